Context: an optimization exercise on an open-source flow, tuned for small area. The choices shown serve that exercise and are no tape-out recipe. At most, simulation tests tie the RTL to the original design; equivalence was not proved. Runs are listed by start time; runs that overlapped did not see each other's results, and the first one shown may already differ from the original design. The series may have gaps, and a smaller design here may also do less where the tests do not look. The RTL of runs 2 and 9 was laid out without a check of its function. Power is estimated from default activity; no workload was simulated.

==> flow/design.v <==
module FirFilterSymmetric
#(
    parameter INPUT_WIDTH        = 16,
    parameter COEFF_WIDTH        = 8,
    parameter OUTPUT_WIDTH       = 26,
    parameter OUTPUT_WIDTH_FULL  = 26,
    parameter SYMMETRY           = 0,   
    parameter NUM_TAPS           = 37,  
    parameter logic [NUM_TAPS * COEFF_WIDTH - 1: 0] COEFFS = '0,
    parameter PIPELINE_MUL       = 1,  
    parameter PIPELINE_PREADD    = 1,  
    parameter PIPELINE_ADD_RATIO = 1,  
    parameter OUTPUT_REG         = 1   
)
(
    input   logic                       clk,
    input   logic                       rst,
    input   logic                       valid_in,
    output  logic                       valid_out,
    input   logic [INPUT_WIDTH - 1: 0]  din,
    output  logic [OUTPUT_WIDTH - 1: 0] dout
);
localparam TreeLevels = $clog2(NUM_TAPS) - 1;  
localparam TreeWidth0 = 1 << TreeLevels;   
localparam TreeLinkWidthMin = INPUT_WIDTH + COEFF_WIDTH + 1;      
localparam TreeLinkWidthMax = TreeLinkWidthMin + TreeLevels;  
localparam SymmetricSamplesCount = (NUM_TAPS + NUM_TAPS % 2) / 2;
logic [INPUT_WIDTH - 1: 0] delayLine [0: NUM_TAPS - 1];
logic [INPUT_WIDTH: 0] symSamples [0: SymmetricSamplesCount - 1];
logic [OUTPUT_WIDTH_FULL - 1: 0] doutFullPrec;
logic [OUTPUT_WIDTH - 1: 0] dout_i;
logic valid_d, valid_pa;
logic valid_i[TreeLevels: 0];
genvar i;
genvar j;
always_ff @(posedge clk) begin
    if (rst) begin
        for (int i = 0; i < NUM_TAPS; ++i) begin
            delayLine[i] <= '0;
        end
    end else begin
        if (valid_in) begin
            delayLine[0] <= din;
            for (int i = 1; i < NUM_TAPS; ++i) begin
                delayLine[i] <= delayLine[i - 1];
            end
        end
    end
    valid_d <= (~rst) & valid_in;
end
generate
    if (PIPELINE_PREADD) begin
        for (i = 0; i < NUM_TAPS / 2; ++i) begin : preadd
            always_ff @(posedge clk) begin
                if (SYMMETRY == 0) begin  
                    symSamples[i] <= $signed(delayLine[i]) + $signed(delayLine[NUM_TAPS - 1 - i]);
                end else begin  
                    symSamples[i] <= $signed(delayLine[i]) - $signed(delayLine[NUM_TAPS - 1 - i]);
                end
            end
        end
        if (NUM_TAPS % 2 != 0) begin : preadd_mid
            always_ff @(posedge clk) begin
                symSamples[NUM_TAPS / 2] <= $signed(delayLine[NUM_TAPS / 2]);
            end
        end
        always_ff @(posedge clk) begin
            valid_pa <= (~rst) & valid_d;
        end
    end else begin
        for (i = 0; i < NUM_TAPS / 2; ++i) begin : preadd
            if (SYMMETRY == 0) begin  
                assign symSamples[i] = $signed(delayLine[i]) + $signed(delayLine[NUM_TAPS - 1 - i]);
            end else begin  
                assign symSamples[i] = $signed(delayLine[i]) - $signed(delayLine[NUM_TAPS - 1 - i]);
            end
        end
        if (NUM_TAPS % 2 != 0) begin : preadd_mid
            assign symSamples[NUM_TAPS / 2] = $signed(delayLine[NUM_TAPS / 2]);
        end
        assign valid_pa = valid_d;
    end
endgenerate
generate
    for (j = 0; j <= TreeLevels; ++j) begin : adderTree
        for (i = 0; i < (TreeWidth0 >> j); ++i) begin : add
            logic [TreeLinkWidthMin - 1 + j: 0] link;
            if (j == 0) begin : mul
                if (i < SymmetricSamplesCount) begin
                    localparam logic [COEFF_WIDTH - 1: 0] Coeff = COEFFS[(NUM_TAPS - 1 - i) * COEFF_WIDTH +: COEFF_WIDTH];
                    if (PIPELINE_MUL) begin
                        always_ff @(posedge clk) begin
                            link <= $signed(symSamples[i]) * $signed(Coeff);
                        end
                    end else begin
                        assign link = $signed(symSamples[i]) * $signed(Coeff);
                    end
                end else begin
                    assign link = '0;
                end
            end else begin : sum
                if (PIPELINE_ADD_RATIO && (j % PIPELINE_ADD_RATIO == 0)) begin
                    always_ff @(posedge clk) begin
                        link <= $signed(adderTree[j - 1].add[2 * i].link) + $signed(adderTree[j - 1].add[2 * i + 1].link);
                    end
                end else begin
                    assign link = $signed(adderTree[j - 1].add[2 * i].link) + $signed(adderTree[j - 1].add[2 * i + 1].link);
                end
            end
        end
        if (j == 0) begin : vmul
            if (PIPELINE_MUL) begin
                always_ff @(posedge clk) begin
                    valid_i[0] <= (~rst) & valid_pa;
                end
            end else begin
                assign valid_i[0] = valid_pa;
            end
        end else begin : vadd
            if (j % PIPELINE_ADD_RATIO == 0) begin
                always_ff @(posedge clk) begin
                    valid_i[j] <= (~rst) & valid_i[j - 1];
                end
            end else begin
                assign valid_i[j] = valid_i[j - 1];
            end
        end
    end
endgenerate
assign doutFullPrec = adderTree[TreeLevels].add[0].link[OUTPUT_WIDTH_FULL - 1: 0];
generate
    if (OUTPUT_WIDTH <= OUTPUT_WIDTH_FULL) begin
        assign dout_i = doutFullPrec[OUTPUT_WIDTH_FULL - 1: OUTPUT_WIDTH_FULL - OUTPUT_WIDTH];
    end else begin
        assign dout_i = $signed(doutFullPrec);
    end
    if (OUTPUT_REG) begin
        always_ff @(posedge clk) begin
            dout      <= (rst) ? '0   : dout_i;
            valid_out <= (rst) ? 1'b0 : valid_i[TreeLevels];
        end
    end else begin
        assign dout      = dout_i;
        assign valid_out = valid_i[TreeLevels];
    end
endgenerate
endmodule
module FirFilter
#(
    parameter INPUT_WIDTH        = 16,
    parameter COEFF_WIDTH        = 8,
    parameter OUTPUT_WIDTH       = 26,  
    parameter OUTPUT_WIDTH_FULL  = 26,  
    parameter SYMMETRY           = 1,  
    parameter NUM_TAPS           = 37,
    parameter logic [NUM_TAPS * COEFF_WIDTH - 1: 0] COEFFS = '0,
    parameter PIPELINE_MUL       = 1,  
    parameter PIPELINE_PREADD    = 1,  
    parameter PIPELINE_ADD_RATIO = 1,  
    parameter OUTPUT_REG         = 1   
)
(
    input   logic                       clk,
    input   logic                       rst,
    input   logic                       valid_in,
    output  logic                       valid_out,
    input   logic [INPUT_WIDTH - 1: 0]  din,
    output  logic [OUTPUT_WIDTH - 1: 0] dout
);
FirFilterSymmetric
#(
    .INPUT_WIDTH        (INPUT_WIDTH),
    .COEFF_WIDTH        (COEFF_WIDTH),
    .OUTPUT_WIDTH       (OUTPUT_WIDTH),
    .OUTPUT_WIDTH_FULL  (OUTPUT_WIDTH_FULL),
    .SYMMETRY           (SYMMETRY - 1),
    .NUM_TAPS           (NUM_TAPS),
    .COEFFS             (COEFFS),
    .PIPELINE_MUL       (PIPELINE_MUL),
    .PIPELINE_PREADD    (PIPELINE_PREADD),
    .PIPELINE_ADD_RATIO (PIPELINE_ADD_RATIO),
    .OUTPUT_REG         (OUTPUT_REG)
)
i_FirFilterSymmetric
(
    .clk       (clk),
    .rst       (rst),
    .valid_in  (valid_in),
    .valid_out (valid_out),
    .din       (din),
    .dout      (dout)
);
endmodule
module FirFilterSym_top
#(
    parameter INPUT_WIDTH        = 16,
    parameter COEFF_WIDTH        = 8,
    parameter OUTPUT_WIDTH       = 26,
    parameter SYMMETRY           = 1,  
    parameter NUM_TAPS           = 37,
    parameter logic [NUM_TAPS * COEFF_WIDTH - 1: 0] COEFFS = {8'sd8, 8'sd6, 8'sd0, -8'sd7, -8'sd11, -8'sd8, 8'sd0, 8'sd10, 8'sd16, 8'sd12, 8'sd0, -8'sd16, -8'sd26, -8'sd22, 8'sd0, 8'sd38, 8'sd80, 8'sd114, 8'sd127, 8'sd114, 8'sd80, 8'sd38, 8'sd0, -8'sd22, -8'sd26, -8'sd16, 8'sd0, 8'sd12, 8'sd16, 8'sd10, 8'sd0, -8'sd8, -8'sd11, -8'sd7, 8'sd0, 8'sd6, 8'sd8},
    parameter PIPELINE_MUL       = 1,  
    parameter PIPELINE_PREADD    = 1,  
    parameter PIPELINE_ADD_RATIO = 1,  
    parameter OUTPUT_REG         = 1   
)
(
    input   logic                       clk,
    input   logic                       rst,
    input   logic                       valid_in,
    output  logic                       valid_out,
    input   logic [INPUT_WIDTH - 1: 0]  din,
    output  logic [OUTPUT_WIDTH - 1: 0] dout
);
function automatic integer calcOutWidthFull();
    integer Acc;
    integer tmp;
    Acc = 0;
    for (integer i = 0; i < NUM_TAPS; i = i + 1) begin
        tmp = $signed(COEFFS[(NUM_TAPS - 1 - i) * COEFF_WIDTH +: COEFF_WIDTH]);
        tmp = (tmp >= 0) ? tmp : -tmp;
        Acc = Acc + tmp;
    end
    calcOutWidthFull = $clog2(Acc) + INPUT_WIDTH;
endfunction
localparam OUTPUT_WIDTH_FULL = calcOutWidthFull();
FirFilter
#(
    .INPUT_WIDTH        (INPUT_WIDTH),
    .COEFF_WIDTH        (COEFF_WIDTH),
    .OUTPUT_WIDTH       (OUTPUT_WIDTH),
    .OUTPUT_WIDTH_FULL  (OUTPUT_WIDTH_FULL),
    .SYMMETRY           (SYMMETRY),
    .NUM_TAPS           (NUM_TAPS),
    .COEFFS             (COEFFS),
    .PIPELINE_MUL       (PIPELINE_MUL),
    .PIPELINE_PREADD    (PIPELINE_PREADD),
    .PIPELINE_ADD_RATIO (PIPELINE_ADD_RATIO),
    .OUTPUT_REG         (OUTPUT_REG)
)
i_FirFilter
(
    .clk       (clk),
    .rst       (rst),
    .valid_in  (valid_in),
    .valid_out (valid_out),
    .din       (din),
    .dout      (dout)
);
endmodule
==> flow/run.sh <==
#!/bin/bash
# synth_recipe.tcl (not shown) runs the flow's synth.tcl, then flattens the netlist and writes it again
# the make line also repeats each setting of config.mk as NAME=value (left out here)
make -C /OpenROAD-flow-scripts/flow DESIGN_CONFIG=/design/flow/config.mk WORK_HOME=/design/flow/orfs CLKGATE_MAP_FILE= SYNTH_SCRIPT=/design/flow/synth_recipe.tcl finish
==> flow/config.mk <==
export PLATFORM = sky130hd
export DESIGN_NAME = FirFilterSym_top
export DESIGN_NICKNAME = FirFilterSym_top
export VERILOG_FILES = /design/flow/design.v
export SDC_FILE = /design/flow/constraint.sdc
export NUM_CORES = 4
export LEC_CHECK = 0
export CAP_MARGIN = 20
export CORE_MARGIN = 2
export CORE_UTILIZATION = 40
export SLEW_MARGIN = 20
==> flow/constraint.sdc <==
create_clock -name core_clock -period 5.0 [get_ports {clk}]
set_input_delay 1.0000 -clock core_clock [delete_from_list [all_inputs] [get_ports {clk}]]
set_output_delay 1.0000 -clock core_clock [all_outputs]
set_load 0.01 [all_outputs]
==> results of run 1 <==
routing by layer:
| metal | part of all wire [%] | vias up | track usage [%] |
|---|---|---|---|
| met5 | 0 | - | 0 |
| met4 | 2.4 | 0 | 4.62 |
| met3 | 3.4 | 264 | 2.47 |
| met2 | 43 | 827 | 26.2 |
| met1 | 51 | 26600 | 24.5 |
| li1 | - | 29300 | - |
per-stage QoR:
step	worst slack (ns)	hold WS, ns	utilization (%)
floorplan	0.420	0.310	-
global route	-0.0532	0.326	45.0
finish	0.253	0.311	45.0
detailed placement	0.157	0.312	42.0
CTS	0.0902	0.315	45.0
global placement	0.149	0.310	42.0
final cells by class:
class / instances / area [um2]
Multi-Input combinational cell: 5820 / 46400
Fill cell: 19600 / 115000
Timing Repair Buffer: 80 / 848
Clock inverter: 92 / 1220
Sequential cell: 1702 / 34100
Clock buffer: 238 / 5040
Tap cell: 2805 / 3510
Antenna cell: 7 / 17.5
Inverter: 838 / 3150
flip-flops by register name, indices dropped and copies added, names as in the netlist:
name and count:
i_FirFilter.i_FirFilterSymmetric.valid_out 1, i_FirFilter.i_FirFilterSymmetric.delayLine 592, i_FirFilter.i_FirFilterSymmetric.adderTree.add.link 821, i_FirFilter.i_FirFilterSymmetric.valid_d 1, i_FirFilter.i_FirFilterSymmetric.valid_pa 1, i_FirFilter.i_FirFilterSymmetric.valid_i 6, i_FirFilter.i_FirFilterSymmetric.dout 26, i_FirFilter.i_FirFilterSymmetric.symSamples 254
how the worst max path moves through the flow:
stage | start | end | depth (start not counted)
2_1_floorplan | i_FirFilter.i_FirFilterSymmetric.symSamples[18][15] | flip-flop | 15
3_3_place_gp | i_FirFilter.i_FirFilterSymmetric.symSamples[18][5] | flip-flop | 17
3_5_place_dp | i_FirFilter.i_FirFilterSymmetric.symSamples[18][5] | flip-flop | 17
4_1_cts | i_FirFilter.i_FirFilterSymmetric.symSamples[18][5] | flip-flop | 17
5_1_grt | i_FirFilter.i_FirFilterSymmetric.symSamples[18][5] | flip-flop | 17
6_report | i_FirFilter.i_FirFilterSymmetric.symSamples[18][5] | flip-flop | 17
power groups by stage:
stage	Sequential [mW]	Combinational (mW)	Clock [mW]
after floorplan	14.6	1.81	0
after global placement	14.8	2.36	0
after detailed placement	14.8	2.41	0
after CTS	14.5	2.43	14.3
after global routing	14.5	2.68	14.9
final	14.4	2.41	13.9
cell families after synthesis:
logic type | share of synthesized area (%)
muxes | 7.23
DFF | 40.5
xor gates and xnor gates | 6.52
AOI/OAI and AO/OA | 11.0
and+or+nand+nor | 10.5
buffers and inverters | 4.40
adders and majority gates | 19.9
synth_stat cells, types with 19 or more instances:
library cell	number	area [um2]
dfxtp_1	1702	34100
ha_1	1026	12800
nor2_1	976	3660
inv_1	838	3150
mux2i_1	600	6010
xnor2_1	475	4160
a21oi_1	425	2130
nand2_1	270	1010
o21ai_0	243	1220
fa_1	196	3920
a21o_1	190	1430
xor2_1	152	1330
nor3_1	151	756
nand3_1	143	716
nor2b_1	136	851
clkbuf_1	95	357
o21a_1	77	578
o21bai_1	72	541
nand2b_1	69	432
and3_1	58	363
or3_1	57	357
buf_1	51	191
a211oi_1	49	368
a31oi_1	39	244
o211ai_1	35	263
a21boi_0	33	248
o31ai_1	24	180
a2111oi_0	19	166
timing repair:
action                                  4_1_cts  5_1_grt
buffers inserted                              0        1
resized for setup                             0        4
endpoints found under the setup margin        0        5
==> metrics.yaml, run 1 <==
critical_path:
  path_common_cell: "fa_1"
  reg2reg_slack_ns: 0.25
  end_kind: "flip-flop"
  r2r_start: "i_FirFilter.i_FirFilterSymmetric.symSamples[18][5]"
  path_buf_inv: 5
  cp_max_fo: 4
  cp.required_ns: 5.75
  timing.critical_path.max_delay_family: "adder cells"
  r2r_cells: 17
  critPathLaunchType: "flip-flop"
  arrival_ns: 5.50
  slowest_stage: "fa_1"
  max_stage_delay_ns: 0.55
  worstPathCellList: "clkinvlp_4, fa_1, inv_1, fa_1, fa_1, inv_1, fa_1, inv_1, ha_1, nor3_1, a21boi_1, o31ai_1, a2111oi_1, buf_4, nor2_1, a31oi_1, xnor2_1"
  worst-setup-path-type: "flip-flop to flip-flop"
floorplanning:
  dieArea_mm2: 0.214
  row_count: 168
  die_x_um: 463
  io-pin-count: 46
  die_height_um: 463
  start_util_pct: 40.2
  design.core.area_mm2: 0.209
placed_design:
  place.detailed.hpwl_um: 145000
  place_area_mm2: 0.0880
  io_buffers: 45
  globalplace.congestion: 0.840
  dp.cells: 11200
routing:
  wl_um: 184000
  drc: 0
  viasPerCell: 4.92
  vias: 57000
  first_pass_iters: 5
  drt_iter0_markers: 2787
  ant_nets: 0
  routedWlPerCell_um: 15.9
sta:
  fmax_ghz: 0.211
  worst_pin_slew_ns: 1.09
  relSlewSlack_pct: 26.8
  clock_skew_ns: 0.0405
  final_hold_viol_count: 0
  rsz0062_at_grt: "yes"
  setup_violations: 0
  report.final.slew_viol_count: 0
  fin_tns_setup_ns: 0
  period_share_pct: 94.9
  min_period_ns: 4.75
clocking:
  cts.sinks: 1702
  cts_root_buf: "clkbuf_16"
  holdBufCountCts: 0
  clock_path_buffers: 3
  clk_latency_ns: 0.84
  cts_buffers: 179
  cts_max_level: 4
  cts_tree: "yes"
  clk_pin_slew_ns: 0.06
cells_and_area:
  layout_common_cells: "1,702 x dfxtp_1, 1,026 x ha_1, 975 x nor2_1"
  nets: 9862
  stdcell_count: 11600
  final_common_cell: "dfxtp_1"
  stdcell_area_mm2: 0.0943
  area_growth_pct: 12.0
  drive_above_1_share_pct: 4.63
pwr:
  power.leakage_nw: 45.5
  seqPwrFrac_pct: 46.9
  power_mw: 30.8
  pwr_density_cell_mw_per_mm2: 326
  power.internal_mw: 23.4
  power.switching_mw: 7.34
  p_sw_share_pct: 23.9
  ir_drop_mv: 0.380
  p_comb_share_pct: 7.8
  clkPwrFrac_pct: 45.2
grt:
  grt_pass1_wl_um: 296000
  grt_start_max_net_pins: 137
  grt_usage_pct: 16.9
  overflow: 0
  antenna_found_initial: 22
  grt_pass1_vias: 55600
yosys:
  synth_seq_cells: 1702
  yosys_warnings: 4
  synth_edf_count: 0
  syn-num-nets: 9749
  yosysSeqAreaShare_pct: 40.5
  netlist_area_mm2: 0.0842
  avgSynthCellArea_um2: 9.89
  ys_types: 84
  async_reset_ff_share_pct: 0
  synthCells: 8508
  synth-main-ff-cell: "dfxtp_1"
run:
  cap_violations: 0
status:
  status: "complete, no violations"
min_path:
  hp-class: "flip-flop to flip-flop"
  hold_depth: 0
--- run 2: outline of the changes from run 1 ---
flow/design.v: 250 -> 2794 lines; modules unchanged: 0
  FirFilterSym_top: edited, 57 -> 2794 lines, shown in part
  removed: FirFilterSymmetric, FirFilter
==> module FirFilterSym_top as of run 2, first 65 of 2794 lines <==
module FirFilterSym_top (
    input  logic        clk,
    input  logic        rst,
    input  logic        valid_in,
    output logic        valid_out,
    input  logic [15:0] din,
    output logic [25:0] dout
);
wire sh = valid_in & ~rst;
wire hd = ~valid_in & ~rst;
logic [15:0] x1;
logic [15:0] x2;
logic [15:0] x3;
logic [15:0] x4;
logic [15:0] x5;
logic [15:0] x6;
logic [15:0] x7;
logic [15:0] x8;
logic [15:0] x9;
logic [15:0] x10;
logic [15:0] x11;
logic [15:0] x12;
logic [15:0] x13;
logic [15:0] x14;
logic [15:0] x15;
logic [15:0] x16;
logic [15:0] x17;
logic [15:0] x18;
logic [15:0] x19;
logic [15:0] x20;
logic [15:0] x21;
logic [15:0] x22;
logic [15:0] x23;
logic [15:0] x24;
logic [15:0] x25;
logic [15:0] x26;
logic [15:0] x27;
logic [15:0] x28;
logic [15:0] x29;
logic [15:0] x30;
logic [15:0] x31;
logic [15:0] x32;
logic [15:0] x33;
logic [15:0] x34;
logic [15:0] x35;
logic [15:0] x36;
always_ff @(posedge clk) begin
    x1 <= ({16{sh}} & din) | ({16{hd}} & x1);
    x2 <= ({16{sh}} & x1) | ({16{hd}} & x2);
    x3 <= ({16{sh}} & x2) | ({16{hd}} & x3);
    x4 <= ({16{sh}} & x3) | ({16{hd}} & x4);
    x5 <= ({16{sh}} & x4) | ({16{hd}} & x5);
    x6 <= ({16{sh}} & x5) | ({16{hd}} & x6);
    x7 <= ({16{sh}} & x6) | ({16{hd}} & x7);
    x8 <= ({16{sh}} & x7) | ({16{hd}} & x8);
    x9 <= ({16{sh}} & x8) | ({16{hd}} & x9);
    x10 <= ({16{sh}} & x9) | ({16{hd}} & x10);
    x11 <= ({16{sh}} & x10) | ({16{hd}} & x11);
    x12 <= ({16{sh}} & x11) | ({16{hd}} & x12);
    x13 <= ({16{sh}} & x12) | ({16{hd}} & x13);
    x14 <= ({16{sh}} & x13) | ({16{hd}} & x14);
    x15 <= ({16{sh}} & x14) | ({16{hd}} & x15);
    x16 <= ({16{sh}} & x15) | ({16{hd}} & x16);
    x17 <= ({16{sh}} & x16) | ({16{hd}} & x17);
    x18 <= ({16{sh}} & x17) | ({16{hd}} & x18);
==> metrics.yaml, run 2 <==
status:
  status: "failed layout checks"
  so_faults: "setup timing"
clocking:
  holdBufCountCts: 0  # unchanged
  clk_latency_ns: 0.65  # -0.19 ns
  cts.sinks: 639  # -62%
  cts_max_level: 3  # -1
  cts_buffers: 70  # -61%
  clk_pin_slew_ns: 0.06  # about the same
  cts_root_buf: "clkbuf_16"
  clock_path_buffers: 3  # unchanged
  cts_tree: "yes"
critical_path:
  cp.required_ns: 5.57  # -0.18 ns
  arrival_ns: 5.80  # +0.30 ns
  worst-setup-path-type: "flip-flop to flip-flop"
  end_kind: "flip-flop"
  critPathLaunchType: "flip-flop"
  r2r_end: "p17_2"
  r2r_start: "x33[12]"
  reg2reg_slack_ns: -0.23  # -0.49 ns
  cp_max_fo: 2  # -2
  r2r_cells: 16  # -1
yosys:
  synth-main-ff-cell: "dfxtp_1"
  synthTopCellsByCount: "1,073 x inv_1, 747 x fa_1, 639 x dfxtp_1"
  yosys.area.top_type: "fa_1"
  yosysSeqAreaShare_pct: 30.5  # -10 points
  synth_seq_cells: 639  # -62%
  yosysTopAreaCellShare_pct: 35.7  # -4.8 points
  async_reset_ff_share_pct: 0  # unchanged
  avgSynthCellArea_um2: 10.7  # +8.6%
  yosys_warnings: 1  # -3
  synthCells: 3900  # -54%
  synth_most_common_cell: "inv_1"
  ys_types: 28  # -67%
  netlist_area_mm2: 0.0419  # -50%
  synth_edf_count: 0  # unchanged
  syn-num-nets: 4753  # -51%
  synth_area_leaders: "fa_1 36%, dfxtp_1 31%, mux2i_1 14%, inv_1 9.6%, nor2_1 5.2%"
grt:
  grt_start_max_net_pins: 135  # -1.5%
  grt_pass1_vias: 28000  # -50%
  use_met2_pct: 35.5  # +9.3 points
  met3_usage_pct: 3.04  # +0.57 points
  antenna_found_initial: 0  # -100%
  grt_pass1_wl_um: 160000  # -46%
  use_met1_pct: 22.9  # -1.5 points
  grt_usage_pct: 19.8  # +2.8 points
  overflow: 0  # unchanged
  top_usage_layer: "met2"
routing:
  viasPerCell: 4.43  # -10%
  first_pass_iters: 5  # unchanged
  drt_iter0_markers: 1197  # -57%
  ant_nets: 0  # unchanged
  routedWlPerCell_um: 17.8  # +12%
  vias: 25100  # -56%
  drc: 0  # unchanged
  wl_um: 101000  # -45%
min_path:
  hold_depth: 2  # +2
  hp-class: "flip-flop to flip-flop"
  hold_path.startpoint: "x10[13]"
  min_to: "x11[13]"
floorplanning:
  die_x_um: 328  # -29%
  row_count: 118  # -30%
  io-pin-count: 46  # unchanged
  start_util_pct: 40.4  # +0.22 points
  die_height_um: 328  # -29%
  dieArea_mm2: 0.107  # -50%
  design.core.area_mm2: 0.104  # -50%
cells_and_area:
  final_common_cell: "inv_1"
  stdcell_area_mm2: 0.0497  # -47%
  area_growth_pct: 18.6
  drive_above_1_share_pct: 20.1  # +15 points
  nets: 5092  # -48%
  num_antenna_cells: 0  # -7
  stdcell_count: 5668  # -51%
  layout_common_cells: "974 x inv_1, 577 x nor2_1, 576 x mux2i_1, 576 x dfxtp_1, 575 x fa_1"
sta:
  final_hold_viol_count: 0  # unchanged
  fmax_ghz: 0.191  # -9.3%
  worst_pin_slew_ns: 0.732  # -0.359 ns
  rsz0062_at_grt: "yes"
  period_share_pct: 105  # +9.7 points
  fin_ws_ns: -0.234  # -0.487 ns
  relSlewSlack_pct: 51.2  # +24 points
  min_period_ns: 5.23  # +0.487 ns
  setup_violations: 13  # +13
  clock_skew_ns: 0.0326  # -0.00787 ns
  report.final.slew_viol_count: 0  # unchanged
placed_design:
  io_buffers: 45  # unchanged
  globalplace.congestion: 0.900  # +7.1%
  dp.cells: 5530  # -51%
  place_area_mm2: 0.0463  # -47%
  place.detailed.hpwl_um: 82700  # -43%
pwr:
  pwr_density_cell_mw_per_mm2: 325  # -0.53%
  power.leakage_nw: 22.9  # -50%
  ir_drop_mv: 0.708  # +86%
run:
  cap_violations: 0  # unchanged
run 2: changes by cell type after synthesis, moves of 135 or more:
cell,before,now
xor2_1,152,10
nand2_1,270,5
xnor2_1,475,1
a21o_1,190,3
o21ai_0,243,4
nor2b_1,136,1
ha_1,1026,87
a21oi_1,425,7
inv_1,838,1073
nor3_1,151,0
dfxtp_1,1702,639
fa_1,196,747
nor2_1,976,577
nand3_1,143,0
run 2: what timing repair did:
item | CTS | global route
pin swaps | 121 | 133
setup endpoints to repair | 43 | 44
gates resized for setup | 239 | 130
gates cloned | 0 | 0
endpoints found under the hold margin | 0 | 0
setup buffers | 11 | 8
run 2: through the flow:
step	TNS (ns)	hold slack, ns	total power, mW	util, %	worst slack (ns)
after floorplan	-0.0336	0.460	8.97	-	-0.0336
after CTS	-1.81	0.485	16.4	47.6	-0.229
after detailed placement	-8.73	0.480	10.7	44.7	-0.629
after global placement	-8.18	0.467	10.7	44.7	-0.627
after global routing	-3.83	0.516	17.2	47.9	-0.347
final	-1.62	0.476	16.1	47.9	-0.234
run 2: power breakdown:
part / internal, mW / switching, mW
clock network: 3.23 / 2.22
logic: 2.51 / 2.80
registers: 5.28 / 0.0847
run 2: logic make-up after synthesis:
family          synth area share, %
fa+ha+maj                      38.3
flops                          30.5
buf+inv                        11.4
simple gates                   5.26
xor+xnor                      0.230
mux                            13.8
compound gates                0.463
run 2: how the worst max path moves through the flow:
| stage | start | end | slack [ns] | cells after the start |
|---|---|---|---|---|
| 3_3_place_gp | din[14] | p17_2 | -0.63 | 13 |
| 6_report | x33[12] | p17_2 | -0.23 | 16 |
| 5_1_grt | x13[8] | p14_1 | -0.35 | 15 |
| 3_5_place_dp | din[14] | p17_2 | -0.63 | 13 |
| 2_1_floorplan | x17[12] | p17_2 | -0.03 | 15 |
| 4_1_cts | x21[8] | p15_0 | -0.23 | 15 |
run 2: final cells by class:
type | count | area, um2
clock buffer | 94 | 1950
clock inverter | 27 | 447
fill | 9524 | 54000
inverter | 1073 | 4050
multi-input combinational | 2034 | 25100
sequential | 639 | 12900
tap | 1380 | 1730
timing repair buffer | 421 | 3480
run 2: metal layers:
layer,wire length (um),vias up
met3,3020,212
met2,51700,386
met5,0,-
met4,6030,0
met1,40100,12500
li1,-,12000
run 2: worst max-delay path: stages, from the launching register on:
cell and delay [ns]:
dfxtp_2 0.34, ha_4 0.16, inv_2 0.05, fa_2 0.47, fa_2 0.40, fa_1 0.55, inv_2 0.05, fa_1 0.55
inv_2 0.05, fa_2 0.52, inv_2 0.04, fa_2 0.43, fa_1 0.48, inv_1 0.05, fa_1 0.49, inv_2 0.04
fa_2 0.52
--- run 3: outline of the changes from run 2 ---
flow/design.v: 2794 -> 2886 lines; modules unchanged: 0
  FirFilterSym_top: edited, 2794 -> 2886 lines, shown in part
==> module FirFilterSym_top as of run 3, first 60 of 2886 lines <==
module FirFilterSym_top (
    input  logic        clk,
    input  logic        rst,
    input  logic        valid_in,
    output logic        valid_out,
    input  logic [15:0] din,
    output logic [25:0] dout
);
wire sh = valid_in & ~rst;
wire hd = ~valid_in & ~rst;
logic [15:0] x1;
logic [15:0] x2;
logic [15:0] x3;
logic [15:0] x4;
logic [15:0] x5;
logic [15:0] x6;
logic [15:0] x7;
logic [15:0] x8;
logic [15:0] x9;
logic [15:0] x10;
logic [15:0] x11;
logic [15:0] x12;
logic [15:0] x13;
logic [15:0] x14;
logic [15:0] x15;
logic [15:0] x16;
logic [15:0] x17;
logic [15:0] x18;
logic [15:0] x19;
logic [15:0] x20;
logic [15:0] x21;
logic [15:0] x22;
logic [15:0] x23;
logic [15:0] x24;
logic [15:0] x25;
logic [15:0] x26;
logic [15:0] x27;
logic [15:0] x28;
logic [15:0] x29;
logic [15:0] x30;
logic [15:0] x31;
logic [15:0] x32;
logic [15:0] x33;
logic [15:0] x34;
logic [15:0] x35;
logic [15:0] x36;
always_ff @(posedge clk) begin
    x1 <= ({16{sh}} & {~din[15], din[14:0]}) | ({16{hd}} & x1) | {rst, 15'd0};
    x2 <= ({16{sh}} & x1) | ({16{hd}} & x2) | {rst, 15'd0};
    x3 <= ({16{sh}} & x2) | ({16{hd}} & x3) | {rst, 15'd0};
    x4 <= ({16{sh}} & x3) | ({16{hd}} & x4) | {rst, 15'd0};
    x5 <= ({16{sh}} & x4) | ({16{hd}} & x5) | {rst, 15'd0};
    x6 <= ({16{sh}} & x5) | ({16{hd}} & x6) | {rst, 15'd0};
    x7 <= ({16{sh}} & x6) | ({16{hd}} & x7) | {rst, 15'd0};
    x8 <= ({16{sh}} & x7) | ({16{hd}} & x8) | {rst, 15'd0};
    x9 <= ({16{sh}} & x8) | ({16{hd}} & x9) | {rst, 15'd0};
    x10 <= ({16{sh}} & x9) | ({16{hd}} & x10) | {rst, 15'd0};
    x11 <= ({16{sh}} & x10) | ({16{hd}} & x11) | {rst, 15'd0};
    x12 <= ({16{sh}} & x11) | ({16{hd}} & x12) | {rst, 15'd0};
    x13 <= ({16{sh}} & x12) | ({16{hd}} & x13) | {rst, 15'd0};
--- a/flow/config.mk
+++ b/flow/config.mk
@@ -5,6 +5,7 @@
 export SDC_FILE = /design/flow/constraint.sdc
 export NUM_CORES = 4
 export LEC_CHECK = 0
+export ABC_AREA = 1
 export CAP_MARGIN = 20
 export CORE_MARGIN = 2
 export CORE_UTILIZATION = 40
==> metrics.yaml, run 3 <==
sta:
  final_hold_viol_count: 0  # unchanged
  rsz0062_at_grt: "no"
  setup_violations: 0  # -13
  fmax_ghz: 0.213  # +11%
  report.final.slew_viol_count: 0  # unchanged
  min_period_ns: 4.70  # -0.538 ns
  period_share_pct: 93.9  # -11 points
  relSlewSlack_pct: 49.8  # -1.4 points
  fin_tns_setup_ns: 0  # +1.62 ns
  worst_pin_slew_ns: 0.752  # +0.0204 ns
  clock_skew_ns: 0.0254  # -0.00722 ns
critical_path:
  end_kind: "flip-flop"
  crit_path_start: "x21[4]"
  slowest_stage: "fa_1"
  r2r_start: "x21[4]"
  cp.required_ns: 5.52  # -0.05 ns
  max_stage_delay_ns: 0.75  # +0.20 ns
  critPathLaunchType: "flip-flop"
  cp_max_fo: 2  # unchanged
  worst-setup-path-type: "flip-flop to flip-flop"
  path_common_cell: "fa_1"
  worstPathCellList: "ha_1, inv_1, fa_1, inv_1, fa_1, fa_1, inv_1, fa_1, fa_1, fa_1, inv_1, fa_1"
  arrival_ns: 5.22  # -0.58 ns
floorplanning:
  row_count: 116  # -1.7%
  die_height_um: 322  # -1.8%
  design.core.area_mm2: 0.100  # -3.4%
  die_x_um: 322  # -1.8%
  start_util_pct: 40.3  # -0.086 points
  dieArea_mm2: 0.104  # -3.5%
  io-pin-count: 46  # unchanged
cells_and_area:
  area_growth_pct: 10.9
  drive_above_1_share_pct: 4.07  # -16 points
  num_antenna_cells: 0  # unchanged
  fin_util_pct: 44.7  # -3.2 points
  layout_common_cells: "1,460 x inv_1, 745 x fa_1, 709 x dfxtp_1"
  multiInputGateArea_mm2: 0.0201  # -20%
  regArea_mm2: 0.0142  # +10%
  final_common_cell: "inv_1"
  top_register: "dout"
  nets: 4676  # -8.2%
  largest_reg_flops: 26
  nFillCells: 9467  # -0.60%
grt:
  grt_start_max_net_pins: 114  # -16%
  grt_usage_pct: 19.2  # -0.62 points
  grt_pass1_wl_um: 147000  # -8.0%
  grt_pass1_vias: 25300  # -9.6%
  overflow: 0  # unchanged
  antenna_found_initial: 0  # unchanged
yosys:
  synth_xor_area_share_pct: 0.217  # -0.013 points
  avgSynthCellArea_um2: 10.6  # -1.0%
  synth_most_common_cell: "inv_1"
  syn-num-nets: 4654  # -2.1%
  netlist_area_mm2: 0.0404  # -3.6%
  yosysTopAreaCellShare_pct: 36.9  # +1.2 points
  yosysSeqAreaShare_pct: 35.1  # +4.6 points
  synth_edf_count: 0  # unchanged
  synth_seq_cells: 709  # +11%
  synthMuxAreaShare_pct: 0  # -14 points
  synth_compound_area_share_pct: 9.12  # +8.7 points
  ys_types: 24  # -14%
  synth_top_family_by_area: "adder cells"
  synthTopCellsByCount: "1,460 x inv_1, 745 x fa_1, 709 x dfxtp_1"
  yosys_warnings: 1  # unchanged
  yosys.area_share.simple_pct: 0.731  # -4.5 points
  synth_area_leaders: "fa_1 37%, dfxtp_1 35%, inv_1 14%, o22ai_1 8.0%, ha_1 2.8%"
  synthCells: 3800  # -2.6%
  synthAdderAreaFrac_pct: 39.7  # +1.4 points
  synth-main-ff-cell: "dfxtp_1"
  async_reset_ff_share_pct: 0  # unchanged
  yosys.area.top_type: "fa_1"
clocking:
  cts.sinks: 709  # +11%
  cts_max_level: 3  # unchanged
  ctsResizeCount: 0  # -100%
  clk_latency_ns: 0.65  # about the same
  cts_tree: "yes"
  cts_setup_buffers: 0  # -11
  holdBufCountCts: 0  # unchanged
  clk_pin_slew_ns: 0.06  # about the same
  cts_buffers: 77  # +10%
  cts_root_buf: "clkbuf_16"
  clock_path_buffers: 3  # unchanged
pwr:
  ir_drop_mv: 0.244  # -65%
  power_mw: 14.1  # -12%
  power.leakage_nw: 18.6  # -19%
  pwr_density_cell_mw_per_mm2: 316  # -2.7%
run:
  cap_violations: 0  # unchanged
routing:
  drt_iter0_markers: 1345  # +12%
  routedWlPerCell_um: 18.5  # +3.7%
  drc: 0  # unchanged
  vias: 23700  # -5.5%
  viasPerCell: 4.58  # +3.4%
  first_pass_iters: 6  # +1
  ant_nets: 0  # unchanged
  wl_um: 95600  # -5.2%
min_path:
  hold_path.startpoint: "p1_0"
  hp-class: "flip-flop to flip-flop"
placed_design:
  globalplace.congestion: 0.883  # -1.8%
  io_buffers: 45  # unchanged
  place.detailed.hpwl_um: 78400  # -5.2%
status:
  status: "complete, no violations"
-- run 3: final cells by class --
| cell class | count | area share, % |
|---|---|---|
| timing repair buffer | 68 | 1.59 |
| tap | 1298 | 3.63 |
| inverter | 1462 | 12.3 |
| multi-input combinational | 1504 | 44.9 |
| sequential | 709 | 31.7 |
| clock inverter | 37 | 1.05 |
| clock buffer | 104 | 4.87 |
-- run 3: final timing paths --
| kind | to | slack [ns] | depth (start not counted) |
|---|---|---|---|
| setup / recovery | p11_1 | 0.30 | 12 |
| hold / removal | dout[1] | 0.36 | 1 |
| setup reg to reg | p11_1 | 0.30 | 12 |
| hold reg to reg | dout[1] | 0.36 | 1 |
-- run 3: routing by layer --
metal  GRT usage, %  part of all wire [%]  wire (um)
met1           22.1                    39      37100
met2           35.3                    54      51400
met3           3.08                   3.2       3090
met4           7.66                   4.2       4010
met5              0                     0          0
-- run 3: cells by family after synthesis --
logic type | count (synthesis)
buffers and inverters | 1587
adder cells (fa/ha/maj) | 835
flip-flops | 709
AO/OA/AOI/OAI | 587
AND/OR/NAND/NOR | 72
XOR/XNOR | 10
-- run 3: critical path, delay by kind of cell, from the launching register on --
family / cells / cell delay (ns)
adders and majority gates: 8 / 3.85
buffers and inverters: 4 / 0.40
DFF: 1 / 0.34
-- run 3: where the power goes --
part	internal, mW	switching (mW)
Clock	3.55	2.43
Combinational	0.908	1.32
Sequential	5.87	0.0707
-- run 3: stage by stage --
step                cells  worst slack (ns)  instance area (um2)  hold WS (ns)
floorplan            3800             0.465                40400         0.338
CTS                  5182             0.263                44800         0.360
finish               5182             0.304                44800         0.357
global route         5182             0.132                44800         0.387
global placement     5041             0.184                42100         0.343
detailed placement   5041             0.148                42100         0.346
==> run 4: changes to the inputs <==
--- a/flow/config.mk
+++ b/flow/config.mk
@@ -9,4 +9,5 @@
 export CAP_MARGIN = 20
 export CORE_MARGIN = 2
 export CORE_UTILIZATION = 40
+export CTS_BUF_LIST = sky130_fd_sc_hd__clkbuf_4
 export SLEW_MARGIN = 20
==> metrics.yaml, run 4 <==
cells_and_area:
  stdcell_area_mm2: 0.0445  # -0.71%
  largest_reg_flops: 26  # unchanged
  nFillCells: 9611  # +1.5%
  nets: 4783  # +2.3%
  final_common_cell: "inv_1"
  top_register: "dout"
  drive_above_1_share_pct: 7.71  # +3.6 points
  area_growth_pct: 10.1
  layout_common_cells: "1,460 x inv_1, 745 x fa_1, 709 x dfxtp_1"
sta:
  setup_violations: 0  # unchanged
  fin_tns_setup_ns: 0  # unchanged
  worst_pin_slew_ns: 0.747  # -0.00529 ns
  final_hold_viol_count: 0  # unchanged
  report.final.slew_viol_count: 0  # unchanged
  period_share_pct: 94.4  # +0.46 points
  clock_skew_ns: 0.0468  # +0.0214 ns
  rsz0062_at_grt: "no"
  relSlewSlack_pct: 50.2  # +0.35 points
  min_period_ns: 4.72  # +0.0228 ns
  fmax_ghz: 0.212  # -0.48%
clocking:
  cts.sinks: 709  # unchanged
  clk_latency_ns: 1.03  # +0.38 ns
  clock_path_buffers: 3  # unchanged
  ctsResizeCount: 0  # unchanged
  cts_buffers: 184  # +140%
  cts_tree: "yes"
  cts_max_level: 4  # +1
  clk_pin_slew_ns: 0.07  # about the same
  cts_root_buf: "clkbuf_4"
  cts_setup_buffers: 0  # unchanged
  holdBufCountCts: 0  # unchanged
routing:
  routedWlPerCell_um: 17.9  # -2.8%
  vias: 24400  # +3.0%
  drt_iter0_markers: 1303  # -3.1%
  ant_nets: 0  # unchanged
  drc: 0  # unchanged
  first_pass_iters: 5  # -1
  wl_um: 96200  # +0.60%
  viasPerCell: 4.56  # -0.46%
critical_path:
  slowest_stage: "fa_1"
  timing.critical_path.max_delay_family: "adder cells"
  r2r_cells: 12  # unchanged
  end_kind: "flip-flop"
  critPathLaunchType: "flip-flop"
  max_stage_delay_ns: 0.68  # -0.07 ns
  r2r_end: "p11_1"
  worst-setup-path-type: "flip-flop to flip-flop"
  r2r_start: "x21[8]"
  path_buf_inv: 4  # unchanged
  cp.required_ns: 5.95  # +0.43 ns
  arrival_ns: 5.67  # +0.45 ns
  worstPathCellList: "ha_1, inv_1, fa_1, inv_1, fa_1, inv_1, fa_1, fa_1, fa_1, fa_1, inv_1, fa_1"
  reg2reg_slack_ns: 0.28  # -0.02 ns
  cp_max_fo: 2  # unchanged
  path_common_cell: "fa_1"
yosys:
  async_reset_ff_share_pct: 0  # unchanged
  synthTopCellsByCount: "1,460 x inv_1, 745 x fa_1, 709 x dfxtp_1"
  yosys.area.top_type: "fa_1"
  synth-main-ff-cell: "dfxtp_1"
  syn-num-nets: 4654  # unchanged
  netlist_area_mm2: 0.0404  # unchanged
  ys_types: 24  # unchanged
  synthCells: 3800  # unchanged
  avgSynthCellArea_um2: 10.6  # unchanged
  synth_edf_count: 0  # unchanged
  yosys_warnings: 1  # unchanged
  synth_most_common_cell: "inv_1"
  synth_area_leaders: "fa_1 37%, dfxtp_1 35%, inv_1 14%, o22ai_1 8.0%, ha_1 2.8%"
  yosysTopAreaCellShare_pct: 36.9  # unchanged
  synth_seq_cells: 709  # unchanged
  yosysSeqAreaShare_pct: 35.1  # unchanged
floorplanning:
  dieArea_mm2: 0.104  # unchanged
  die_height_um: 322  # unchanged
  start_util_pct: 40.3  # unchanged
  design.core.area_mm2: 0.100  # unchanged
  row_count: 116  # unchanged
  die_x_um: 322  # unchanged
  io-pin-count: 46  # unchanged
placed_design:
  place_area_mm2: 0.0421  # unchanged
  io_buffers: 45  # unchanged
  globalplace.congestion: 0.883  # unchanged
  place.detailed.hpwl_um: 78400  # unchanged
grt:
  grt_pass1_vias: 26000  # +2.9%
  antenna_found_initial: 2  # +2
  grt_start_max_net_pins: 114  # unchanged
  grt_usage_pct: 19.3  # +0.14 points
  grt_pass1_wl_um: 148000  # +0.66%
  overflow: 0  # unchanged
pwr:
  p_comb_share_pct: 16.8  # +1.1 points
  power.internal_mw: 9.41  # -8.8%
  power.switching_mw: 3.80  # -0.45%
  clkPwrFrac_pct: 38.3  # -4.0 points
  power.leakage_nw: 18.7  # +0.53%
  seqPwrFrac_pct: 44.9  # +2.9 points
  p_sw_share_pct: 28.8  # +1.8 points
  pwr_density_cell_mw_per_mm2: 297  # -5.9%
  ir_drop_mv: 0.217  # -11%
min_path:
  hold_path.startpoint: "p1_0"
  min_to: "dout[1]"
  hp-class: "flip-flop to flip-flop"
  hold_depth: 1  # unchanged
status:
  status: "complete, no violations"
run:
  cap_violations: 0  # unchanged
## run 4: cell counts after synthesis
No cell type changed its count.
## run 4: worst max-delay path by stage
stage | to | startpoint | cells past startpoint
floorplan | p11_1 | x8[7] | 10
global route | p11_1 | x21[4] | 12
detailed placement | p11_1 | din[8] | 9
CTS | p13_4 | x17[4] | 11
finish | p11_1 | x21[8] | 12
global placement | p11_1 | din[8] | 9
## run 4: final cells by class
class	count	area (um2)	area share (%)
multi-input cells	1504	20100	45.2
flip-flops and latches	709	14200	31.9
inverters	1462	5500	12.4
clock buffers	259	1940	4.37
well taps	1298	1620	3.65
repair buffers	68	711	1.60
clock inverters	59	384	0.864
diodes	3	7.51	0.0169
## run 4: cell families after synthesis
| group | Yosys count | share of synthesized area, % |
|---|---|---|
| AOI/OAI and AO/OA | 587 | 9.12 |
| xor gates and xnor gates | 10 | 0.217 |
| adders and majority gates | 835 | 39.7 |
| buffers and inverters | 1587 | 15.1 |
| DFF | 709 | 35.1 |
| and+or+nand+nor | 72 | 0.731 |
## run 4: metal layers
| layer | share of wire, % | GRT usage (%) |
|---|---|---|
| met1 | 38 | 21.8 |
| met2 | 53 | 35.0 |
| met3 | 3.9 | 3.62 |
| met4 | 4.2 | 9.09 |
| met5 | 0 | 0 |
## run 4: worst reg2reg max path: stages (launching register included)
cell and delay (ns):
dfxtp_1 0.33, ha_1 0.15, inv_1 0.05, fa_1 0.68, inv_1 0.21, fa_1 0.52
inv_1 0.05, fa_1 0.56, fa_1 0.46, fa_1 0.53, fa_1 0.54, inv_1 0.06
fa_1 0.52
## run 4: metrics by stage
step                std cells  utilization [%]  total power, mW  setup slack, ns  hold WS (ns)
floorplan                3800                -             7.57            0.465         0.338
global placement         5041             42.1             8.30            0.184         0.343
detailed placement       5041             42.1             8.33            0.148         0.346
CTS                      5359             44.4             13.4            0.251         0.360
global route             5361             44.4             14.1            0.103         0.390
finish                   5362             44.4             13.2            0.281         0.356
## run 4: power groups by stage
stage / Combinational [mW] / Sequential (mW) / Clock (mW)
4_1_cts: 2.29 / 5.94 / 5.22
5_1_grt: 2.58 / 5.95 / 5.53
3_3_place_gp: 2.23 / 6.07 / 0
2_1_floorplan: 1.48 / 6.10 / 0
6_report: 2.22 / 5.93 / 5.05
3_5_place_dp: 2.27 / 6.07 / 0
==> run 5: changes to the inputs <==
==> flow/flow/run.sh (new file) <==
#!/bin/bash
# Own layout flow: the standard flow, with two changes to synthesis only.
#  1. Yosys's early "abc -fast" is skipped (SYNTH_ARGS=-noabc), so extract_fa sees the
#     RTL's full-adder equations as written and maps them without extra inverters.
#  2. flow/post.py rewrites the delay-line next-state logic of the synthesized netlist
#     (one a22o/a221o per register instead of o22ai + inverter); registers are untouched.
# Then the standard flow runs from the netlist on (floorplan ... finish).
set -euo pipefail
W=$(pwd)
RES=$W/orfs/results/${FLOW_PLATFORM}/FirFilterSym_top/base
bash standard.sh SYNTH_ARGS=-noabc synth > $W/synth.log 2>&1
cp $RES/1_2_yosys.v $W/synth_orig.v
python3 $W/flow/post.py $W/synth_orig.v $W/synth_post.v > $W/post.log 2>&1
cp $W/synth_post.v $RES/1_2_yosys.v
rm -f $RES/1_synth.odb $RES/1_synth.sdc
bash standard.sh SYNTH_ARGS=-noabc finish > $W/layout.log 2>&1
==> flow/flow/post.py (new file) <==
#!/usr/bin/env python3
"""Rewrite the delay-line next-state logic of the synthesized netlist.

Each delay-line register x<k>[i] loads x<k-1>[i] (din for k=1) on an accepted
sample, holds otherwise, and clears on reset (bit 15 is stored inverted, so it
sets).  ABC maps this as o22ai plus inverters; here every such D input gets one
a22o (a221o for bit 15) fed by two shared select nets, and the old cones that
become unused are removed.  Everything else is left as it was.

usage: post.py IN.v OUT.v
"""
import re
import sys
from collections import defaultdict

OUTPINS = {'X', 'Y', 'Q', 'Q_N', 'SUM', 'COUT', 'HI', 'LO'}
P = 'sky130_fd_sc_hd__'


def esc(n):
    return n + ' ' if n.startswith('\\') else n


def main(src, dst):
    text = open(src).read()
    text = re.sub(r'\(\*.*?\*\)', '', text, flags=re.S)
    text = re.sub(r'/\*.*?\*/', '', text, flags=re.S)
    text = re.sub(r'//[^\n]*', '', text)
    m = re.search(r'\bmodule\b', text)
    body = text[m.start():]
    end = body.rfind('endmodule')
    body = body[:end]
    stmts = [s.strip() for s in body.split(';')]
    header = stmts[0]
    decls, assigns, cells = [], [], []
    for s in stmts[1:]:
        if not s:
            continue
        w = s.split(None, 1)[0]
        if w in ('input', 'output', 'wire', 'inout'):
            decls.append(s)
        elif w == 'assign':
            assigns.append(s)
        else:
            mm = re.match(r'^(\S+)\s+(\\\S+\s|\S+)\s*\((.*)\)$', s, re.S)
            if not mm:
                raise SystemExit('cannot parse: %r' % s[:200])
            typ, name, pbody = mm.group(1), mm.group(2).strip(), mm.group(3)
            pins = {}
            for pm in re.finditer(r'\.(\w+)\s*\(\s*(\\\S+\s|[^()\s]+)\s*\)', pbody):
                pins[pm.group(1)] = pm.group(2).strip()
            cells.append([typ, name, pins])

    # nets read by assigns or driving ports count as loads
    assign_refs = set()
    for a in assigns:
        for tok in re.findall(r'\\\S+|[A-Za-z_][\w$]*(?:\s*\[\d+\])?', a[len('assign'):]):
            assign_refs.add(re.sub(r'\s+', '', tok))
    ports = set()
    for d in decls:
        w = d.split(None, 1)[0]
        if w in ('input', 'output'):
            mm = re.match(r'(input|output)\s*(\[(\d+):(\d+)\])?\s*(.*)$', d, re.S)
            for nm in mm.group(5).split(','):
                nm = nm.strip()
                if mm.group(2):
                    hi, lo = int(mm.group(3)), int(mm.group(4))
                    for b in range(min(hi, lo), max(hi, lo) + 1):
                        ports.add('%s[%d]' % (nm, b))
                else:
                    ports.add(nm)

    qnet = {}
    ff = {}
    for c in cells:
        mm = re.match(r'^\\x(\d+)\[(\d+)\]\$_DFF_P_$', c[1])
        if mm and c[0].startswith(P + 'dfxtp'):
            k, i = int(mm.group(1)), int(mm.group(2))
            qnet[(k, i)] = c[2]['Q']
            ff[(k, i)] = c
    nk = max(k for k, i in ff) if ff else 0
    assert len(ff) == nk * 16, (len(ff), nk)

    new = []
    newwires = ['dl_sh', 'dl_hd', 'dl_din15n']
    new.append([P + 'nor2b_1', 'dl_shg', {'A': 'rst', 'B_N': 'valid_in', 'Y': 'dl_sh'}])
    new.append([P + 'nor2_1', 'dl_hdg', {'A': 'valid_in', 'B': 'rst', 'Y': 'dl_hd'}])
    new.append([P + 'inv_1', 'dl_dinv', {'A': 'din[15]', 'Y': 'dl_din15n'}])
    for (k, i), c in sorted(ff.items()):
        if k == 1:
            prev = 'dl_din15n' if i == 15 else 'din[%d]' % i
        else:
            prev = qnet[(k - 1, i)]
        dn = 'dl_d_%d_%d' % (k, i)
        newwires.append(dn)
        if i == 15:
            new.append([P + 'a221o_1', 'dl_g_%d_%d' % (k, i),
                        {'A1': prev, 'A2': 'dl_sh', 'B1': qnet[(k, i)], 'B2': 'dl_hd', 'C1': 'rst', 'X': dn}])
        else:
            new.append([P + 'a22o_1', 'dl_g_%d_%d' % (k, i),
                        {'A1': prev, 'A2': 'dl_sh', 'B1': qnet[(k, i)], 'B2': 'dl_hd', 'X': dn}])
        c[2]['D'] = dn
    cells += new

    # remove cells that drive nothing, repeatedly (never registers)
    removed = 0
    while True:
        loads = defaultdict(int)
        for typ, name, pins in cells:
            for p, n in pins.items():
                if p not in OUTPINS:
                    loads[n] += 1
        keep = []
        for c in cells:
            outs = [n for p, n in c[2].items() if p in OUTPINS]
            isreg = re.search(r'__(df|edf|sdf|dl)', c[0]) is not None
            if not isreg and outs and all(loads[n] == 0 and n not in ports and n not in assign_refs
                                          for n in outs):
                removed += 1
                continue
            keep.append(c)
        if len(keep) == len(cells):
            break
        cells = keep

    with open(dst, 'w') as f:
        f.write(header + ' ;\n')
        for d in decls:
            f.write('  ' + d + ' ;\n')
        for w in newwires:
            f.write('  wire %s;\n' % w)
        for a in assigns:
            f.write('  ' + a + ' ;\n')
        for typ, name, pins in cells:
            f.write('  %s %s (%s);\n' % (typ, esc(name),
                    ', '.join('.%s(%s)' % (p, esc(n)) for p, n in pins.items())))
        f.write('endmodule\n')
    print('delay-line registers rewired: %d; cells removed: %d; cells now: %d'
          % (len(ff), removed, len(cells)))


if __name__ == '__main__':
    main(sys.argv[1], sys.argv[2])
==> flow/standard.sh (new file) <==
#!/bin/bash
# synth_recipe.tcl (not shown) runs the flow's synth.tcl, then flattens the netlist and writes it again
# the make line also repeats each setting of config.mk as NAME=value (left out here)
make -C /OpenROAD-flow-scripts/flow DESIGN_CONFIG=/design/flow/config.mk WORK_HOME=/design/flow/orfs CLKGATE_MAP_FILE= SYNTH_SCRIPT=/design/flow/synth_recipe.tcl "${@:-finish}"
removed: flow/run.sh
==> metrics.yaml, run 5 <==
pwr:
  pwr_density_cell_mw_per_mm2: 381  # +28%
  power_mw: 15.4  # +17%
  ir_drop_mv: 0.342  # +58%
  power.leakage_nw: 19.0  # +1.6%
clocking:
  cts_setup_buffers: 0  # unchanged
  cts_tree: "yes"
  cts.sinks: 709  # unchanged
  ctsResizeCount: 0  # unchanged
  cts_buffers: 182  # -1.1%
  cts_max_level: 4  # unchanged
  cts_root_buf: "clkbuf_4"
  clk_latency_ns: 1.05  # +0.02 ns
  clock_path_buffers: 3  # unchanged
  holdBufCountCts: 0  # unchanged
  clk_pin_slew_ns: 0.07  # about the same
grt:
  antenna_found_initial: 3  # +1
  grt_pass1_vias: 23000  # -12%
  grt_start_max_net_pins: 140  # +23%
  grt_usage_pct: 19.8  # +0.50 points
  grt_pass1_wl_um: 138000  # -6.7%
  overflow: 0  # unchanged
floorplanning:
  die_x_um: 305  # -5.4%
  start_util_pct: 40.3  # -0.082 points
  design.core.area_mm2: 0.0897  # -10%
  row_count: 110  # -5.2%
  io-pin-count: 46  # unchanged
  die_height_um: 305  # -5.4%
  dieArea_mm2: 0.0927  # -10%
sta:
  fmax_ghz: 0.214  # +1.2%
  clock_skew_ns: 0.0645  # +0.0177 ns
  setup_violations: 0  # unchanged
  min_period_ns: 4.66  # -0.0564 ns
  timing.hold.ws_ns: 0.356  # +0.0000120 ns
  period_share_pct: 93.2  # -1.1 points
  relSlewSlack_pct: 48.0  # -2.2 points
  worst_pin_slew_ns: 0.778  # +0.0305 ns
  final_hold_viol_count: 0  # unchanged
  rsz0062_at_grt: "no"
  report.final.slew_viol_count: 0  # unchanged
routing:
  wl_met2_um: 45700  # -11%
  ant_nets: 0  # unchanged
  wl_um: 89000  # -7.5%
  drc: 0  # unchanged
  m1WireLength_um: 36000  # -2.6%
  top_layer: "met4"
  dr_wl_met3_um: 4260  # +13%
  routedWlPerCell_um: 23.0  # +28%
  viasPerCell: 5.29  # +16%
  first_pass_iters: 5  # unchanged
  vias: 20500  # -16%
  drt_iter0_markers: 1352  # +3.8%
critical_path:
  cp.required_ns: 5.88  # -0.07 ns
  worstPathCellList: "ha_1, fa_1, fa_1, fa_1, fa_1, fa_1, fa_1, fa_1, fa_1"
  max_stage_delay_ns: 0.78  # +0.10 ns
  arrival_ns: 5.55  # -0.12 ns
  cp_max_fo: 3  # +1
  r2r_cells: 9  # -3
  slowest_stage: "fa_1"
  worst-setup-path-type: "flip-flop to flip-flop"
  path_common_cell: "fa_1"
  critPathLaunchType: "flip-flop"
  end_kind: "flip-flop"
yosys:
  syn-num-nets: 3162  # -32%
  yosys_warnings: 1  # unchanged
  avgSynthCellArea_um2: 15.7  # +47%
  netlist_area_mm2: 0.0361  # -11%
  synthCells: 2308  # -39%
placed_design:
  globalplace.congestion: 0.904  # +2.3%
  dp.cells: 3553  # -30%
  place.detailed.hpwl_um: 71400  # -9.0%
  io_buffers: 45  # unchanged
cells_and_area:
  nets: 3415  # -29%
  area_growth_pct: 12.2
  final_common_cell: "fa_1"
  stdcell_count: 3866  # -28%
  layout_common_cells: "745 x fa_1, 709 x dfxtp_1, 540 x a22o_1"
  regArea_mm2: 0.0142  # unchanged
  nFillCells: 8010  # -17%
  drive_above_1_share_pct: 11.6  # +3.9 points
  multiInputGateArea_mm2: 0.0215  # +6.9%
  largest_reg_flops: 26  # unchanged
  top_register: "dout"
min_path:
  hold_depth: 1  # unchanged
  hp-class: "flip-flop to flip-flop"
status:
  status: "complete, no violations"
run:
  cap_violations: 0  # unchanged
## run 5: critical path: cells and delay by family (launching register included)
| family | cells | cell delay [ns] |
|---|---|---|
| DFF | 1 | 0.33 |
| adders and majority gates | 9 | 4.17 |
## run 5: path summary, 6_finish.rpt
path	from	endpoint	slack (ns)
setup / recovery	x4[8]	p16_4	0.34
hold / removal	p1_0	dout[1]	0.36
setup reg to reg	x4[8]	p16_4	0.34
hold reg to reg	p1_0	dout[1]	0.36
## run 5: area by class of cell
| type | count | area share [%] |
|---|---|---|
| clock buffer | 263 | 4.87 |
| antenna | 8 | 0.0494 |
| tap | 1176 | 3.63 |
| inverter | 118 | 1.09 |
| timing repair buffer | 70 | 1.76 |
| sequential | 709 | 35.0 |
| multi-input combinational | 1480 | 53.0 |
| clock inverter | 42 | 0.543 |
## run 5: report_power, final
part	internal (mW)	switching, mW
clock	2.45	2.35
sequential	6.05	0.145
combinational	1.95	2.49
## run 5: routing by layer
layer  up-vias  GRT usage, %
met5         -             0
met4         0          7.78
met3       166          4.33
met2       526          33.8
met1     10900          24.5
li1       8862             -
## run 5: through the flow
step	util [%]	setup WS (ns)	setup TNS (ns)	cell area, um2
after floorplan	-	-2.78	-1567.19	36100
after global placement	42.7	-0.00506	-0.00506	38300
after detailed placement	42.7	0.0298	0	38300
after CTS	45.1	0.310	0	40500
after global routing	45.2	0.164	0	40500
final	45.2	0.338	0	40500
==> run 6: changes to the inputs <==
--- a/flow/config.mk
+++ b/flow/config.mk
@@ -9,5 +9,7 @@
 export CAP_MARGIN = 20
 export CORE_MARGIN = 2
 export CORE_UTILIZATION = 40
-export CTS_BUF_LIST = sky130_fd_sc_hd__clkbuf_4
+export CTS_BUF_LIST = sky130_fd_sc_hd__clkbuf_8
+export CTS_CLUSTER_DIAMETER = 60
+export CTS_CLUSTER_SIZE = 20
 export SLEW_MARGIN = 20
==> metrics.yaml, run 6 <==
status:
  status: "complete, no violations"
placed_design:
  globalplace.congestion: 0.904  # unchanged
  dp.cells: 3553  # unchanged
  io_buffers: 45  # unchanged
  place_area_mm2: 0.0383  # unchanged
  place.detailed.hpwl_um: 71400  # unchanged
critical_path:
  arrival_ns: 5.29  # -0.26 ns
  critPathLaunchType: "flip-flop"
  cp_max_fo: 3  # unchanged
  end_kind: "flip-flop"
  worst-setup-path-type: "flip-flop to flip-flop"
  cp.required_ns: 5.62  # -0.26 ns
cells_and_area:
  area_growth_pct: 10.1
  nets: 3293  # -3.6%
  layout_common_cells: "745 x fa_1, 709 x dfxtp_1, 540 x a22o_1"
  drive_above_1_share_pct: 5.67  # -5.9 points
  final_common_cell: "fa_1"
  nFillCells: 7977  # -0.41%
  largest_reg_flops: 26  # unchanged
  stdcell_area_mm2: 0.0398  # -1.8%
  top_register: "dout"
  stdcell_count: 3666  # -5.2%
yosys:
  netlist_area_mm2: 0.0361  # unchanged
  yosys_warnings: 1  # unchanged
  syn-num-nets: 3162  # unchanged
  avgSynthCellArea_um2: 15.7  # unchanged
  synthCells: 2308  # unchanged
routing:
  drt_iter0_markers: 1457  # +7.8%
  viasPerCell: 5.35  # +1.1%
  first_pass_iters: 5  # unchanged
  wl_um: 87700  # -1.5%
  routedWlPerCell_um: 23.9  # +3.9%
  vias: 19600  # -4.2%
  drc: 0  # unchanged
  ant_nets: 0  # unchanged
sta:
  fmax_ghz: 0.214  # -0.13%
  fin_tns_setup_ns: 0  # unchanged
  setup_violations: 0  # unchanged
  rsz0062_at_grt: "no"
  report.final.slew_viol_count: 0  # unchanged
  period_share_pct: 93.4  # +0.12 points
  clock_skew_ns: 0.0336  # -0.0309 ns
  timing.hold.ws_ns: 0.367  # +0.0108 ns
  relSlewSlack_pct: 48.7  # +0.67 points
  min_period_ns: 4.67  # +0.00584 ns
  final_hold_viol_count: 0  # unchanged
  worst_pin_slew_ns: 0.768  # -0.0100 ns
clocking:
  cts_max_level: 2  # -2
  cts_buffers: 60  # -67%
  cts.sinks: 709  # unchanged
  cts_root_buf: "clkbuf_8"
  clock_path_buffers: 3  # unchanged
  clk_pin_slew_ns: 0.12  # +0.05 ns
  ctsResizeCount: 0  # unchanged
  clk_latency_ns: 0.75  # -0.30 ns
  cts_setup_buffers: 0  # unchanged
  holdBufCountCts: 0  # unchanged
  cts_tree: "yes"
grt:
  grt_start_max_net_pins: 140  # unchanged
  grt_pass1_wl_um: 136000  # -2.0%
  grt_usage_pct: 19.3  # -0.52 points
  grt_pass1_vias: 21900  # -4.9%
  antenna_found_initial: 2  # -1
  overflow: 0  # unchanged
floorplanning:
  design.core.area_mm2: 0.0897  # unchanged
  die_height_um: 305  # unchanged
  start_util_pct: 40.3  # unchanged
  dieArea_mm2: 0.0927  # unchanged
  row_count: 110  # unchanged
  die_x_um: 305  # unchanged
  io-pin-count: 46  # unchanged
min_path:
  hp-class: "flip-flop to flip-flop"
pwr:
  power_mw: 14.5  # -6.0%
  power.leakage_nw: 18.4  # -3.1%
  pwr_density_cell_mw_per_mm2: 365  # -4.2%
  ir_drop_mv: 0.337  # -1.7%
run:
  cap_violations: 0  # unchanged
## run 6: cell count changes in the layout (fill, tap and decap cells not counted), moves of 6 or more
cell / change
clkbuf_4: -263
clkbuf_8: +64
clkinv_1: -26
diode_2: -6
inv_6: +10
## run 6: area by class of cell
type / instances / area (um2) / share of cell area (%)
Antenna cell: 2 / 5.00 / 0.0126
Clock buffer: 64 / 881 / 2.21
Clock inverter: 47 / 583 / 1.47
Inverter: 118 / 443 / 1.11
Multi-Input combinational cell: 1480 / 21500 / 54.0
Sequential cell: 709 / 14200 / 35.7
Tap cell: 1176 / 1470 / 3.70
Timing Repair Buffer: 70 / 713 / 1.79
## run 6: power breakdown
| group | internal, mW | switching, mW |
|---|---|---|
| clock | 1.57 | 2.31 |
| combinational | 1.95 | 2.49 |
| sequential | 6.05 | 0.144 |
| total | 9.56 | 4.95 |
## run 6: critical path, cell delays in order, from the launching register on
cell and delay, ns:
dfxtp_1 0.35, ha_1 0.22, fa_1 0.41, fa_1 0.69
fa_1 0.54, fa_1 0.43, fa_1 0.49, fa_1 0.48
fa_1 0.53, fa_1 0.40
## run 6: path summary, 6_finish.rpt
path / end / cells past startpoint / startpoint / slack [ns]
worst min register to register: dout[1] / 1 / p1_0 / 0.37
worst max-delay path: p15_1 / 9 / x17[8] / 0.33
worst max register to register: p15_1 / 9 / x17[8] / 0.33
worst min-delay path: dout[1] / 1 / p1_0 / 0.37
## run 6: layer usage
metal	GRT usage (%)	wire, um	up-vias
li1	-	-	8498
met1	24.8	36300	10500
met2	33.7	45000	414
met3	2.75	3510	151
met4	5.85	2830	0
met5	0	0	-
## run 6: through the flow
| stage | util (%) | setup slack, ns |
|---|---|---|
| finish | 44.3 | 0.332 |
| global placement | 42.7 | -0.00506 |
| detailed placement | 42.7 | 0.0298 |
| global route | 44.3 | 0.228 |
| CTS | 44.3 | 0.328 |
| floorplan | - | -2.78 |
==> run 7: changes to the inputs <==
--- a/flow/config.mk
+++ b/flow/config.mk
@@ -9,7 +9,7 @@
 export CAP_MARGIN = 20
 export CORE_MARGIN = 2
 export CORE_UTILIZATION = 40
-export CTS_BUF_LIST = sky130_fd_sc_hd__clkbuf_8
-export CTS_CLUSTER_DIAMETER = 60
-export CTS_CLUSTER_SIZE = 20
+export CTS_BUF_LIST = sky130_fd_sc_hd__clkbuf_16
+export CTS_CLUSTER_DIAMETER = 100
+export CTS_CLUSTER_SIZE = 30
 export SLEW_MARGIN = 20
==> metrics.yaml, run 7 <==
cells_and_area:
  final_common_cell: "fa_1"
  nets: 3264  # -0.88%
  area_growth_pct: 8.89
  layout_common_cells: "745 x fa_1, 709 x dfxtp_1, 540 x a22o_1"
  largest_reg_flops: 26  # unchanged
  drive_above_1_share_pct: 3.14  # -2.5 points
  top_register: "dout"
  num_antenna_cells: 0  # -2
floorplanning:
  design.core.area_mm2: 0.0897  # unchanged
  dieArea_mm2: 0.0927  # unchanged
  row_count: 110  # unchanged
  io-pin-count: 46  # unchanged
  die_x_um: 305  # unchanged
  die_height_um: 305  # unchanged
  start_util_pct: 40.3  # unchanged
yosys:
  yosys_warnings: 1  # unchanged
  avgSynthCellArea_um2: 15.7  # unchanged
  netlist_area_mm2: 0.0361  # unchanged
  syn-num-nets: 3162  # unchanged
  synthCells: 2308  # unchanged
clocking:
  cts_max_level: 1  # -1
  clock_path_buffers: 3  # unchanged
  holdBufCountCts: 0  # unchanged
  cts_root_buf: "clkbuf_16"
  cts_tree: "yes"
  cts_buffers: 31  # -48%
  clk_latency_ns: 0.66  # -0.09 ns
  cts_setup_buffers: 0  # unchanged
  clk_pin_slew_ns: 0.11  # about the same
  cts.sinks: 709  # unchanged
  ctsResizeCount: 0  # unchanged
min_path:
  hold_depth: 1  # unchanged
  hp-class: "flip-flop to flip-flop"
  min_to: "dout[1]"
  hold_path.startpoint: "p1_0"
critical_path:
  cp_max_fo: 3  # unchanged
  r2r_cells: 9  # unchanged
  worst-setup-path-type: "flip-flop to flip-flop"
  path_buf_inv: 0  # unchanged
  r2r_start: "x17[8]"
  arrival_ns: 5.18  # -0.11 ns
  max_stage_delay_ns: 0.69  # about the same
  cp.required_ns: 5.54  # -0.08 ns
  path_common_cell: "fa_1"
  slowest_stage: "fa_1"
  worstPathCellList: "ha_1, fa_1, fa_1, fa_1, fa_1, fa_1, fa_1, fa_1, fa_1"
  reg2reg_slack_ns: 0.35  # +0.02 ns
  end_kind: "flip-flop"
  timing.critical_path.max_delay_family: "adder cells"
  r2r_end: "p15_1"
  critPathLaunchType: "flip-flop"
pwr:
  ir_drop_mv: 0.337  # about the same
  power.leakage_nw: 18.1  # -1.3%
  power_mw: 13.9  # -4.3%
  pwr_density_cell_mw_per_mm2: 353  # -3.2%
grt:
  grt_usage_pct: 19.0  # -0.26 points
  grt_pass1_vias: 21500  # -1.7%
  grt_pass1_wl_um: 134000  # -1.5%
  grt_start_max_net_pins: 140  # unchanged
  overflow: 0  # unchanged
  antenna_found_initial: 2  # unchanged
sta:
  fmax_ghz: 0.215  # +0.47%
  period_share_pct: 92.9  # -0.44 points
  fin_ws_ns: 0.354  # +0.0218 ns
  report.final.slew_viol_count: 0  # unchanged
  worst_pin_slew_ns: 0.760  # -0.00731 ns
  rsz0062_at_grt: "no"
  final_hold_viol_count: 0  # unchanged
  relSlewSlack_pct: 49.2  # +0.49 points
  fin_tns_setup_ns: 0  # unchanged
  clock_skew_ns: 0.0305  # -0.00310 ns
  min_period_ns: 4.65  # -0.0218 ns
  setup_violations: 0  # unchanged
routing:
  ant_nets: 0  # unchanged
  vias: 19300  # -1.5%
  first_pass_iters: 7  # +2
  routedWlPerCell_um: 24.1  # +0.91%
  wl_um: 86800  # -0.94%
  viasPerCell: 5.37  # +0.34%
  drc: 0  # unchanged
  drt_iter0_markers: 1633  # +12%
run:
  cap_violations: 0  # unchanged
placed_design:
  place_ws_ns: 0.0298  # unchanged
  io_buffers: 45  # unchanged
  place.detailed.hpwl_um: 71400  # unchanged
  globalplace.congestion: 0.904  # unchanged
status:
  status: "complete, no violations"
## run 7: area by class of cell
class | instances | area (um2)
Clock inverter | 15 | 240
Sequential cell | 709 | 14200
Tap cell | 1176 | 1470
Fill cell | 7996 | 50400
Clock buffer | 31 | 776
Multi-Input combinational cell | 1480 | 21500
Timing Repair Buffer | 70 | 713
Inverter | 118 | 443
## run 7: worst max-delay path by stage
stage,startpoint,endpoint,slack [ns],cells after the start
final,x17[8],p15_1,0.35,9
after global routing,x4[8],p13_4,0.21,9
after CTS,x4[8],p16_4,0.34,9
after detailed placement,din[7],p15_1,0.03,8
after global placement,din[7],p15_1,-0.005,8
after floorplan,valid_in,x10[15],-2.78,2
## run 7: through the flow
step / std cells / hold WS, ns / instance area, um2 / util (%)
after CTS: 3599 / 0.368 / 39300 / 43.8
after detailed placement: 3553 / 0.342 / 38300 / 42.7
after global placement: 3553 / 0.339 / 38300 / 42.7
after floorplan: 2308 / 0.338 / 36100 / -
final: 3599 / 0.368 / 39300 / 43.8
after global routing: 3599 / 0.388 / 39300 / 43.8
## run 7: layer usage
layer  track usage (%)  vias up  wire, um
li1                  -     8401         -
met1              24.7    10400     35600
met2              33.1      404     44500
met3              2.55      131      3650
met4              6.01        0      3140
met5                 0        -         0
## run 7: power breakdown
group | switching (mW) | internal [mW] | total (mW)
sequential | 0.144 | 6.05 | 6.19
clock | 1.92 | 1.34 | 3.26
combinational | 2.49 | 1.95 | 4.43
total | 4.55 | 9.34 | 13.9
==> run 8: changes to the inputs <==
--- a/flow/flow/post.py
+++ b/flow/flow/post.py
@@ -19,6 +19,101 @@
 
 def esc(n):
     return n + ' ' if n.startswith('\\') else n
+
+
+def push_bubbles(cells, ports, assign_refs, newwires):
+    """A full adder is self-dual: FA(~a,~b,~c) = (~s,~co).  Flip an adder's polarity
+    wherever that removes more inverters around it than it adds."""
+    def isinv(c):
+        return c[0].startswith(P + 'inv_')
+    cnt = [0]
+
+    def newnet():
+        cnt[0] += 1
+        n = 'bp_n%d' % cnt[0]
+        newwires.append(n)
+        return n
+    flips = 0
+    while True:
+        drv = {}
+        loads = defaultdict(list)
+        for idx, c in enumerate(cells):
+            for p, n in c[2].items():
+                if p in OUTPINS:
+                    drv[n] = idx
+                else:
+                    loads[n].append(idx)
+        best = None
+        for idx, c in enumerate(cells):
+            if not c[0].startswith(P + 'fa_'):
+                continue
+            delta = 0
+            ok = True
+            for p in ('A', 'B', 'CIN'):
+                n = c[2][p]
+                d = drv.get(n)
+                if d is not None and isinv(cells[d]):
+                    if len(loads[n]) == 1:
+                        delta -= 1
+                else:
+                    delta += 1
+            for p in ('SUM', 'COUT'):
+                o = c[2][p]
+                invs = [l for l in loads[o] if isinv(cells[l])]
+                others = [l for l in loads[o] if not isinv(cells[l])]
+                ext = o in ports or o in assign_refs
+                for l in invs[1:]:
+                    q = cells[l][2]['Y']
+                    if q in ports or q in assign_refs:
+                        ok = False
+                delta -= len(invs)
+                if others or ext:
+                    delta += 1
+            if ok and delta < 0 and (best is None or delta < best[0]):
+                best = (delta, idx)
+        if best is None:
+            break
+        idx = best[1]
+        c = cells[idx]
+        dead = set()
+        added = []
+        for p in ('A', 'B', 'CIN'):
+            n = c[2][p]
+            d = drv.get(n)
+            if d is not None and isinv(cells[d]):
+                c[2][p] = cells[d][2]['A']
+                if len(loads[n]) == 1:
+                    dead.add(d)
+            else:
+                m = newnet()
+                added.append([P + 'inv_1', 'bp_i' + m[4:], {'A': n, 'Y': m}])
+                c[2][p] = m
+        rename = {}
+        for p in ('SUM', 'COUT'):
+            o = c[2][p]
+            invs = [l for l in loads[o] if isinv(cells[l])]
+            others = [l for l in loads[o] if not isinv(cells[l])]
+            ext = o in ports or o in assign_refs
+            if invs:
+                q0 = cells[invs[0]][2]['Y']
+                c[2][p] = q0
+                for l in invs:
+                    dead.add(l)
+                    if l != invs[0]:
+                        rename[cells[l][2]['Y']] = q0
+            else:
+                q0 = newnet()
+                c[2][p] = q0
+            if others or ext:
+                added.append([P + 'inv_1', 'bp_i%d_%s' % (flips, p), {'A': q0, 'Y': o}])
+        cells[:] = [x for i, x in enumerate(cells) if i not in dead] + added
+        if rename:
+            for x in cells:
+                for p, n in list(x[2].items()):
+                    if p not in OUTPINS and n in rename:
+                        x[2][p] = rename[n]
+        flips += 1
+    return flips
 
 
 def main(src, dst):
@@ -101,6 +196,7 @@
                         {'A1': prev, 'A2': 'dl_sh', 'B1': qnet[(k, i)], 'B2': 'dl_hd', 'X': dn}])
         c[2]['D'] = dn
     cells += new
+    nflip = push_bubbles(cells, ports, assign_refs, newwires)
 
     # remove cells that drive nothing, repeatedly (never registers)
     removed = 0
@@ -135,8 +231,8 @@
             f.write('  %s %s (%s);\n' % (typ, esc(name),
                     ', '.join('.%s(%s)' % (p, esc(n)) for p, n in pins.items())))
         f.write('endmodule\n')
-    print('delay-line registers rewired: %d; cells removed: %d; cells now: %d'
-          % (len(ff), removed, len(cells)))
+    print('delay-line registers rewired: %d; adders flipped: %d; cells removed: %d; cells now: %d'
+          % (len(ff), nflip, removed, len(cells)))
 
 
 if __name__ == '__main__':
--- a/flow/config.mk
+++ b/flow/config.mk
@@ -10,6 +10,6 @@
 export CORE_MARGIN = 2
 export CORE_UTILIZATION = 40
 export CTS_BUF_LIST = sky130_fd_sc_hd__clkbuf_16
-export CTS_CLUSTER_DIAMETER = 100
+export CTS_CLUSTER_DIAMETER = 60
 export CTS_CLUSTER_SIZE = 30
 export SLEW_MARGIN = 20
==> metrics.yaml, run 8 <==
status:
  status: "complete, no violations"
cells_and_area:
  nets: 3264  # unchanged
  final_common_cell: "fa_1"
  largest_reg_flops: 26  # unchanged
  fin_util_pct: 45.0  # +1.1 points
  layout_common_cells: "745 x fa_1, 709 x dfxtp_1, 540 x a22o_1"
  area_growth_pct: 11.9
  top_register: "dout"
  drive_above_1_share_pct: 5.70  # +2.6 points
  num_antenna_cells: 0  # unchanged
  stdcell_area_mm2: 0.0403  # +2.4%
floorplanning:
  row_count: 110  # unchanged
  dieArea_mm2: 0.0924  # -0.34%
  die_height_um: 304  # -0.17%
  io-pin-count: 46  # unchanged
  start_util_pct: 40.2  # -0.076 points
  design.core.area_mm2: 0.0896  # -0.15%
  die_x_um: 304  # -0.17%
clocking:
  cts_tree: "yes"
  holdBufCountCts: 0  # unchanged
  clock_path_buffers: 3  # unchanged
  cts.sinks: 709  # unchanged
  clk_pin_slew_ns: 0.09  # -0.02 ns
  cts_max_level: 2  # +1
  cts_setup_buffers: 0  # unchanged
  cts_root_buf: "clkbuf_16"
  ctsResizeCount: 0  # unchanged
  cts_buffers: 54  # +74%
  clk_latency_ns: 0.65  # about the same
yosys:
  syn-num-nets: 3129  # -1.0%
  synthCells: 2275  # -1.4%
  avgSynthCellArea_um2: 15.8  # +1.1%
  netlist_area_mm2: 0.0360  # -0.34%
  yosys_warnings: 1  # unchanged
grt:
  grt_pass1_wl_um: 137000  # +2.2%
  grt_start_max_net_pins: 131  # -6.4%
  grt_pass1_vias: 21800  # +1.7%
  grt_usage_pct: 19.5  # +0.46 points
  overflow: 0  # unchanged
  antenna_found_initial: 0  # -2
sta:
  fmax_ghz: 0.214  # -0.66%
  final_hold_viol_count: 0  # unchanged
  report.final.slew_viol_count: 0  # unchanged
  relSlewSlack_pct: 46.1  # -3.1 points
  setup_violations: 0  # unchanged
  worst_pin_slew_ns: 0.807  # +0.0464 ns
  fin_ws_ns: 0.323  # -0.0310 ns
  period_share_pct: 93.5  # +0.62 points
  min_period_ns: 4.68  # +0.0310 ns
  rsz0062_at_grt: "no"
  clock_skew_ns: 0.0395  # +0.00900 ns
critical_path:
  arrival_ns: 5.19  # about the same
  worst-setup-path-type: "flip-flop to flip-flop"
  critPathLaunchType: "flip-flop"
  cp_max_fo: 3  # unchanged
  cp.required_ns: 5.51  # -0.03 ns
  end_kind: "flip-flop"
run:
  cap_violations: 0  # unchanged
placed_design:
  place_area_mm2: 0.0383  # about the same
  place_ws_ns: -0.00926  # -0.0390 ns
  io_buffers: 45  # unchanged
  globalplace.congestion: 0.917  # +1.4%
  place.detailed.hpwl_um: 72200  # +1.2%
routing:
  viasPerCell: 5.38  # +0.19%
  ant_nets: 0  # unchanged
  drt_iter0_markers: 1429  # -12%
  wl_um: 88100  # +1.5%
  vias: 19500  # +1.1%
  drc: 0  # unchanged
  first_pass_iters: 5  # -2
  routedWlPerCell_um: 24.3  # +0.54%
pwr:
  power.leakage_nw: 18.5  # +1.9%
  ir_drop_mv: 0.394  # +17%
  pwr_density_cell_mw_per_mm2: 384  # +8.8%
min_path:
  hp-class: "flip-flop to flip-flop"
run 8: critical path, stage by stage, from the launching register on:
cell and delay (ns):
dfxtp_1 0.34, ha_1 0.24, fa_1 0.41, fa_1 0.67, fa_1 0.53, fa_1 0.45
fa_1 0.48, fa_1 0.46, fa_1 0.54, fa_1 0.42
run 8: stage by stage:
step                std cells  power [mW]  setup TNS [ns]  hold WS, ns
floorplan                2275        9.37        -1567.19        0.338
CTS                      3632        15.8               0        0.363
finish                   3632        15.5               0        0.361
global route             3632        16.5               0        0.376
detailed placement       3530        10.9        -0.00926        0.345
global placement         3530        10.8         -0.0135        0.340
run 8: layout make-up:
cell class / instances / area (um2)
clock inverters: 45 / 568
flip-flops and latches: 709 / 14200
multi-input cells: 1480 / 21500
repair buffers: 80 / 813
clock buffers: 57 / 1430
fillers: 7786 / 49300
inverters: 85 / 319
well taps: 1176 / 1470
run 8: worst paths after layout:
| kind | slack (ns) | start | end | cells past startpoint |
|---|---|---|---|---|
| max | 0.32 | x17[8] | p15_1 | 9 |
| min reg2reg | 0.36 | p1_0 | dout[1] | 1 |
| min | 0.36 | p1_0 | dout[1] | 1 |
| max reg2reg | 0.32 | x17[8] | p15_1 | 9 |
run 8: power by group:
part           internal (mW)  switching, mW
sequential              6.04          0.150
combinational           1.95           2.47
clock                   2.37           2.48
run 8: metal layers:
| metal | track usage (%) | wire, um |
|---|---|---|
| met3 | 2.17 | 2930 |
| met2 | 33.7 | 45000 |
| met5 | 0 | 0 |
| met1 | 25.7 | 37300 |
| met4 | 6.38 | 2860 |
==> run 9: too many edits to list; what changed since run 8 <==
flow/design.v: 2886 -> 2845 lines; modules unchanged: 0
  FirFilterSym_top: edited, 2886 -> 2845 lines, shown in part
==> module FirFilterSym_top, changes in run 9, first 44 of 3559 lines <==
@@ -608,23 +608,23 @@
 assign s349 = s339 ^ s345 ^ ~s347;
 assign c350 = (s339 & s345) | (s339 & ~s347) | (s345 & ~s347);
 wire s351, c352;
-assign s351 = x5[0] ^ x31[0] ^ x18[3];
-assign c352 = (x5[0] & x31[0]) | (x5[0] & x18[3]) | (x31[0] & x18[3]);
+assign s351 = x5[0] ^ x31[0];
+assign c352 = x5[0] & x31[0];
 wire s353, c354;
 assign s353 = x36[0] ^ s97 ^ s129;
 assign c354 = (x36[0] & s97) | (x36[0] & s129) | (s97 & s129);
 wire s355, c356;
-assign s355 = s33 ^ s65 ^ s161;
-assign c356 = (s33 & s65) | (s33 & s161) | (s65 & s161);
+assign s355 = x18[3] ^ s351 ^ s33;
+assign c356 = (x18[3] & s351) | (x18[3] & s33) | (s351 & s33);
 wire s357, c358;
 assign s357 = c334 ^ s3 ^ s131;
 assign c358 = (c334 & s3) | (c334 & s131) | (s3 & s131);
 wire s359, c360;
-assign s359 = s353 ^ din[0] ^ s227;
-assign c360 = (s353 & din[0]) | (s353 & s227) | (din[0] & s227);
+assign s359 = s65 ^ s161 ^ s355;
+assign c360 = (s65 & s161) | (s65 & s355) | (s161 & s355);
 wire s361, c362;
-assign s361 = s351 ^ s195 ^ s355;
-assign c362 = (s351 & s195) | (s351 & s355) | (s195 & s355);
+assign s361 = s353 ^ din[0] ^ s227;
+assign c362 = (s353 & din[0]) | (s353 & s227) | (din[0] & s227);
 wire s363, c364;
 assign s363 = s5 ^ s101 ^ c338;
 assign c364 = (s5 & s101) | (s5 & c338) | (s101 & c338);
@@ -632,1842 +632,1867 @@
 assign s365 = s229 ^ s293 ^ c340;
 assign c366 = (s229 & s293) | (s229 & c340) | (s293 & c340);
 wire s367, c368;
-assign s367 = c336 ^ s69 ^ s165;
-assign c368 = (c336 & s69) | (c336 & s165) | (s69 & s165);
+assign s367 = s195 ^ c336 ^ s69;
+assign c368 = (s195 & c336) | (s195 & s69) | (c336 & s69);
 wire s369, c370;
-assign s369 = s197 ^ c342 ^ s361;
-assign c370 = (s197 & c342) | (s197 & s361) | (c342 & s361);
+assign s369 = s165 ^ s197 ^ c342;
--- a/flow/config.mk
+++ b/flow/config.mk
@@ -10,6 +10,6 @@
 export CORE_MARGIN = 2
 export CORE_UTILIZATION = 40
 export CTS_BUF_LIST = sky130_fd_sc_hd__clkbuf_16
-export CTS_CLUSTER_DIAMETER = 60
+export CTS_CLUSTER_DIAMETER = 100
 export CTS_CLUSTER_SIZE = 30
 export SLEW_MARGIN = 20
==> metrics.yaml, run 9 <==
status:
  status: "complete, no violations"
yosys:
  netlist_area_mm2: 0.0356  # -1.2%
  yosys_warnings: 1  # unchanged
  syn-num-nets: 3103  # -0.83%
  avgSynthCellArea_um2: 15.8  # about the same
  synthCells: 2248  # -1.2%
grt:
  grt_start_max_net_pins: 177  # +35%
  grt_pass1_vias: 21800  # -0.11%
  grt_pass1_wl_um: 135000  # -1.2%
  grt_usage_pct: 19.6  # +0.16 points
  antenna_found_initial: 0  # unchanged
  overflow: 0  # unchanged
cells_and_area:
  drive_above_1_share_pct: 10.5  # +4.8 points
  top_register: "dout"
  largest_reg_flops: 26  # unchanged
  layout_common_cells: "709 x fa_1, 669 x dfxtp_1, 540 x a22o_1"
  final_common_cell: "fa_1"
  nFillCells: 7723  # -0.81%
  num_antenna_cells: 0  # unchanged
  stdcell_count: 3636  # +0.11%
  nets: 3312  # +1.5%
  fin_util_pct: 45.1  # +0.17 points
  area_growth_pct: 11.9  # about the same
floorplanning:
  dieArea_mm2: 0.0913  # -1.2%
  io-pin-count: 46  # unchanged
  die_x_um: 302  # -0.58%
  start_util_pct: 40.3  # +0.14 points
  design.core.area_mm2: 0.0882  # -1.5%
  die_height_um: 302  # -0.58%
  row_count: 109  # -0.91%
run:
  cap_violations: 0  # unchanged
sta:
  timing.hold.ws_ns: 0.367  # +0.00577 ns
  clock_skew_ns: 0.0217  # -0.0177 ns
  relSlewSlack_pct: 49.7  # +3.6 points
  period_share_pct: 97.9  # +4.3 points
  rsz0062_at_grt: "no"
  fmax_ghz: 0.204  # -4.4%
  fin_tns_setup_ns: 0  # unchanged
  min_period_ns: 4.89  # +0.217 ns
  report.final.slew_viol_count: 0  # unchanged
  final_hold_viol_count: 0  # unchanged
  worst_pin_slew_ns: 0.755  # -0.0519 ns
  fin_ws_ns: 0.105  # -0.217 ns
  setup_violations: 0  # unchanged
pwr:
  pwr_density_cell_mw_per_mm2: 322  # -16%
  ir_drop_mv: 0.307  # -22%
  power.leakage_nw: 18.2  # -1.4%
critical_path:
  cp.required_ns: 5.52  # about the same
  r2r_cells: 10  # +1
  end_kind: "flip-flop"
  critPathLaunchType: "flip-flop"
  r2r_end: "p15_3"
  reg2reg_slack_ns: 0.11  # -0.22 ns
  cp_max_fo: 3  # unchanged
  worst-setup-path-type: "flip-flop to flip-flop"
  r2r_start: "x32[8]"
  arrival_ns: 5.42  # +0.23 ns
placed_design:
  place_ws_ns: -0.425  # -0.415 ns
  place.detailed.hpwl_um: 72100  # -0.18%
  globalplace.congestion: 0.901  # -1.7%
  io_buffers: 45  # unchanged
  dp.cells: 3587  # +1.6%
clocking:
  cts_tree: "yes"
  cts_buffers: 31  # -43%
  cts_max_level: 1  # -1
  holdBufCountCts: 0  # unchanged
  clk_pin_slew_ns: 0.11  # +0.02 ns
  clock_path_buffers: 3  # unchanged
  clk_latency_ns: 0.65  # about the same
  cts.sinks: 688  # -3.0%
  cts_root_buf: "clkbuf_16"
min_path:
  min_to: "dout[1]"
  hold_depth: 1  # unchanged
  hold_path.startpoint: "p1_0"
  hp-class: "flip-flop to flip-flop"
routing:
  drc: 0  # unchanged
  ant_nets: 0  # unchanged
  viasPerCell: 5.35  # -0.57%
  first_pass_iters: 5  # unchanged
  vias: 19400  # -0.46%
  wl_um: 87100  # -1.1%
  drt_iter0_markers: 1382  # -3.3%
  routedWlPerCell_um: 24.0  # -1.2%
run 9: report_power, final:
part           switching [mW]  internal (mW)  total [mW]
registers               0.182           5.86        6.04
clock network            1.90           1.26        3.16
logic                    1.98           1.65        3.63
run 9: worst max-delay path by stage:
stage / slack [ns] / depth (start not counted) / endpoint / from
after CTS: 0.002 / 10 / p12_0 / x15[4]
after global routing: 0.001 / 10 / p18_1 / x33[12]
after detailed placement: -0.42 / 9 / p12_0 / din[3]
final: 0.11 / 10 / p15_3 / x32[8]
after floorplan: -2.78 / 2 / x10[15] / valid_in
after global placement: -0.41 / 9 / p16_0 / din[7]
run 9: layer usage:
layer	vias to the layer above	wire, um	part of all wire [%]	track usage (%)
met1	10500	35200	40	25.0
met4	0	4200	4.8	7.39
met2	373	44900	52	34.7
met5	-	0	0	0
li1	8473	-	-	-
met3	130	2820	3.2	1.98
run 9: timing repair:
| action | CTS | global route |
|---|---|---|
| setup buffers | 0 | 2 |
| pin swaps | 0 | 3 |
| setup endpoints to repair | 7 | 16 |
| resized for setup | 13 | 64 |
run 9: through the flow:
step | instance area (um2) | total power, mW
final | 39800 | 12.8
after global placement | 38600 | 9.83
after floorplan | 35600 | 8.70
after CTS | 39700 | 13.1
after global routing | 39800 | 13.8
after detailed placement | 38600 | 9.91
run 9: critical path, cell delays in order, from the launching register on:
cell and delay, ns:
dfxtp_1 0.34, ha_2 0.45, fa_2 0.49, fa_1 0.42, fa_1 0.40, fa_1 0.43, fa_1 0.43, fa_1 0.47
fa_1 0.44, fa_1 0.45, fa_1 0.45
run 9: final cells by class:
| cell class | count | area, um2 | area share (%) |
|---|---|---|---|
| inverter | 78 | 293 | 0.735 |
| clock inverter | 16 | 214 | 0.537 |
| multi-input combinational | 1481 | 21700 | 54.5 |
| timing repair buffer | 177 | 1570 | 3.93 |
| clock buffer | 31 | 776 | 1.95 |
| tap | 1165 | 1460 | 3.66 |
| sequential | 688 | 13800 | 34.6 |
==> run 10: changes to the inputs <==
==> flow/design.v: back to that of run 3 <==
==> metrics.yaml, run 10 <==
critical_path:
  cp.required_ns: 5.53  # about the same
  cp_max_fo: 3  # unchanged
  end_kind: "flip-flop"
  crit_path_start: "x12[8]"
  r2r_start: "x12[8]"
  critPathLaunchType: "flip-flop"
  r2r_cells: 9  # -1
  worst-setup-path-type: "flip-flop to flip-flop"
  arrival_ns: 5.20  # -0.22 ns
clocking:
  clock_path_buffers: 3  # unchanged
  cts_buffers: 30  # -3.2%
  cts_setup_buffers: 0  # unchanged
  cts.sinks: 709  # +3.1%
  clk_pin_slew_ns: 0.11  # about the same
  clk_latency_ns: 0.65  # about the same
  cts_root_buf: "clkbuf_16"
  cts_tree: "yes"
  holdBufCountCts: 0  # unchanged
  ctsResizeCount: 0  # -13
  cts_max_level: 1  # unchanged
pwr:
  power.internal_mw: 9.18  # +4.7%
  clkPwrFrac_pct: 22.2  # -2.4 points
  power.leakage_nw: 18.0  # -1.5%
  p_comb_share_pct: 32.4  # +4.1 points
  ir_drop_mv: 0.392  # +28%
  pwr_density_cell_mw_per_mm2: 348  # +8.2%
  power.switching_mw: 4.49  # +10%
  seqPwrFrac_pct: 45.3  # -1.8 points
  p_sw_share_pct: 32.8  # +1.2 points
sta:
  fmax_ghz: 0.214  # +4.9%
  fin_tns_setup_ns: 0  # unchanged
  min_period_ns: 4.67  # -0.228 ns
  period_share_pct: 93.3  # -4.6 points
  clock_skew_ns: 0.0252  # +0.00351 ns
  relSlewSlack_pct: 46.0  # -3.7 points
  final_hold_viol_count: 0  # unchanged
  worst_pin_slew_ns: 0.809  # +0.0539 ns
  report.final.slew_viol_count: 0  # unchanged
  setup_violations: 0  # unchanged
  rsz0062_at_grt: "no"
cells_and_area:
  largest_reg_flops: 26  # unchanged
  final_common_cell: "fa_1"
  drive_above_1_share_pct: 3.38  # -7.1 points
  num_antenna_cells: 0  # unchanged
  top_register: "dout"
  nets: 3240  # -2.2%
  layout_common_cells: "745 x fa_1, 709 x dfxtp_1, 540 x a22o_1"
  fin_util_pct: 43.8  # -1.4 points
  area_growth_pct: 8.92
min_path:
  hp-class: "flip-flop to flip-flop"
  hold_path.startpoint: "p1_0"
  hold_depth: 1  # unchanged
floorplanning:
  die_height_um: 304  # +0.58%
  row_count: 110  # +0.92%
  io-pin-count: 46  # unchanged
  design.core.area_mm2: 0.0896  # +1.5%
  dieArea_mm2: 0.0924  # +1.2%
  start_util_pct: 40.2  # -0.14 points
  die_x_um: 304  # +0.58%
grt:
  grt_start_max_net_pins: 131  # -26%
  overflow: 0  # unchanged
  grt_pass1_vias: 21600  # -1.2%
  grt_usage_pct: 19.2  # -0.45 points
  antenna_found_initial: 0  # unchanged
  grt_pass1_wl_um: 135000  # about the same
routing:
  routedWlPerCell_um: 24.4  # +2.0%
  first_pass_iters: 5  # unchanged
  drc: 0  # unchanged
  viasPerCell: 5.41  # +1.3%
  drt_iter0_markers: 1368  # -1.0%
  ant_nets: 0  # unchanged
  wl_um: 87400  # +0.25%
  vias: 19300  # -0.47%
status:
  status: "complete, no violations"
placed_design:
  globalplace.congestion: 0.917  # +1.7%
  io_buffers: 45  # unchanged
  place.detailed.hpwl_um: 72200  # +0.18%
run:
  cap_violations: 0  # unchanged
yosys:
  yosys_warnings: 1  # unchanged
  netlist_area_mm2: 0.0360  # +1.2%
  syn-num-nets: 3129  # +0.84%
  avgSynthCellArea_um2: 15.8  # about the same
  synthCells: 2275  # +1.2%
==> run 10: power by group through the flow <==
stage / logic, mW / clock network (mW) / registers [mW]
3_3_place_gp: 4.48 / 0 / 6.33
2_1_floorplan: 3.04 / 0 / 6.33
3_5_place_dp: 4.58 / 0 / 6.34
6_report: 4.43 / 3.04 / 6.20
5_1_grt: 5.16 / 3.32 / 6.23
4_1_cts: 4.60 / 3.13 / 6.21
==> run 10: worst max-delay path: stages (launching register included) <==
cell     delay (ns)
dfxtp_1        0.36
ha_1           0.47
fa_1           0.52
fa_1           0.43
fa_1           0.45
fa_1           0.49
fa_1           0.46
fa_1           0.45
fa_1           0.53
fa_1           0.40
==> run 10: layer usage <==
metal  routed length, um  GRT usage [%]  part of all wire (%)  vias up
li1                    -              -                     -     8333
met1               37100           25.6                    42    10600
met2               45100           33.8                    52      361
met3                2700           1.82                   3.1      101
met4                2460           4.74                   2.8        0
met5                   0              0                     0        -
==> run 10: per-stage QoR <==
stage	hold slack, ns	power [mW]	setup WS, ns	cells	area [um2]
floorplan	0.338	9.37	-2.78	2275	36000
global placement	0.340	10.8	-0.0135	3530	38300
detailed placement	0.345	10.9	-0.00926	3530	38300
CTS	0.370	13.9	0.296	3573	39200
global route	0.385	14.7	0.170	3573	39200
finish	0.368	13.7	0.333	3573	39200
==> run 10: worst paths after layout <==
path	end	slack (ns)
worst min register to register	dout[1]	0.37
worst min-delay path	dout[1]	0.37
worst max register to register	p17_4	0.33
worst max-delay path	p17_4	0.33
==> run 10: final cells by class <==
cell class	instances	area (um2)
fillers	7859	50400
clock inverters	12	140
clock buffers	31	776
well taps	1176	1470
flip-flops and latches	709	14200
inverters	85	319
repair buffers	80	813
multi-input cells	1480	21500
==> run 11: changes to the inputs <==
--- a/flow/config.mk
+++ b/flow/config.mk
@@ -8,7 +8,7 @@
 export ABC_AREA = 1
 export CAP_MARGIN = 20
 export CORE_MARGIN = 2
-export CORE_UTILIZATION = 40
+export CORE_UTILIZATION = 60
 export CTS_BUF_LIST = sky130_fd_sc_hd__clkbuf_16
 export CTS_CLUSTER_DIAMETER = 100
 export CTS_CLUSTER_SIZE = 30
==> metrics.yaml, run 11 <==
critical_path:
  worst-setup-path-type: "flip-flop to flip-flop"
  slowest_stage: "fa_1"
  arrival_ns: 5.17  # -0.03 ns
  crit_path_end: "p17_4"
  cp_max_fo: 3  # unchanged
  max_stage_delay_ns: 0.53  # about the same
  cp.required_ns: 5.51  # -0.02 ns
  crit_path_start: "x12[8]"
  r2r_start: "x12[8]"
  path_common_cell: "fa_1"
  r2r_cells: 9  # unchanged
  end_kind: "flip-flop"
  worstPathCellList: "ha_1, fa_1, fa_1, fa_1, fa_1, fa_1, fa_1, fa_1, fa_1"
  critPathLaunchType: "flip-flop"
  r2r_end: "p17_4"
  reg2reg_slack_ns: 0.34  # about the same
clocking:
  cts_tree: "yes"
  clk_latency_ns: 0.65  # about the same
  cts_setup_buffers: 0  # unchanged
  ctsResizeCount: 0  # unchanged
  holdBufCountCts: 0  # unchanged
  cts.sinks: 709  # unchanged
  clock_path_buffers: 3  # unchanged
  cts_root_buf: "clkbuf_16"
  clk_pin_slew_ns: 0.11  # about the same
  cts_max_level: 1  # unchanged
  cts_buffers: 31  # +3.3%
placed_design:
  dp.cells: 3140  # -11%
  globalplace.congestion: 0.943  # +2.9%
  io_buffers: 45  # unchanged
  place_ws_ns: 0.0317  # +0.0409 ns
  place.detailed.hpwl_um: 72500  # +0.40%
grt:
  grt_pass1_wl_um: 136000  # +0.60%
  grt_usage_pct: 29.4  # +10 points
  antenna_found_initial: 0  # unchanged
  grt_pass1_vias: 21400  # -0.74%
  overflow: 0  # unchanged
  grt_start_max_net_pins: 148  # +13%
sta:
  relSlewSlack_pct: 43.8  # -2.1 points
  report.final.slew_viol_count: 0  # unchanged
  clock_skew_ns: 0.0361  # +0.0108 ns
  period_share_pct: 93.3  # about the same
  fin_ws_ns: 0.335  # +0.00211 ns
  min_period_ns: 4.66  # -0.00211 ns
  final_hold_viol_count: 0  # unchanged
  rsz0062_at_grt: "no"
  setup_violations: 0  # unchanged
  worst_pin_slew_ns: 0.840  # +0.0318 ns
  fmax_ghz: 0.214  # about the same
routing:
  vias: 19600  # +1.2%
  routedWlPerCell_um: 27.4  # +12%
  m1WireLength_um: 35900  # -3.2%
  first_pass_iters: 5  # unchanged
  wl_um: 87300  # about the same
  viasPerCell: 6.15  # +14%
  drc: 0  # unchanged
  top_layer: "met4"
  ant_nets: 0  # unchanged
  dr_wl_met3_um: 3360  # +24%
  drt_iter0_markers: 1405  # +2.7%
  wl_met2_um: 44600  # -0.98%
cells_and_area:
  drive_above_1_share_pct: 3.98  # +0.60 points
  area_growth_pct: 7.93
  fin_util_pct: 65.7  # +22 points
  nFillCells: 4233  # -46%
  num_antenna_cells: 0  # unchanged
  layout_common_cells: "745 x fa_1, 709 x dfxtp_1, 540 x a22o_1"
  top_register: "dout"
  nets: 3254  # +0.43%
  largest_reg_flops: 26  # unchanged
  stdcell_count: 3183  # -11%
  final_common_cell: "fa_1"
min_path:
  hp-class: "flip-flop to flip-flop"
floorplanning:
  die_x_um: 249  # -18%
  die_height_um: 249  # -18%
  start_util_pct: 60.9  # +21 points
  design.core.area_mm2: 0.0591  # -34%
  dieArea_mm2: 0.0620  # -33%
  row_count: 89  # -19%
  io-pin-count: 46  # unchanged
pwr:
  power.leakage_nw: 18.0  # +0.48%
  ir_drop_mv: 0.416  # +6.1%
  pwr_density_cell_mw_per_mm2: 357  # +2.5%
  power_mw: 13.9  # +1.6%
yosys:
  synthCells: 2275  # unchanged
  avgSynthCellArea_um2: 15.8  # unchanged
  syn-num-nets: 3129  # unchanged
  yosys_warnings: 1  # unchanged
  netlist_area_mm2: 0.0360  # unchanged
run:
  cap_violations: 0  # unchanged
status:
  status: "complete, no violations"
==> run 11: cell types whose count changed in the layout (fill, tap and decap cells not counted) <==
| cell | delta |
|---|---|
| bufinv_16 | +1 |
| inv_8 | -1 |
| inv_12 | +3 |
| inv_1 | -1 |
| clkinv_4 | -1 |
| buf_4 | +13 |
| clkinv_1 | -1 |
==> run 11: through the flow <==
stage / hold WS [ns] / TNS (ns) / cell area, um2
global placement: 0.347 / 0 / 37900
floorplan: 0.338 / -1567.19 / 36000
finish: 0.371 / 0 / 38900
global route: 0.381 / 0 / 38900
detailed placement: 0.347 / 0 / 37900
CTS: 0.373 / 0 / 38900
==> run 11: cell type report <==
cell class                      count  area (um2)  area share, %
Multi-Input combinational cell   1480       21500           55.3
Sequential cell                   709       14200           36.5
Tap cell                          773         967           2.49
Timing Repair Buffer               93         911           2.34
Clock buffer                       31         776           2.00
Inverter                           85         319          0.821
Clock inverter                     12         191          0.493
==> run 11: how the worst min path moves through the flow <==
stage / from / slack (ns) / endpoint / cells past startpoint
2_1_floorplan: p0_0 / 0.34 / dout[0] / 1
3_3_place_gp: p1_0 / 0.35 / dout[1] / 1
3_5_place_dp: p1_0 / 0.35 / dout[1] / 1
4_1_cts: p1_0 / 0.37 / dout[1] / 1
5_1_grt: p1_0 / 0.38 / dout[1] / 1
6_report: p1_0 / 0.37 / dout[1] / 1
==> run 11: critical path, delay by kind of cell (launching register included) <==
kind | cells | cell delay [ns]
flops | 1 | 0.35
fa+ha+maj | 9 | 4.18
==> run 11: metal layers <==
metal  GRT usage (%)  up-vias
met3            3.25      131
met1            40.3    10600
met2            50.2      452
met4            9.02        0
li1                -     8371
met5               0        -
==> run 11: power by group <==
group,switching [mW],internal (mW),total (mW)
registers,0.165,6.05,6.21
clock network,1.91,1.24,3.15
logic,2.54,1.98,4.52
total,4.61,9.27,13.9
## Run 12: large edit since run 11, in outline
flow/design.v: 2886 -> 2847 lines; modules unchanged: 0
  FirFilterSym_top: edited, 2886 -> 2847 lines, shown in part
==> module FirFilterSym_top, changes in run 12, first 41 of 3550 lines <==
@@ -650,1633 +650,1649 @@
 assign s377 = s369 ^ c348 ^ s375;
 assign c378 = (s369 & c348) | (s369 & s375) | (c348 & s375);
 wire s379, c380;
-assign s379 = x36[1] ^ x8[0] ^ x28[0];
-assign c380 = (x36[1] & x8[0]) | (x36[1] & x28[0]) | (x8[0] & x28[0]);
+assign s379 = s371 ^ s373 ^ c350;
+assign c380 = (s371 & s373) | (s371 & c350) | (s373 & c350);
 wire s381, c382;
-assign s381 = x5[1] ^ x31[1] ^ x11[0];
-assign c382 = (x5[1] & x31[1]) | (x5[1] & x11[0]) | (x31[1] & x11[0]);
+assign s381 = s349 ^ s379 ^ ~s377;
+assign c382 = (s349 & s379) | (s349 & ~s377) | (s379 & ~s377);
 wire s383, c384;
-assign s383 = x25[0] ^ x18[4] ^ s73;
-assign c384 = (x25[0] & x18[4]) | (x25[0] & s73) | (x18[4] & s73);
+assign s383 = x36[1] ^ x8[0] ^ x28[0];
+assign c384 = (x36[1] & x8[0]) | (x36[1] & x28[0]) | (x8[0] & x28[0]);
 wire s385, c386;
-assign s385 = s161 ^ s193 ^ s289;
-assign c386 = (s161 & s193) | (s161 & s289) | (s193 & s289);
+assign s385 = x5[1] ^ x31[1] ^ x11[0];
+assign c386 = (x5[1] & x31[1]) | (x5[1] & x11[0]) | (x31[1] & x11[0]);
 wire s387, c388;
-assign s387 = s41 ^ s257 ^ s379;
-assign c388 = (s41 & s257) | (s41 & s379) | (s257 & s379);
+assign s387 = x25[0] ^ x18[4] ^ s73;
+assign c388 = (x25[0] & x18[4]) | (x25[0] & s73) | (x18[4] & s73);
 wire s389, c390;
-assign s389 = c352 ^ s381 ^ c356;
-assign c390 = (c352 & s381) | (c352 & c356) | (s381 & c356);
+assign s389 = s161 ^ s193 ^ s289;
+assign c390 = (s161 & s193) | (s161 & s289) | (s193 & s289);
 wire s391, c392;
-assign s391 = c354 ^ s99 ^ s131;
-assign c392 = (c354 & s99) | (c354 & s131) | (s99 & s131);
+assign s391 = s41 ^ s257 ^ s383;
+assign c392 = (s41 & s257) | (s41 & s383) | (s257 & s383);
 wire s393, c394;
-assign s393 = s35 ^ s67 ^ s163;
-assign c394 = (s35 & s67) | (s35 & s163) | (s67 & s163);
--- a/flow/config.mk
+++ b/flow/config.mk
@@ -8,7 +8,7 @@
 export ABC_AREA = 1
 export CAP_MARGIN = 20
 export CORE_MARGIN = 2
-export CORE_UTILIZATION = 60
+export CORE_UTILIZATION = 40
 export CTS_BUF_LIST = sky130_fd_sc_hd__clkbuf_16
 export CTS_CLUSTER_DIAMETER = 100
 export CTS_CLUSTER_SIZE = 30
==> metrics.yaml, run 12 <==
status:
  status: "complete, no violations"
floorplanning:
  dieArea_mm2: 0.0917  # +48%
  die_height_um: 303  # +22%
  row_count: 109  # +22%
  start_util_pct: 40.4  # -21 points
  io-pin-count: 46  # unchanged
  design.core.area_mm2: 0.0885  # +50%
  die_x_um: 303  # +22%
sta:
  relSlewSlack_pct: 50.2  # +6.3 points
  fin_tns_setup_ns: 0  # unchanged
  min_period_ns: 4.67  # +0.00782 ns
  period_share_pct: 93.5  # +0.16 points
  final_hold_viol_count: 0  # unchanged
  clock_skew_ns: 0.0428  # +0.00672 ns
  rsz0062_at_grt: "no"
  worst_pin_slew_ns: 0.748  # -0.0929 ns
  report.final.slew_viol_count: 0  # unchanged
  fmax_ghz: 0.214  # -0.17%
  setup_violations: 0  # unchanged
  fin_ws_ns: 0.327  # -0.00782 ns
routing:
  viasPerCell: 5.44  # -12%
  wl_um: 87000  # -0.31%
  drc: 0  # unchanged
  first_pass_iters: 24  # +19
  vias: 19300  # -1.6%
  ant_nets: 0  # unchanged
  drt_iter0_markers: 1767  # +26%
  routedWlPerCell_um: 24.6  # -10%
cells_and_area:
  nets: 3208  # -1.4%
  stdcell_count: 3543  # +11%
  largest_reg_flops: 26  # unchanged
  top_register: "dout"
  nFillCells: 7750  # +83%
  layout_common_cells: "747 x fa_1, 700 x dfxtp_1, 540 x a22o_1"
  num_antenna_cells: 0  # unchanged
  area_growth_pct: 9.37
  final_common_cell: "fa_1"
  drive_above_1_share_pct: 3.49  # -0.49 points
critical_path:
  cp.required_ns: 5.48  # -0.03 ns
  worst-setup-path-type: "flip-flop to flip-flop"
  end_kind: "flip-flop"
  cp_max_fo: 3  # unchanged
  critPathLaunchType: "flip-flop"
  arrival_ns: 5.15  # -0.02 ns
pwr:
  pwr_density_cell_mw_per_mm2: 357  # about the same
  p_comb_share_pct: 31.0  # -1.6 points
  power.internal_mw: 9.36  # +0.98%
  power.leakage_nw: 17.9  # -0.95%
  clkPwrFrac_pct: 25.1  # +2.4 points
  power_mw: 14.0  # +0.61%
  seqPwrFrac_pct: 43.9  # -0.9 points
  ir_drop_mv: 0.450  # +8.2%
  power.switching_mw: 4.61  # -0.15%
  p_sw_share_pct: 33.0  # -0.25 points
clocking:
  cts_max_level: 2  # +1
  cts_tree: "yes"
  cts_setup_buffers: 0  # unchanged
  clk_latency_ns: 0.61  # -0.04 ns
  cts.sinks: 700  # -1.3%
  clock_path_buffers: 3  # unchanged
  holdBufCountCts: 0  # unchanged
  cts_root_buf: "clkbuf_16"
  ctsResizeCount: 0  # unchanged
  clk_pin_slew_ns: 0.12  # about the same
  cts_buffers: 35  # +13%
min_path:
  hp-class: "flip-flop to flip-flop"
grt:
  grt_pass1_wl_um: 134000  # -1.1%
  grt_usage_pct: 19.6  # -9.8 points
  grt_start_max_net_pins: 167  # +13%
  overflow: 0  # unchanged
  grt_pass1_vias: 21300  # -0.71%
  antenna_found_initial: 1  # +1
yosys:
  yosys_warnings: 1  # unchanged
  syn-num-nets: 3102  # -0.86%
  netlist_area_mm2: 0.0357  # -0.76%
  synthCells: 2255  # -0.88%
  avgSynthCellArea_um2: 15.8  # +0.12%
placed_design:
  place.detailed.hpwl_um: 71300  # -1.7%
  place_ws_ns: 0.0110  # -0.0206 ns
  globalplace.congestion: 0.926  # -1.9%
  dp.cells: 3489  # +11%
  io_buffers: 45  # unchanged
run:
  cap_violations: 0  # unchanged
==> run 12: critical path, cell delays in order (launching register included) <==
cell and delay [ns]:
dfxtp_1 0.41, fa_1 0.51, fa_1 0.42, fa_1 0.43, fa_1 0.48, fa_1 0.47, fa_1 0.46, fa_1 0.46
fa_1 0.43, fa_1 0.50
==> run 12: area by class of cell <==
type                    instances  area [um2]  area share (%)
flip-flops and latches        700       14000            35.9
inverters                      84         315           0.807
clock inverters                18         314           0.804
multi-input cells            1470       21400            54.8
repair buffers                 70         663            1.70
clock buffers                  36         901            2.31
well taps                    1165        1460            3.73
==> run 12: final timing paths <==
check         start      end  slack, ns  cells past startpoint
max          x28[3]    p15_1       0.33                      9
min            p3_0  dout[3]       0.34                      0
max reg2reg  x28[3]    p15_1       0.33                      9
min reg2reg    p3_0  dout[3]       0.34                      0
==> run 12: metrics by stage <==
step                      area, um2  hold WS (ns)  utilization, %
after floorplan               35700         0.310               -
after global placement        37900         0.313            42.8
after detailed placement      37900         0.319            42.8
after CTS                     39100         0.345            44.1
after global routing          39100         0.347            44.1
final                         39100         0.344            44.1
==> run 12: per-layer routing <==
metal  track usage (%)  vias up  wire, um
met4              5.51        0      2530
li1                  -     8281         -
met5                 0        -         0
met1              26.3    10400     36900
met3              1.97      118      2940
met2              34.0      433     44600
==> run 12: power by group through the flow <==
stage | Combinational (mW) | Sequential (mW) | Clock, mW
after global routing | 4.99 | 6.17 | 3.81
final | 4.33 | 6.13 | 3.50
after CTS | 4.50 | 6.14 | 3.60
after global placement | 4.36 | 6.26 | 0
after detailed placement | 4.48 | 6.27 | 0
after floorplan | 2.94 | 6.26 | 0
==> run 13: changes to the inputs <==
==> flow/flow/run.sh (replaced) <==
#!/bin/bash
# Own layout flow: the standard flow, with two changes to synthesis only.
#  1. Yosys's early "abc -fast" is skipped (SYNTH_ARGS=-noabc), so extract_fa sees the
#     RTL's full-adder equations as written and maps them without extra inverters.
#  2. flow/post.py rewrites the delay-line next-state logic of the synthesized netlist
#     (one a22o/a221o per register instead of o22ai + inverter) and flips full adders'
#     polarity where that saves inverters; registers are untouched.
# Then the standard flow runs from the netlist on (floorplan ... finish); every port still
# gets its own buffer, but a buf_1 instead of the larger delay buffer buffer_ports picks.
set -euo pipefail
W=$(pwd)
RES=$W/orfs/results/${FLOW_PLATFORM}/FirFilterSym_top/base
bash standard.sh SYNTH_ARGS=-noabc synth > $W/synth.log 2>&1
cp $RES/1_2_yosys.v $W/synth_orig.v
python3 $W/flow/post.py $W/synth_orig.v $W/synth_post.v > $W/post.log 2>&1
cp $W/synth_post.v $RES/1_2_yosys.v
rm -f $RES/1_synth.odb $RES/1_synth.sdc
bash standard.sh SYNTH_ARGS=-noabc 'BUFFER_PORTS_ARGS=-buffer_cell sky130_fd_sc_hd__buf_1' finish > $W/layout.log 2>&1
--- a/flow/flow/post.py
+++ b/flow/flow/post.py
@@ -5,7 +5,9 @@
 sample, holds otherwise, and clears on reset (bit 15 is stored inverted, so it
 sets).  ABC maps this as o22ai plus inverters; here every such D input gets one
 a22o (a221o for bit 15) fed by two shared select nets, and the old cones that
-become unused are removed.  Everything else is left as it was.
+become unused are removed.  Then full adders are flipped to their dual
+polarity (FA(~a,~b,~c) = ~FA(a,b,c)) where that removes inverters around them.
+Registers are never touched.
 
 usage: post.py IN.v OUT.v
 """
==> metrics.yaml, run 13 <==
routing:
  drt_iter0_markers: 1601  # -9.4%
  drc: 0  # unchanged
  top_layer: "met4"
  dr_wl_met3_um: 3590  # +22%
  wl_met2_um: 45700  # +2.5%
  m1WireLength_um: 35700  # -3.4%
  wl_um: 88000  # +1.1%
  routedWlPerCell_um: 24.9  # +1.3%
  first_pass_iters: 19  # -21%
  ant_nets: 0  # unchanged
  viasPerCell: 5.44  # about the same
  vias: 19200  # -0.19%
critical_path:
  r2r_start: "x35[4]"
  r2r_end: "p11_1"
  worstPathCellList: "ha_1, fa_1, fa_1, fa_1, fa_1, fa_1, fa_1, fa_1, fa_1"
  critPathLaunchType: "flip-flop"
  slowest_stage: "fa_1"
  path_buf_inv: 0  # unchanged
  reg2reg_slack_ns: 0.37  # +0.04 ns
  cp.required_ns: 5.49  # about the same
  path_common_cell: "fa_1"
  r2r_cells: 9  # unchanged
  max_stage_delay_ns: 0.57  # +0.06 ns
  arrival_ns: 5.12  # -0.03 ns
  timing.critical_path.max_delay_family: "adder cells"
  cp_max_fo: 3  # unchanged
  end_kind: "flip-flop"
  worst-setup-path-type: "flip-flop to flip-flop"
cells_and_area:
  stdcell_count: 3535  # -0.23%
  num_antenna_cells: 0  # unchanged
  stdcell_area_mm2: 0.0387  # -1.0%
  multiInputGateArea_mm2: 0.0214  # unchanged
  fin_util_pct: 43.7  # -0.44 points
  nFillCells: 7841  # +1.2%
  nets: 3204  # -0.12%
  final_common_cell: "fa_1"
  layout_common_cells: "747 x fa_1, 700 x dfxtp_1, 540 x a22o_1"
  regArea_mm2: 0.0140  # unchanged
  drive_above_1_share_pct: 3.16  # -0.33 points
  largest_reg_flops: 26  # unchanged
  top_register: "dout"
  area_growth_pct: 8.28
clocking:
  clock_path_buffers: 3  # unchanged
  clk_pin_slew_ns: 0.11  # about the same
  clk_latency_ns: 0.62  # about the same
  cts_root_buf: "clkbuf_16"
  ctsResizeCount: 0  # unchanged
  cts_buffers: 34  # -2.9%
  cts_setup_buffers: 0  # unchanged
  cts_max_level: 2  # unchanged
  cts_tree: "yes"
  holdBufCountCts: 0  # unchanged
  cts.sinks: 700  # unchanged
grt:
  antenna_found_initial: 0  # -1
  overflow: 0  # unchanged
  grt_pass1_wl_um: 134000  # -0.38%
  grt_pass1_vias: 21300  # +0.13%
  grt_usage_pct: 19.7  # +0.093 points
  grt_start_max_net_pins: 213  # +28%
yosys:
  synthCells: 2255  # unchanged
  avgSynthCellArea_um2: 15.8  # unchanged
  netlist_area_mm2: 0.0357  # unchanged
  yosys_warnings: 1  # unchanged
  syn-num-nets: 3102  # unchanged
floorplanning:
  io-pin-count: 46  # unchanged
  dieArea_mm2: 0.0917  # unchanged
  row_count: 109  # unchanged
  design.core.area_mm2: 0.0885  # unchanged
  die_x_um: 303  # unchanged
  start_util_pct: 40.4  # unchanged
  die_height_um: 303  # unchanged
pwr:
  power.leakage_nw: 17.7  # -0.99%
  pwr_density_cell_mw_per_mm2: 352  # -1.6%
  power_mw: 13.6  # -2.6%
  ir_drop_mv: 0.406  # -9.9%
min_path:
  hold_depth: 0  # unchanged
  hold_path.startpoint: "p3_0"
  hp-class: "flip-flop to flip-flop"
  min_to: "dout[3]"
placed_design:
  globalplace.congestion: 0.923  # -0.32%
  place.detailed.hpwl_um: 72300  # +1.4%
  place_ws_ns: 0.360  # +0.349 ns
  place_area_mm2: 0.0376  # -0.70%
  dp.cells: 3486  # -0.086%
  io_buffers: 45  # unchanged
sta:
  min_period_ns: 4.63  # -0.0384 ns
  report.final.slew_viol_count: 0  # unchanged
  period_share_pct: 92.7  # -0.77 points
  final_hold_viol_count: 0  # unchanged
  clock_skew_ns: 0.0389  # -0.00391 ns
  fmax_ghz: 0.216  # +0.83%
  fin_ws_ns: 0.366  # +0.0384 ns
  rsz0062_at_grt: "no"
  setup_violations: 0  # unchanged
  relSlewSlack_pct: 33.7  # -16 points
  worst_pin_slew_ns: 0.994  # +0.247 ns
status:
  status: "complete, no violations"
run:
  cap_violations: 0  # unchanged
==> run 13: power by group <==
part           leakage (nW)  switching, mW  internal (mW)  total (mW)
combinational          11.5           2.39           1.75        4.15
sequential             5.68          0.152           5.98        6.13
clock                 0.523           1.96           1.36        3.32
==> run 13: metal layers <==
metal | vias up | global-route usage (%)
met5 | - | 0
met4 | 0 | 6.19
met3 | 129 | 2.66
met2 | 453 | 34.9
met1 | 10400 | 25.1
li1 | 8244 | -
==> run 13: layout make-up <==
class	instances	area share (%)
multi-input combinational	1470	55.3
inverter	84	0.815
clock inverter	14	0.553
timing repair buffer	67	1.03
tap	1165	3.77
sequential	700	36.2
clock buffer	35	2.26
==> run 13: worst max-delay path by stage <==
stage               slack [ns]  endpoint  cells after the start  startpoint
floorplan                -2.78   x10[15]                      2    valid_in
global placement          0.36     p15_1                      9       x8[3]
detailed placement        0.36     p17_2                      9      x15[8]
CTS                       0.34     p11_1                      9      x15[4]
global route              0.23     p11_1                      9      x15[4]
finish                    0.37     p11_1                      9      x35[4]
==> run 13: stage by stage <==
step | hold slack [ns] | TNS, ns
floorplan | 0.310 | -1567.19
global placement | 0.316 | 0
detailed placement | 0.314 | 0
CTS | 0.340 | 0
global route | 0.344 | 0
finish | 0.340 | 0
==> run 14: changes to the inputs <==
--- a/flow/config.mk
+++ b/flow/config.mk
@@ -6,10 +6,10 @@
 export NUM_CORES = 4
 export LEC_CHECK = 0
 export ABC_AREA = 1
-export CAP_MARGIN = 20
+export CAP_MARGIN = 5
 export CORE_MARGIN = 2
 export CORE_UTILIZATION = 40
 export CTS_BUF_LIST = sky130_fd_sc_hd__clkbuf_16
 export CTS_CLUSTER_DIAMETER = 100
 export CTS_CLUSTER_SIZE = 30
-export SLEW_MARGIN = 20
+export SLEW_MARGIN = 5
==> metrics.yaml, run 14 <==
sta:
  worst_pin_slew_ns: 0.994  # unchanged
  fmax_ghz: 0.216  # unchanged
  final_hold_viol_count: 0  # unchanged
  clock_skew_ns: 0.0389  # unchanged
  rsz0062_at_grt: "no"
  relSlewSlack_pct: 33.7  # unchanged
  min_period_ns: 4.63  # unchanged
  setup_violations: 0  # unchanged
  fin_ws_ns: 0.366  # unchanged
  period_share_pct: 92.7  # unchanged
  fin_tns_setup_ns: 0  # unchanged
  report.final.slew_viol_count: 0  # unchanged
pwr:
  p_sw_share_pct: 33.1  # unchanged
  power_mw: 13.6  # unchanged
  clkPwrFrac_pct: 24.4  # about the same
  power.switching_mw: 4.51  # unchanged
  power.leakage_nw: 17.7  # unchanged
  seqPwrFrac_pct: 45.1  # about the same
  pwr_density_cell_mw_per_mm2: 352  # unchanged
  power.internal_mw: 9.10  # unchanged
  ir_drop_mv: 0.406  # unchanged
  p_comb_share_pct: 30.5  # about the same
critical_path:
  max_stage_delay_ns: 0.57  # about the same
  timing.critical_path.max_delay_family: "adder cells"
  arrival_ns: 5.12  # about the same
  worst-setup-path-type: "flip-flop to flip-flop"
  cp.required_ns: 5.49  # about the same
  reg2reg_slack_ns: 0.37  # about the same
  worstPathCellList: "ha_1, fa_1, fa_1, fa_1, fa_1, fa_1, fa_1, fa_1, fa_1"
  slowest_stage: "fa_1"
  path_common_cell: "fa_1"
  critPathLaunchType: "flip-flop"
  cp_max_fo: 3  # unchanged
  path_buf_inv: 0  # unchanged
  end_kind: "flip-flop"
clocking:
  cts_max_level: 2  # unchanged
  holdBufCountCts: 0  # unchanged
  cts_buffers: 34  # unchanged
  ctsResizeCount: 0  # unchanged
  cts_setup_buffers: 0  # unchanged
  cts.sinks: 700  # unchanged
  cts_root_buf: "clkbuf_16"
  clk_pin_slew_ns: 0.11  # about the same
  cts_tree: "yes"
  clock_path_buffers: 3  # unchanged
  clk_latency_ns: 0.62  # about the same
floorplanning:
  dieArea_mm2: 0.0917  # unchanged
  row_count: 109  # unchanged
  die_x_um: 303  # unchanged
  die_height_um: 303  # unchanged
  start_util_pct: 40.4  # unchanged
  io-pin-count: 46  # unchanged
  design.core.area_mm2: 0.0885  # unchanged
routing:
  ant_nets: 0  # unchanged
  drc: 0  # unchanged
  vias: 19200  # unchanged
  first_pass_iters: 19  # unchanged
  drt_iter0_markers: 1601  # unchanged
  viasPerCell: 5.44  # unchanged
  routedWlPerCell_um: 24.9  # unchanged
  wl_um: 88000  # unchanged
placed_design:
  place_ws_ns: 0.360  # unchanged
  globalplace.congestion: 0.923  # unchanged
  io_buffers: 45  # unchanged
  place.detailed.hpwl_um: 72300  # unchanged
  dp.cells: 3486  # unchanged
grt:
  overflow: 0  # unchanged
  grt_pass1_wl_um: 134000  # unchanged
  antenna_found_initial: 0  # unchanged
  grt_start_max_net_pins: 213  # unchanged
  grt_usage_pct: 19.7  # unchanged
  grt_pass1_vias: 21300  # unchanged
run:
  cap_violations: 0  # unchanged
cells_and_area:
  area_growth_pct: 8.28  # unchanged
  stdcell_count: 3535  # unchanged
  top_register: "dout"
  nets: 3204  # unchanged
  largest_reg_flops: 26  # unchanged
  fin_util_pct: 43.7  # unchanged
  layout_common_cells: "747 x fa_1, 700 x dfxtp_1, 540 x a22o_1"
  final_common_cell: "fa_1"
  num_antenna_cells: 0  # unchanged
  drive_above_1_share_pct: 3.16  # unchanged
yosys:
  avgSynthCellArea_um2: 15.8  # unchanged
  netlist_area_mm2: 0.0357  # unchanged
  syn-num-nets: 3102  # unchanged
  yosys_warnings: 1  # unchanged
  synthCells: 2255  # unchanged
status:
  status: "complete, no violations"
min_path:
  hp-class: "flip-flop to flip-flop"
[run 14: cell counts in the layout (fill, tap and decap cells not counted)]
No cell type changed its count.
[run 14: worst paths after layout]
| path | start | to | depth (start not counted) |
|---|---|---|---|
| max | x35[4] | p11_1 | 9 |
| min | p3_0 | dout[3] | 0 |
| max reg2reg | x35[4] | p11_1 | 9 |
| min reg2reg | p3_0 | dout[3] | 0 |
[run 14: final cells by class]
type	instances	area, um2
Tap cell	1165	1460
Inverter	84	315
Multi-Input combinational cell	1470	21400
Clock inverter	14	214
Timing Repair Buffer	67	398
Fill cell	7841	49800
Sequential cell	700	14000
Clock buffer	35	876
[run 14: metrics by stage]
step                cell area [um2]  hold WS [ns]
floorplan                     35700         0.310
global placement              37600         0.316
detailed placement            37600         0.314
CTS                           38700         0.340
global route                  38700         0.344
finish                        38700         0.340
[run 14: layer usage]
metal / vias to the layer above / wire (um) / GRT usage (%)
met3: 129 / 3590 / 2.66
met5: - / 0 / 0
met2: 453 / 45700 / 34.9
met1: 10400 / 35700 / 25.1
li1: 8244 / - / -
met4: 0 / 2990 / 6.19
[run 14: worst reg2reg max path, stage by stage, from the launching register on]
cell and delay [ns]:
dfxtp_1 0.36, ha_1 0.39, fa_1 0.57, fa_1 0.42
fa_1 0.44, fa_1 0.43, fa_1 0.46, fa_1 0.46
fa_1 0.56, fa_1 0.42
[run 14: power groups by stage]
stage	Combinational (mW)	Clock, mW	Sequential (mW)
2_1_floorplan	2.94	0	6.26
3_3_place_gp	4.19	0	6.26
3_5_place_dp	4.33	0	6.27
4_1_cts	4.34	3.41	6.14
5_1_grt	4.86	3.60	6.17
6_report	4.15	3.32	6.13
==> run 15: changes to the inputs <==
--- a/flow/config.mk
+++ b/flow/config.mk
@@ -6,10 +6,10 @@
 export NUM_CORES = 4
 export LEC_CHECK = 0
 export ABC_AREA = 1
-export CAP_MARGIN = 5
+export CAP_MARGIN = 20
 export CORE_MARGIN = 2
 export CORE_UTILIZATION = 40
-export CTS_BUF_LIST = sky130_fd_sc_hd__clkbuf_16
+export CTS_BUF_LIST = sky130_fd_sc_hd__clkbuf_16 sky130_fd_sc_hd__clkbuf_8
 export CTS_CLUSTER_DIAMETER = 100
 export CTS_CLUSTER_SIZE = 30
-export SLEW_MARGIN = 5
+export SLEW_MARGIN = 20
==> metrics.yaml, run 15 <==
status:
  status: "complete, no violations"
routing:
  routedWlPerCell_um: 24.9  # about the same
  ant_nets: 0  # unchanged
  first_pass_iters: 20  # +1
  drt_iter0_markers: 1640  # +2.4%
  wl_um: 87900  # about the same
  viasPerCell: 5.43  # -0.13%
  dr_wl_met3_um: 3630  # +0.89%
  m1WireLength_um: 35700  # about the same
  wl_met2_um: 45500  # -0.42%
  drc: 0  # unchanged
  vias: 19200  # -0.13%
  top_layer: "met4"
sta:
  min_period_ns: 4.64  # +0.00111 ns
  rsz0062_at_grt: "no"
  fin_ws_ns: 0.365  # -0.00111 ns
  final_hold_viol_count: 0  # unchanged
  report.final.slew_viol_count: 0  # unchanged
  period_share_pct: 92.7  # about the same
  worst_pin_slew_ns: 0.979  # -0.0158 ns
  fmax_ghz: 0.216  # about the same
  relSlewSlack_pct: 34.8  # +1.1 points
  setup_violations: 0  # unchanged
  timing.hold.ws_ns: 0.339  # -0.000527 ns
  clock_skew_ns: 0.0415  # +0.00265 ns
clocking:
  clk_latency_ns: 0.62  # about the same
  cts_max_level: 2  # unchanged
  cts_setup_buffers: 0  # unchanged
  cts_root_buf: "clkbuf_16"
  cts.sinks: 700  # unchanged
  holdBufCountCts: 0  # unchanged
  ctsResizeCount: 0  # unchanged
  clk_pin_slew_ns: 0.11  # about the same
  clock_path_buffers: 3  # unchanged
  cts_tree: "yes"
  cts_buffers: 34  # unchanged
placed_design:
  dp.cells: 3486  # unchanged
  place_area_mm2: 0.0376  # unchanged
  place_ws_ns: 0.360  # unchanged
  place.detailed.hpwl_um: 72300  # unchanged
  globalplace.congestion: 0.923  # unchanged
  io_buffers: 45  # unchanged
critical_path:
  critPathLaunchType: "flip-flop"
  arrival_ns: 5.12  # about the same
  end_kind: "flip-flop"
  cp.required_ns: 5.49  # about the same
  r2r_start: "x35[4]"
  worst-setup-path-type: "flip-flop to flip-flop"
  r2r_cells: 9  # unchanged
  r2r_end: "p11_1"
  reg2reg_slack_ns: 0.36  # about the same
  cp_max_fo: 3  # unchanged
pwr:
  ir_drop_mv: 0.406  # about the same
  pwr_density_cell_mw_per_mm2: 352  # +0.17%
  power.leakage_nw: 17.7  # about the same
yosys:
  avgSynthCellArea_um2: 15.8  # unchanged
  netlist_area_mm2: 0.0357  # unchanged
  synthCells: 2255  # unchanged
  syn-num-nets: 3102  # unchanged
  yosys_warnings: 1  # unchanged
min_path:
  hold_path.startpoint: "p3_0"
  hp-class: "flip-flop to flip-flop"
  hold_depth: 0  # unchanged
  min_to: "dout[3]"
grt:
  grt_pass1_wl_um: 134000  # about the same
  antenna_found_initial: 0  # unchanged
  grt_pass1_vias: 21300  # -0.0094%
  overflow: 0  # unchanged
  grt_start_max_net_pins: 213  # unchanged
  grt_usage_pct: 19.7  # about the same
floorplanning:
  start_util_pct: 40.4  # unchanged
  die_height_um: 303  # unchanged
  io-pin-count: 46  # unchanged
  die_x_um: 303  # unchanged
  dieArea_mm2: 0.0917  # unchanged
  design.core.area_mm2: 0.0885  # unchanged
  row_count: 109  # unchanged
cells_and_area:
  area_growth_pct: 8.33  # about the same
  stdcell_count: 3535  # unchanged
  largest_reg_flops: 26  # unchanged
  layout_common_cells: "747 x fa_1, 700 x dfxtp_1, 540 x a22o_1"
  num_antenna_cells: 0  # unchanged
  stdcell_area_mm2: 0.0387  # about the same
  nFillCells: 7836  # -0.064%
  drive_above_1_share_pct: 3.25  # +0.084 points
  top_register: "dout"
  final_common_cell: "fa_1"
  nets: 3204  # unchanged
run:
  cap_violations: 0  # unchanged
run 15: metrics by stage:
stage                     total power [mW]   TNS, ns  util [%]
final                                 13.6         0      43.7
after global routing                  14.7         0      43.7
after CTS                             13.9         0      43.7
after detailed placement              10.6         0      42.5
after global placement                10.5         0      42.5
after floorplan                       9.20  -1567.19         -
run 15: worst max-delay path by stage:
stage              from  endpoint  depth (start not counted)
2_1_floorplan  valid_in   x10[15]                          2
3_3_place_gp      x8[3]     p15_1                          9
3_5_place_dp     x15[8]     p17_2                          9
4_1_cts          x15[4]     p11_1                          9
5_1_grt          x15[4]     p11_1                          9
6_report         x35[4]     p11_1                          9
run 15: layout make-up:
class	instances	area (um2)	share of cell area [%]
clock buffer	37	903	2.33
clock inverter	12	206	0.533
inverter	84	315	0.815
multi-input combinational	1470	21400	55.3
sequential	700	14000	36.2
tap	1165	1460	3.77
timing repair buffer	67	398	1.03
run 15: routing by layer:
metal / global-route usage [%] / vias to the layer above
li1: - / 8256
met1: 25.1 / 10400
met2: 34.9 / 459
met3: 2.65 / 131
met4: 6.19 / 0
met5: 0 / -
run 15: critical path, stage by stage (launching register included):
cell and delay, ns:
dfxtp_1 0.37, ha_1 0.39, fa_1 0.57, fa_1 0.42
fa_1 0.44, fa_1 0.43, fa_1 0.46, fa_1 0.45
fa_1 0.56, fa_1 0.42
run 15: power breakdown:
part	internal (mW)	leakage [nW]	total, mW	switching, mW
Combinational	1.75	11.5	4.15	2.39
Clock	1.39	0.534	3.36	1.96
Sequential	5.98	5.68	6.13	0.152
==> run 16: changes to the inputs <==
--- a/flow/config.mk
+++ b/flow/config.mk
@@ -9,7 +9,7 @@
 export CAP_MARGIN = 20
 export CORE_MARGIN = 2
 export CORE_UTILIZATION = 40
-export CTS_BUF_LIST = sky130_fd_sc_hd__clkbuf_16 sky130_fd_sc_hd__clkbuf_8
-export CTS_CLUSTER_DIAMETER = 100
-export CTS_CLUSTER_SIZE = 30
+export CTS_BUF_LIST = sky130_fd_sc_hd__clkbuf_16
+export CTS_CLUSTER_DIAMETER = 90
+export CTS_CLUSTER_SIZE = 32
 export SLEW_MARGIN = 20
==> metrics.yaml, run 16 <==
status:
  status: "complete, no violations"
grt:
  grt_pass1_vias: 21300  # +0.15%
  grt_usage_pct: 19.7  # -0.051 points
  overflow: 0  # unchanged
  grt_pass1_wl_um: 134000  # about the same
  grt_start_max_net_pins: 213  # unchanged
  antenna_found_initial: 0  # unchanged
pwr:
  power.switching_mw: 4.57  # +1.3%
  p_sw_share_pct: 33.2  # +0.15 points
  clkPwrFrac_pct: 25.2  # +0.6 points
  power.internal_mw: 9.19  # +0.66%
  pwr_density_cell_mw_per_mm2: 354  # +0.60%
  power_mw: 13.8  # +0.88%
  seqPwrFrac_pct: 44.6  # -0.4 points
  p_comb_share_pct: 30.2  # -0.2 points
  ir_drop_mv: 0.402  # -1.0%
  power.leakage_nw: 17.7  # +0.22%
clocking:
  clk_pin_slew_ns: 0.11  # about the same
  cts_setup_buffers: 0  # unchanged
  cts.sinks: 700  # unchanged
  clk_latency_ns: 0.62  # about the same
  cts_tree: "yes"
  holdBufCountCts: 0  # unchanged
  ctsResizeCount: 0  # unchanged
  clock_path_buffers: 3  # unchanged
  cts_max_level: 2  # unchanged
  cts_root_buf: "clkbuf_16"
  cts_buffers: 34  # unchanged
cells_and_area:
  drive_above_1_share_pct: 3.45  # +0.21 points
  fin_util_pct: 43.8  # +0.12 points
  largest_reg_flops: 26  # unchanged
  top_register: "dout"
  final_common_cell: "fa_1"
  num_antenna_cells: 0  # unchanged
  layout_common_cells: "747 x fa_1, 700 x dfxtp_1, 540 x a22o_1"
  nets: 3204  # unchanged
  area_growth_pct: 8.63
yosys:
  netlist_area_mm2: 0.0357  # unchanged
  yosys_warnings: 1  # unchanged
  synthCells: 2255  # unchanged
  syn-num-nets: 3102  # unchanged
  avgSynthCellArea_um2: 15.8  # unchanged
floorplanning:
  start_util_pct: 40.4  # unchanged
  row_count: 109  # unchanged
  die_height_um: 303  # unchanged
  die_x_um: 303  # unchanged
  io-pin-count: 46  # unchanged
  dieArea_mm2: 0.0917  # unchanged
  design.core.area_mm2: 0.0885  # unchanged
routing:
  drt_iter0_markers: 1478  # -9.9%
  ant_nets: 0  # unchanged
  routedWlPerCell_um: 24.8  # -0.29%
  first_pass_iters: 19  # -5.0%
  drc: 0  # unchanged
  viasPerCell: 5.43  # about the same
  wl_um: 87700  # -0.18%
  vias: 19200  # +0.021%
placed_design:
  globalplace.congestion: 0.923  # unchanged
  io_buffers: 45  # unchanged
  place_ws_ns: 0.360  # unchanged
  place.detailed.hpwl_um: 72300  # unchanged
sta:
  fmax_ghz: 0.215  # -0.44%
  period_share_pct: 93.1  # +0.41 points
  timing.hold.ws_ns: 0.342  # +0.00269 ns
  fin_ws_ns: 0.344  # -0.0204 ns
  clock_skew_ns: 0.0565  # +0.0149 ns
  setup_violations: 0  # unchanged
  relSlewSlack_pct: 31.9  # -2.9 points
  rsz0062_at_grt: "no"
  final_hold_viol_count: 0  # unchanged
  report.final.slew_viol_count: 0  # unchanged
  worst_pin_slew_ns: 1.02  # +0.0436 ns
  min_period_ns: 4.66  # +0.0204 ns
  fin_tns_setup_ns: 0  # unchanged
critical_path:
  worstPathCellList: "ha_1, fa_1, fa_1, fa_1, fa_1, fa_1, fa_1, fa_1, fa_1"
  path_common_cell: "fa_1"
  cp.required_ns: 5.47  # -0.02 ns
  max_stage_delay_ns: 0.56  # about the same
  slowest_stage: "fa_1"
  end_kind: "flip-flop"
  timing.critical_path.max_delay_family: "adder cells"
  worst-setup-path-type: "flip-flop to flip-flop"
  critPathLaunchType: "flip-flop"
  arrival_ns: 5.13  # about the same
  cp_max_fo: 3  # unchanged
  path_buf_inv: 0  # unchanged
run:
  cap_violations: 0  # unchanged
min_path:
  hp-class: "flip-flop to flip-flop"
run 16: final timing paths:
kind	slack [ns]	startpoint	endpoint	cells after the start
max	0.34	x15[4]	p11_1	9
min	0.34	p3_0	dout[3]	0
max reg2reg	0.34	x15[4]	p11_1	9
min reg2reg	0.34	p3_0	dout[3]	0
run 16: cell type report:
cell class,count,area [um2]
fill,7832,49700
multi-input combinational,1470,21400
sequential,700,14000
tap,1165,1460
clock buffer,35,876
timing repair buffer,67,398
clock inverter,18,340
inverter,84,315
run 16: metrics by stage:
step                      cell area (um2)  instances
after detailed placement            37600       3486
after floorplan                     35700       2255
after global routing                38800       3539
final                               38800       3539
after CTS                           38800       3539
after global placement              37600       3486
run 16: layer usage:
| metal | share of wire, % | vias to the layer above | GRT usage, % |
|---|---|---|---|
| met5 | 0 | - | 0 |
| met4 | 3.1 | 0 | 6.19 |
| met3 | 3.8 | 117 | 2.41 |
| met1 | 41 | 10400 | 25.1 |
| li1 | - | 8256 | - |
| met2 | 52 | 438 | 34.9 |
run 16: power by group through the flow:
| stage | logic, mW | registers [mW] | clock network (mW) |
|---|---|---|---|
| after floorplan | 2.94 | 6.26 | 0 |
| after CTS | 4.34 | 6.14 | 3.58 |
| after global routing | 4.87 | 6.17 | 3.77 |
| after global placement | 4.19 | 6.26 | 0 |
| final | 4.15 | 6.13 | 3.47 |
| after detailed placement | 4.33 | 6.27 | 0 |

==> re-timing with driven ports <==
The results above use ideal ports. As a check the final layouts listed here were re-extracted and re-timed, cells and wires unchanged. Step 1 (the two cells are an assumption about what drives the block):
set clk [get_ports {clk}]
set_driving_cell -lib_cell sky130_fd_sc_hd__clkbuf_16 $clk
set_driving_cell -lib_cell sky130_fd_sc_hd__buf_2 [delete_from_list [all_inputs] $clk]
Step 2 times the ports against the registers' clock, not the clock port: input delays grow and output delays shrink by t, the midpoint of the rising clock arrivals with the driver on. Slacks: no drivers / after step 1 / after step 2; pairs: no drivers / after step 1.
run | shift t [ns] | setup slack, ns | worst slew at a driven data input, ns
run 1 | 0.905 | 0.253 / 0.253 / 0.253 | 0.05
run 2 | 0.702 | -0.234 / -0.234 / -0.668 | 0.08
run 3 | 0.700 | 0.304 / 0.304 / 0.211 | 0.03
run 4 | 1.070 | 0.281 / 0.281 / 0.174 | 0.03
run 5 | 1.084 | 0.338 / 0.338 / 0.057 | 0.03
run 6 | 0.794 | 0.332 / 0.332 / 0.053 | 0.03
run 7 | 0.703 | 0.354 / 0.354 / 0.058 | 0.03
run 8 | 0.699 | 0.323 / 0.323 / -0.033 | 0.04
run 9 | 0.698 | 0.105 / 0.105 / -0.302 | 0.03
run 10 | 0.705 | 0.333 / 0.333 / -0.003 | 0.04
run 11 | 0.702 | 0.335 / 0.335 / 0.035 | 0.04
run 12 | 0.655 | 0.327 / 0.327 / 0.062 | 0.03
run 13 | 0.661 | 0.366 / 0.366 / 0.366 | 0.04
run 14 | 0.661 | 0.366 / 0.366 / 0.366 | 0.04
run 15 | 0.661 | 0.365 / 0.365 / 0.365 | 0.04
run 16 | 0.664 | 0.344 / 0.344 / 0.344 | 0.04
Met with ideal ports but missed after step 2: setup timing in run 8, run 9 and run 10. For run 2, which loses most, drivers alone change the setup slack by 0.000 ns; drivers and shift together by -0.434 ns.
